This is an optimization exercise on Yosys and OpenROAD, whose aim is small area, a short achievable clock period and few clock cycles, not a production implementation.
RTL that was checked went through simulation tests only; none was proved equivalent to the original.
Runs are listed by start time; runs that overlapped did not see each other's results, and the first one shown may already differ from the original design.
The series may have gaps, and a smaller design here may also do less where the tests do not look.
No functional check of the RTL was part of runs 1 and 2.
Power and IR drop assume default switching activity.

==> design/flow/design.v <==
module core #(                              
	parameter ADDR_W = 32,
	parameter INST_W = 32,
	parameter DATA_W = 32
)(
	input                   i_clk,
	input                   i_rst_n,
	output [ ADDR_W-1 : 0 ] o_i_addr,
	input  [ INST_W-1 : 0 ] i_i_inst,
	output                  o_d_wen,
	output [ ADDR_W-1 : 0 ] o_d_addr,
	output [ DATA_W-1 : 0 ] o_d_wdata,
	input  [ DATA_W-1 : 0 ] i_d_rdata,
	output [        1 : 0 ] o_status,
	output                  o_status_valid
);
reg     [31:0]  pc;          
reg             f_v;         
reg             boot;        
reg     [31:0]  sk;          
reg             sk_v;
reg     [31:0]  ir;
reg     [31:0]  r_sa, r_sb;    
reg             r_v;
reg     [31:0]  rpn;         
reg             halt;        
wire    [3:0]   r_op = ir[29:26];
wire    [4:0]   r_rs = ir[25:21];
wire    [4:0]   r_rt = ir[20:16];
wire    [4:0]   r_rd = ir[15:11];
wire    [15:0]  r_im = ir[15:0];
wire    r_lw    = (r_op == 4'd1);
wire    r_sw    = (r_op == 4'd2);
wire    r_sub   = (r_op == 4'd4);
wire    r_addi  = (r_op == 4'd5);
wire    r_or    = (r_op == 4'd6);
wire    r_xor   = (r_op == 4'd7);
wire    r_beq   = (r_op == 4'd8);
wire    r_bne   = (r_op == 4'd9);
wire    r_eof   = (r_op == 4'd10);
wire    r_br    = r_beq | r_bne;
wire    r_use_s = ~r_eof;
wire    r_use_t = ~(r_lw | r_addi | r_eof);
wire    r_wr    = r_lw | (r_op == 4'd3) | r_sub | r_addi | r_or | r_xor;
wire    r_use_im= r_lw | r_sw | r_addi;
wire    r_itype = r_lw | r_sw | r_addi | r_br;
wire    [4:0]   r_dst = (r_lw | r_addi) ? r_rt : r_rd;
reg             e_v, e_wr, e_lw, e_sw, e_sub, e_or, e_xor, e_use_im, e_itype, e_eof, e_arith;
reg     [4:0]   e_dst;
reg     [31:0]  e_a, e_b;
reg     [15:0]  e_im;
reg             e_fa, e_fb;
reg             e_beq, e_bne;
reg     [31:0]  e_tgt;
reg     [31:0]  m_res;
reg     [31:0]  m_wdata;
reg             m_wen;
reg             m_v;
reg     [1:0]   m_status;
reg             m_wr, m_lw;
reg     [4:0]   m_dst;
reg     [31:0]  w_res;
reg             w_wr, w_lw;
reg     [4:0]   w_dst;
wire    [31:0]  rf_a, rf_b;
wire    [31:0]  w_val = w_lw ? i_d_rdata : w_res;
Register u_register (
    .i_clk  (i_clk),
    .i_rst_n(i_rst_n),
    .i_sa   (r_sa),
    .i_sb   (r_sb),
    .i_we   (w_wr),
    .i_wa   (w_dst),
    .i_wd   (w_val),
    .o_rda  (rf_a),
    .o_rdb  (rf_b)
);
wire    hit_ea = e_v & e_wr & (e_dst == r_rs);
wire    hit_eb = e_v & e_wr & (e_dst == r_rt);
wire    hit_ma = m_v & m_wr & (m_dst == r_rs);
wire    hit_mb = m_v & m_wr & (m_dst == r_rt);
wire    hit_wa = w_wr & (w_dst == r_rs);
wire    hit_wb = w_wr & (w_dst == r_rt);
wire    stall_a = r_use_s & (hit_ea ? e_lw : (hit_ma & m_lw));
wire    stall_b = r_use_t & (hit_eb ? e_lw : (hit_mb & m_lw));
wire    stall   = r_v & (stall_a | stall_b);
wire    [31:0]  r_a = hit_ma ? m_res : hit_wa ? w_val : rf_a;
wire    [31:0]  r_b = hit_mb ? m_res : hit_wb ? w_val : rf_b;
wire    [31:0]  r_tgt = rpn + {16'd0, r_im};
wire            redirect;                    
wire    issue   = ~(stall & (sk_v | f_v));
wire    r_go    = r_v & ~stall & ~halt & ~redirect;      
always @(posedge i_clk or negedge i_rst_n) begin
    if (~i_rst_n) begin
        pc   <= 32'd0;
        f_v  <= 1'b1;
        boot <= 1'b1;
        sk_v <= 1'b0;
        r_v  <= 1'b0;
        rpn  <= 32'd0;
        halt <= 1'b0;
    end
    else begin
        boot <= 1'b0;
        if (redirect) begin
            pc   <= e_tgt;
            rpn  <= e_tgt;
            f_v  <= 1'b0;
            sk_v <= 1'b0;
            r_v  <= 1'b0;
        end
        else begin
            if (issue) pc <= pc + 32'd4;
            f_v <= issue & ~boot;
            if (stall) begin
                if (~sk_v & f_v) sk_v <= 1'b1;
            end
            else begin
                sk_v <= 1'b0;
                r_v  <= sk_v | f_v;
            end
            if (~stall & (sk_v | f_v))
                rpn <= rpn + 32'd4;
        end
        if (r_go & r_eof) halt <= 1'b1;
    end
end
wire    [31:0]  nxt_inst = sk_v ? sk : i_i_inst;
always @(posedge i_clk) begin
    if (stall) begin
        if (~sk_v) sk <= i_i_inst;
    end
    else begin
        ir   <= nxt_inst;
        r_sa <= 32'd1 << nxt_inst[25:21];
        r_sb <= 32'd1 << nxt_inst[20:16];
    end
end
always @(posedge i_clk or negedge i_rst_n) begin
    if (~i_rst_n) begin
        e_v   <= 1'b0;
        e_wr  <= 1'b0;
        e_sw  <= 1'b0;
        e_beq <= 1'b0;
        e_bne <= 1'b0;
    end
    else begin
        e_v   <= r_go;
        e_wr  <= r_go & r_wr;
        e_sw  <= r_go & r_sw;
        e_beq <= r_go & r_beq;
        e_bne <= r_go & r_bne;
    end
end
always @(posedge i_clk) begin
    e_lw     <= r_lw;
    e_sub    <= r_sub;
    e_or     <= r_or;
    e_xor    <= r_xor;
    e_use_im <= r_use_im;
    e_itype  <= r_itype;
    e_eof    <= r_eof;
    e_arith  <= ~(r_or | r_xor | r_br | r_eof);
    e_dst    <= r_dst;
    e_a      <= r_a;
    e_b      <= r_b;
    e_im     <= r_im;
    e_tgt    <= r_tgt;
    e_fa     <= hit_ea;
    e_fb     <= hit_eb;
end
wire    [31:0]  x_a = e_fa ? m_res : e_a;
wire    [31:0]  x_b = e_fb ? m_res : e_b;
wire    [31:0]  x_res;
wire            x_ovf;
Alu u_alu (
    .i_a        (x_a),
    .i_b        (x_b),
    .i_im       (e_im),
    .i_use_im   (e_use_im),
    .i_sub      (e_sub),
    .i_or       (e_or),
    .i_xor      (e_xor),
    .o_result   (x_res),
    .o_overflow (x_ovf)
);
wire            x_eq = (x_a == x_b);
assign  redirect = (e_beq & x_eq) | (e_bne & ~x_eq);
wire    [1:0]   x_status = e_eof ? 2'd3 : (e_arith & x_ovf) ? 2'd2 : {1'b0, e_itype};
always @(posedge i_clk or negedge i_rst_n) begin
    if (~i_rst_n) begin
        m_v   <= 1'b0;
        m_wen <= 1'b0;
        m_wr  <= 1'b0;
        w_wr  <= 1'b0;
    end
    else begin
        m_v   <= e_v;
        m_wen <= e_sw;
        m_wr  <= e_wr;
        w_wr  <= m_wr;
    end
end
always @(posedge i_clk) begin
    m_res    <= x_res;
    m_wdata  <= x_b;
    m_status <= x_status;
    m_lw     <= e_lw;
    m_dst    <= e_dst;
    w_res    <= m_res;
    w_lw     <= m_lw;
    w_dst    <= m_dst;
end
assign  o_i_addr       = pc;
assign  o_d_wen        = m_wen;
assign  o_d_addr       = m_res;
assign  o_d_wdata      = m_wdata;
assign  o_status       = m_status;
assign  o_status_valid = m_v;
endmodule
module Register (
    input               i_clk,
    input               i_rst_n,
    input       [31:0]  i_sa,        
    input       [31:0]  i_sb,        
    input               i_we,
    input       [4:0]   i_wa,
    input       [31:0]  i_wd,
    output reg  [31:0]  o_rda,
    output reg  [31:0]  o_rdb
);
reg     [1023:0]    rf;
reg     [31:0]      vld;
wire    [31:0]      wsel = i_we ? (32'd1 << i_wa) : 32'd0;
always @(posedge i_clk or negedge i_rst_n) begin
    if (~i_rst_n) vld <= 32'd0;
    else          vld <= vld | wsel;
end
genvar k;
generate
    for (k = 0; k < 32; k = k + 1) begin : g_reg
        always @(posedge i_clk) begin
            if (wsel[k]) rf[32*k +: 32] <= i_wd;
        end
    end
endgenerate
integer j;
always @(*) begin
    o_rda = 32'd0;
    o_rdb = 32'd0;
    for (j = 0; j < 32; j = j + 1) begin
        o_rda = o_rda | ({32{i_sa[j]}} & rf[32*j +: 32]);
        o_rdb = o_rdb | ({32{i_sb[j]}} & rf[32*j +: 32]);
    end
    o_rda = o_rda & {32{|(i_sa & vld)}};
    o_rdb = o_rdb & {32{|(i_sb & vld)}};
end
endmodule
module Alu (
    input       [31:0]  i_a,
    input       [31:0]  i_b,
    input       [15:0]  i_im,
    input               i_use_im,    
    input               i_sub,       
    input               i_or,
    input               i_xor,
    output      [31:0]  o_result,
    output              o_overflow
);
wire    [31:0]  y   = (i_use_im ? {{16{i_im[15]}}, i_im} : i_b) ^ {32{i_sub}};
wire    [31:0]  sum = i_a + y + {31'd0, i_sub};
assign o_overflow = (i_a[31] == y[31]) & (sum[31] != i_a[31]);
assign o_result   = i_or  ? (i_a | i_b) :
                    i_xor ? (i_a ^ i_b) : sum;
endmodule
==> design/flow/flow/run.sh <==
#!/bin/bash
# Standard ORFS flow; timing repair aims for extra setup slack so that the
# achieved period (clock period less slack) is as short as possible.
bash standard.sh SETUP_SLACK_MARGIN=8 finish > standard.log 2>&1
==> design/flow/standard.sh <==
#!/bin/bash
# synth_recipe.tcl (not shown) runs the flow's synth.tcl, then flattens the netlist and writes it again
# the make line also repeats each setting of config.mk as NAME=value (left out here)
make -C /OpenROAD-flow-scripts/flow DESIGN_CONFIG=/design/flow/config.mk WORK_HOME=/design/flow/orfs CLKGATE_MAP_FILE= SYNTH_SCRIPT=/design/flow/synth_recipe.tcl "${@:-finish}"
==> design/flow/config.mk <==
export PLATFORM = sky130hd
export DESIGN_NAME = core
export DESIGN_NICKNAME = core
export VERILOG_FILES = /design/flow/design.v
export SDC_FILE = /design/flow/constraint.sdc
export NUM_CORES = 4
export LEC_CHECK = 0
export CAP_MARGIN = 20
export CORE_MARGIN = 2
export CORE_UTILIZATION = 40
export PLACE_DENSITY = 0.55
export SETUP_SLACK_MARGIN = 5
export SLEW_MARGIN = 20
==> design/flow/constraint.sdc <==
create_clock -name core_clock -period 12.0 [get_ports {i_clk}]
set_input_delay 2.4000 -clock core_clock [delete_from_list [all_inputs] [get_ports {i_clk}]]
set_output_delay 2.4000 -clock core_clock [all_outputs]
set_load 0.01 [all_outputs]
==> summary.txt, run 1 <==
Outcome
  • Status: timing/DRC/antenna clean

Placed design
  • Placed Cells incl. Taps: just under 7,000
  • IO buf count: about 160
  • Routability cong.: just over 0.9
  • Hpwl dp: roughly 150,000 um
  • Area after DPL: 67,600 sq um

Worst setup path
  • CP max FO: 6
  • Worst Path Arrival: 1.55 ns
  • Worst R2R Path Depth: 15
  • CP endpoint kind: primary output
  • CP cell instances: clkdlybuf4s15_2
  • End of the worst register-to-register path: m_res[18]$_DFF_P_
  • Crit path max-delay family: flip-flops
  • Setup CP Type: reg2out
  • WP buf/inv: 1
  • Worst reg2reg setup slack: 8.08 ns
  • Max incr delay on CP: 0.45 ns
  • Slowest CP cell: dfxtp_1
  • CP startpoint kind: register
  • RR Startpoint: e_fb$_DFF_P_
  • Req. time, crit path: ~9.6 ns

Logic synthesis
  • Cell area after synthesis: 63,400 sq um
  • Avg Synthesized Cell Area: 13.4 sq um
  • Syn_nets: around 4,900
  • Cell variety after synth: between 80 and 90
  • Dominant synthesized flop cell: edfxtp_1
  • Number of synthesized flops with an enable pin: 1,148
  • Post-synthesis async set-or-reset flop share: 7.23%
  • Register area share after synthesis: 66.1%
  • YS warnings: 2
  • Gate Count Post-Synth: around 4,700
  • Synthesized flop and latch total: between 1,000 and 1,500

Timing
  • Final Max Slew Viols: 0
  • Tightest Pin Transition: 1.35 ns
  • Final setup viols: 0
  • Fmax: ~250 MHz
  • Final hold vios: 0
  • Skew final: 0.0409 ns
  • Rel. slew slack: between 10% and 20%
  • Sum Neg Setup Slack: 0 ns
  • RSZ-0062 raised after global routing: true
  • Tcrit/Tclk final: 32.9%
  • Tmin final: 3.95 ns

Global route
  • Largest net degree at the start of global routing: 89
  • First-pass GRT wire length: between 300,000 and 400,000 um
  • Total grt overflow: 0
  • Antenna violations before repair: 8
  • Vias in the first global route: a little under 50,000
  • Global Route Usage Sum: roughly 34%

CTS
  • CTS tree: done
  • Clock buffer depth: 3
  • Num CTS Buffers: around 160
  • Root buf cell: clkbuf_16
  • CTS Sinks: 1,493
  • Worst-Skew Late Latency: 0.83 ns
  • Clock slew seen by the registers of the worst setup and hold paths: 0.06 ns
  • H-tree levels: 4

Route
  • Initial DRC count: 10,200
  • DR DRC count: 0
  • First-pass DRT Iterations: 10
  • Routed len/inst: slightly above 40 um
  • Routed vias/inst: between 7 and 8
  • Total wire length: between 200,000 and 300,000 um
  • Vias post-DR: between 50,000 and 60,000
  • Antenna Violating Nets Remaining: 0

Floorplanning
  • Die area: 162,000 sq um
  • DIE HEIGHT: around 400 um
  • Die width: 402 um
  • Placeable Area: 158,000 sq um
  • Starting Density: 40.2%
  • Row count: roughly 150
  • Top-Level Pins: 166

Cells and area
  • Layout net count: between 5,000 and 6,000
  • Fraction of layout cells with a size suffix above 1: 12.9%
  • Fin util: between 40% and 50%
  • Synthesis-to-finish area growth: 15.7%
  • Fin area: 73,300 sq um
  • Fillers: 14,200
  • Multi-input logic area: a little over 20,000 sq um
  • Reg area: about 42,000 sq um
  • Finished Layout Cells: ~7,100

Min path
  • Worst min path class: reg2reg
  • WHS Endpoint: w_lw$_DFF_P_
  • Hold Path Stages: 0
  • Hold Path Origin: m_lw$_DFF_P_

Pwr
  • Overall power consumption: 0.0133 W
  • Peak supply drop: between 150 and 200 uV
  • PwrDens: roughly 180 nW/um^2
  • Leakage: ~25 nW

Flow run
  • Max cap viols: 0
logic make-up (layout without fill, tap and decap cells):
| group | count (synthesis) | after routing | share of synthesized area, % |
|---|---|---|---|
| AO/OA/AOI/OAI | 1461 | 1461 | 17.2 |
| XOR/XNOR | 161 | 161 | 2.22 |
| adder cells (fa/ha/maj) | 82 | 82 | 1.64 |
| buffers and inverters | 433 | 719 | 2.60 |
| flip-flops | 1493 | 1493 | 66.1 |
| multiplexers | 149 | 149 | 2.53 |
| other | 1 | 5 | 0.00592 |
| AND/OR/NAND/NOR | 940 | 941 | 7.69 |
synthesized netlist by cell type (4+ instances only):
master,instances,area [sq um]
edfxtp_1,1148,34500
a22oi_1,849,6370
clkbuf_1,300,1130
dfxtp_1,237,4740
nor2_1,221,830
nand3_1,174,871
nand4_1,160,1000
a221oi_1,137,1200
a22o_1,137,1200
nand2_1,137,514
a21oi_1,134,671
dfrtp_1,106,2650
xnor2_1,99,867
inv_1,96,360
mux2_2,87,980
o21ai_0,87,435
ha_1,80,1000
or4_1,65,488
xor2_1,62,543
mux2i_1,60,601
or2_2,38,238
nor3_1,34,170
buf_1,30,113
nor4_1,24,150
and3_1,21,131
nand2b_1,19,119
a21o_1,15,113
or3_1,14,87.6
o21a_1,13,97.6
a31oi_1,12,75.1
a211oi_1,11,82.6
a21boi_0,8,60.1
a221o_1,7,70.1
nor2b_1,6,37.5
and4_1,5,43.8
o211a_1,5,50.1
o211ai_1,5,37.5
and2_1,4,25.0
o311a_1,4,40.0
o31ai_1,4,30.0
per-layer routing:
layer  vias up  track usage [%]  share of wire (%)  routed length, um
met5         -            0.327              0.040                113
met4         8             21.4                7.6              21700
met3      1210             12.5                 15              43100
met2      4761             48.5                 41             118000
met1     24900             44.2                 36             102000
li1      19300                -                  -                  -
layout by cell type (no fill, tap or decap), types with 13 or more instances in the layout:
cell / count
a22o_1: 136
or4_1: 65
mux2_2: 86
nor3_1: 26
clkbuf_16: 169
ha_1: 79
nand4_1: 160
buf_4: 149
o21a_1: 13
or3_1: 14
clkinv_1: 26
or2_2: 38
nand3_1: 174
nor2_4: 28
xnor2_1: 99
a22oi_1: 849
nor4_1: 22
a21oi_1: 132
clkdlybuf4s50_1: 62
o21ai_0: 84
xor2_1: 62
dfxtp_1: 200
mux2i_1: 56
edfxtp_1: 1148
nor2_1: 192
and3_1: 19
clkinv_2: 32
clkbuf_1: 38
dfxtp_2: 30
dlygate4sd2_1: 90
inv_1: 95
a21o_1: 15
nand2_1: 137
a221oi_1: 136
dfrtp_1: 102
nand2b_1: 18
sequential cells by signal (all words and copies together), names as in the netlist, 2 cells and up:
signal,count
sk,30
e_dst,5
e_a,32
pc,31
rpn,31
w_res,32
e_im,16
u_register.vld,32
m_dst,5
e_tgt,32
e_b,32
m_status,2
m_res,32
u_register.rf,1024
m_wdata,32
ir,30
w_dst,5
r_sb,32
r_sa,32
worst max path at each step:
stage,startpoint,to,cells after the start
floorplan,ir[20]$_DFFE_PN_,rpn[18]$_DFFE_PN0P_,10
global placement,e_use_im$_DFF_P_,m_status[0]$_SDFF_PP1_,14
detailed placement,e_use_im$_DFF_P_,m_status[1]$_SDFF_PP1_,14
CTS,e_fb$_DFF_P_,m_res[28]$_DFF_P_,14
global route,e_fb$_DFF_P_,m_res[12]$_DFF_P_,14
finish,m_res[7]$_DFF_P_,o_d_addr[7],1
cell type report:
class / instances / share of cell area (%)
flip-flops and latches: 1493 / 57.3
multi-input cells: 2795 / 27.7
clock buffers: 214 / 6.08
repair buffers: 322 / 3.90
well taps: 2072 / 3.54
clock inverters: 85 / 1.04
inverters: 98 / 0.524
diodes: 4 / 0.0136
what timing repair did:
item                       4_1_cts  5_1_grt
gates cloned                     2        1
setup endpoints to repair      278       96
buffers inserted                 9       13
hold buffers                     0        0
pin swaps                        0       17
resized for setup              183       31
report_power, final:
group	switching, W	internal, W	leakage (nW)	total, W
clock network	0.00217	0.00284	2.55	0.00501
logic	0.00119	0.000646	8.77	0.00184
registers	0.000285	0.00617	14.0	0.00645
total	0.00365	0.00965	25.3	0.0133
through the flow:
step	hold WS [ns]	setup WS (ns)
final	0.348	8.05
after CTS	0.368	7.98
after global placement	0.336	7.24
after detailed placement	0.357	7.20
after global routing	0.378	7.91
after floorplan	0.331	8.12
==> inputs of run 2 (changes only) <==
==> design/flow/flow/run.sh (replaced) <==
#!/bin/bash
# Standard ORFS flow; timing repair aims for extra setup slack so that the
# achieved period (clock period less slack) is as short as possible.
bash standard.sh SETUP_SLACK_MARGIN=7 finish > standard.log 2>&1
==> run 2 against run 1 <==
Net effect:
- still clean on timing, DRC and antenna
- cell count down 0.52%
- first-iteration DRC count up 6.0%
- critical path depth increased by 11
- clock-buffer cell count shrank 8
- sequential share of layout area increased by 0.33 points
- clock power about the same
- combinational power hardly changed
- largest cell class unchanged
- largest power group unchanged
- highest routed layer unchanged
==> summary.txt, run 2 <==
Route
  • Routed len/inst: ~40 um
  • Antenna Violating Nets Remaining: 0
  • Total wire length: between 200,000 and 300,000 um
  • Routed vias/inst: 7.08
  • First-pass DRT Iterations: 11
  • DR DRC count: 0
  • Initial DRC count: roughly 11,000
  • Vias post-DR: roughly 50,000

Pwr
  • PwrDens: ~180 nW/um^2
  • Peak supply drop: ~170 uV
  • Overall power consumption: ~0.013 W
  • Leakage: around 25 nW

Timing
  • Fmax: 206 MHz
  • Sum Neg Setup Slack: 0 ns
  • Tcrit/Tclk final: roughly 40%
  • Tmin final: between 4 and 5 ns
  • Final setup viols: 0
  • Final Max Slew Viols: 0
  • Rel. slew slack: around an eighth
  • Hold slack: between 0.3 and 0.4 ns
  • Final hold vios: 0
  • RSZ-0062 raised after global routing: false
  • Tightest Pin Transition: around 1.3 ns
  • Skew final: 0.0365 ns

Placed design
  • Hpwl dp: 146,000 um
  • Area after DPL: about 68,000 sq um
  • IO buf count: approximately 160
  • Routability cong.: approximately 0.93

Worst setup path
  • Worst Path Arrival: ~5.6 ns
  • CP max FO: 60
  • Setup CP Type: reg2reg
  • Req. time, crit path: around 13 ns
  • CP endpoint kind: register
  • Worst R2R Path Depth: 12
  • CP startpoint kind: register

CTS
  • Root buf cell: clkbuf_16
  • CTS Hold Bufs: 0
  • Clock slew seen by the registers of the worst setup and hold paths: ~0.060 ns
  • Worst-Skew Late Latency: slightly above 0.8 ns
  • H-tree levels: 4
  • Post-CTS setup repair buffer count: 0
  • Num CTS Buffers: approximately 160
  • Clock buffer depth: 3
  • CTS tree: done
  • CTS Sinks: around 1,500

Logic synthesis
  • Post-synthesis async set-or-reset flop share: between 7 and 8%
  • Dominant synthesized flop cell: edfxtp_1
  • Register area share after synthesis: around 66%
  • Gate Count Post-Synth: approximately 4,700
  • Avg Synthesized Cell Area: between 10 and 15 sq um
  • Cell variety after synth: between 80 and 90
  • Number of synthesized flops with an enable pin: approximately 1,100
  • Count leader, synth: edfxtp_1
  • Synth area leader: edfxtp_1
  • Synthesized flop and latch total: between 1,000 and 1,500
  • Synth top area share: between 50% and 60%
  • Ranking of synthesized cells by area: edfxtp_1 (54%), a22oi_1 (10%), dfxtp_1 (7.5%)
  • YS warnings: 2
  • Syn_nets: roughly 5,000
  • Synth cell count leaders: edfxtp_1 (1,148), a22oi_1 (849), clkbuf_1 (300)
  • Cell area after synthesis: ~63,000 sq um

Cells and area
  • Synthesis-to-finish area growth: 14.9%
  • Most frequent cells in the layout: edfxtp_1 (1,148), a22oi_1 (849), dfxtp_1 (231)
  • Commonest non-fill, non-tap cell in the layout: edfxtp_1
  • Fin area: between 70,000 and 80,000 sq um
  • Reg with most FFs: u_register.rf
  • Max FFs per register: 1,024
  • Layout net count: ~5,000
  • Fraction of layout cells with a size suffix above 1: 11.1%

Floorplanning
  • Top-Level Pins: 166
  • Die width: about 400 um
  • Row count: 146
  • Placeable Area: about 160,000 sq um
  • DIE HEIGHT: about 400 um
  • Starting Density: between 40% and 50%
  • Die area: 162,000 sq um

Global route
  • Global Route Usage Sum: roughly a third
  • GR Util met1: about 45%
  • Vias in the first global route: roughly 48,000
  • Antenna violations before repair: 11
  • Most Crowded Layer GR: met2
  • GR Util met2: 47.4%
  • Largest net degree at the start of global routing: 77
  • Total grt overflow: 0
  • Grt met3 use: 12.0%
  • First-pass GRT wire length: approximately 380,000 um

Outcome
  • Status: timing/DRC/antenna clean

Flow run
  • Max cap viols: 0

Min path
  • Worst min path class: reg2reg
  • Hold Path Stages: 0
run 2: logic make-up after synthesis:
kind of cell | synth area share (%)
and+or+nand+nor | 7.69
AOI/OAI and AO/OA | 17.2
other | 0.00592
buffers and inverters | 2.60
DFF | 66.1
muxes | 2.53
adders and majority gates | 1.64
xor gates and xnor gates | 2.22
run 2: worst paths after layout:
path                                start                            to  slack, ns
setup / recovery             e_fb$_DFF_P_            rpn[9]$_DFFE_PN0P_       7.15
max in group asynchronous         i_rst_n  u_register.vld[16]$_DFF_PN0_       9.00
hold / removal             e_sw$_DFF_PN0_               m_wen$_DFF_PN0_       0.35
min in group asynchronous         i_rst_n            pc[23]$_DFFE_PN0P_       1.65
hold reg to reg            e_sw$_DFF_PN0_               m_wen$_DFF_PN0_       0.35
setup reg to reg             e_fb$_DFF_P_            rpn[9]$_DFFE_PN0P_       7.15
run 2: timing repair:
item | in CTS | in global routing
endpoints found under the hold margin | 0 | 0
gates resized for setup | 0 | 1
setup endpoints to repair | 0 | 2
run 2: worst max-delay path, cell delays in order, from the launching register on:
cell and delay [ns]:
dfxtp_2 0.32, buf_4 0.44, mux2_2 0.43, inv_1 0.06, ha_1 0.24, nor4_1 0.55
nand4_1 0.39, nor2_1 0.54, mux2i_4 0.33, buf_4 0.35, buf_4 0.57, nor2_1 0.24
a21oi_1 0.17
run 2: report_power, final:
part / internal, W / switching [W] / leakage, nW
sequential: 0.00615 / 0.000303 / 14.0
clock: 0.00291 / 0.00211 / 2.55
combinational: 0.000679 / 0.00116 / 8.30
run 2: layer usage:
metal,vias to the layer above,part of all wire (%)
met5,-,0.023
met4,10,8.0
met3,1174,16
met2,4942,40
met1,24500,36
li1,19200,-
run 2: metrics by stage:
| step | utilization, % | setup slack, ns | instances |
|---|---|---|---|
| finish | 46.1 | 7.15 | 7046 |
| global route | 46.1 | 7.01 | 7040 |
| CTS | 46.1 | 7.21 | 7040 |
| detailed placement | 42.8 | 7.24 | 6752 |
| global placement | 42.8 | 7.23 | 6752 |
| floorplan | - | 7.24 | 4720 |
run 2: layout make-up:
type | instances | area (sq um)
Antenna cell | 6 | 15.0
Fill cell | 14100 | 85000
Timing Repair Buffer | 295 | 2620
Clock inverter | 82 | 863
Multi-Input combinational cell | 2794 | 20100
Clock buffer | 206 | 4340
Tap cell | 2072 | 2590
Sequential cell | 1493 | 41900
Inverter | 98 | 368
==> inputs of run 3 (changes only) <==
--- a/design/flow/design.v
+++ b/design/flow/design.v
@@ -230,17 +230,13 @@
     output reg  [31:0]  o_rdb
 );
 reg     [1023:0]    rf;
-reg     [31:0]      vld;
-wire    [31:0]      wsel = i_we ? (32'd1 << i_wa) : 32'd0;
-always @(posedge i_clk or negedge i_rst_n) begin
-    if (~i_rst_n) vld <= 32'd0;
-    else          vld <= vld | wsel;
-end
+wire    [31:0]      wsel = (i_we ? (32'd1 << i_wa) : 32'd0) | {32{~i_rst_n}};
+wire    [31:0]      wd   = i_wd & {32{i_rst_n}};
 genvar k;
 generate
     for (k = 0; k < 32; k = k + 1) begin : g_reg
         always @(posedge i_clk) begin
-            if (wsel[k]) rf[32*k +: 32] <= i_wd;
+            if (wsel[k]) rf[32*k +: 32] <= wd;
         end
     end
 endgenerate
@@ -252,8 +248,6 @@
         o_rda = o_rda | ({32{i_sa[j]}} & rf[32*j +: 32]);
         o_rdb = o_rdb | ({32{i_sb[j]}} & rf[32*j +: 32]);
     end
-    o_rda = o_rda & {32{|(i_sa & vld)}};
-    o_rdb = o_rdb & {32{|(i_sb & vld)}};
 end
 endmodule
 module Alu (
==> design/flow/flow/run.sh (replaced) <==
#!/bin/bash
# Standard ORFS flow; timing repair aims for extra setup slack so that the
# achieved period (clock period less slack) is as short as possible.
bash standard.sh SETUP_SLACK_MARGIN=8 finish > standard.log 2>&1
==> run 3 against run 2 <==
Net effect:
- critical path type is now in2reg
- die area fell by 1.8%
- via count fell by 2.6%
- worst setup slack improved by 0.82 ns
- synthesized cell count fell by 3.7%
- sequential power rose by 16%
- still clean on timing, DRC and antenna
- clock skew rose by 0.0090 ns
- cell area barely moved
- total power rose by 14%
- largest cell class unchanged
==> summary.txt, run 3 <==
Logic synthesis
  • Ranking of synthesized cells by area: edfxtp_1 (55%), dfxtp_1 (7.6%), a221oi_1 (4.6%)
  • Post-synthesis async set-or-reset flop share: 5.20%
  • Syn_nets: approximately 4,700
  • Cell variety after synth: 76
  • Synthesized flop and latch total: between 1,000 and 1,500
  • Synth top area share: between 50% and 60%
  • YS warnings: 2
  • Number of synthesized flops with an enable pin: between 1,000 and 1,500
  • Dominant synthesized flop cell: edfxtp_1
  • Gate Count Post-Synth: about 4,500
  • Avg Synthesized Cell Area: ~14 sq um
  • Count leader, synth: edfxtp_1
  • Register area share after synthesis: 66.1%
  • Synth area leader: edfxtp_1
  • Cell area after synthesis: just over 60,000 sq um
  • Synth cell count leaders: edfxtp_1 (1,148), a22oi_1 (374), a221oi_1 (326), a22o_1 (326), clkbuf_1 (258)

Route
  • DR DRC count: 0
  • Routed len/inst: approximately 40 um
  • Routed vias/inst: 6.99
  • Antenna Violating Nets Remaining: 0
  • First-pass DRT Iterations: 9
  • Total wire length: between 200,000 and 300,000 um
  • Initial DRC count: slightly below 10,000
  • Vias post-DR: about 50,000

Worst setup path
  • Worst path most repeated cell: buf_12
  • Worst reg2reg setup slack: roughly 8 ns
  • Worst R2R Path Depth: 13
  • End of the worst register-to-register path: e_beq$_DFF_PN0_
  • Worst Path Arrival: ~4.4 ns
  • Req. time, crit path: about 12 ns
  • Setup CP Type: in2reg
  • Max incr delay on CP: 0.77 ns
  • CP max FO: between 60 and 70
  • Slowest CP cell: buf_4
  • RR Startpoint: e_fb$_DFF_P_
  • CP cell instances: clkbuf_16, buf_12, buf_12, o21ai_4, buf_4
  • CP startpoint kind: primary input
  • CP endpoint kind: register

Timing
  • Skew final: 0.0455 ns
  • Hold slack: 0.346 ns
  • Tmin final: about 4 ns
  • Final Max Slew Viols: 0
  • Fmax: between 200 and 250 MHz
  • Tightest Pin Transition: ~1.2 ns
  • Sum Neg Setup Slack: 0 ns
  • RSZ-0062 raised after global routing: true
  • Final hold vios: 0
  • Tcrit/Tclk final: approximately 34%
  • Final setup viols: 0
  • Rel. slew slack: between 10% and 20%

Global route
  • Vias in the first global route: 46,200
  • First-pass GRT wire length: roughly 370,000 um
  • Antenna violations before repair: 8
  • Global Route Usage Sum: 33.6%
  • Total grt overflow: 0
  • Largest net degree at the start of global routing: 76

Cells and area
  • Max FFs per register: roughly 1,000
  • Fillers: 13,700
  • Most frequent cells in the layout: edfxtp_1 (1,148), a22oi_1 (374), a22o_1 (326), a221oi_1 (326), dfxtp_1 (202)
  • Commonest non-fill, non-tap cell in the layout: edfxtp_1
  • Layout net count: 4,920
  • Reg with most FFs: u_register.rf
  • Synthesis-to-finish area growth: 17.0%
  • Fraction of layout cells with a size suffix above 1: roughly 14%
  • Fin area: 72,800 sq um

Placed design
  • IO buf count: approximately 160
  • Area after DPL: 67,000 sq um
  • Routability cong.: between 0.9 and 1
  • Hpwl dp: ~150,000 um

Pwr
  • Leakage: 25.9 nW
  • Peak supply drop: between 150 and 200 uV
  • PwrDens: ~210 nW/um^2

CTS
  • CTS tree: done
  • Clock slew seen by the registers of the worst setup and hold paths: roughly 0.060 ns
  • Root buf cell: clkbuf_16
  • CTS Sinks: 1,461
  • Worst-Skew Late Latency: between 0.8 and 0.9 ns
  • H-tree levels: 4
  • Num CTS Buffers: approximately 150
  • CTS Hold Bufs: 0
  • Clock buffer depth: 3

Min path
  • Worst min path class: reg2reg
  • WHS Endpoint: m_wen$_DFF_PN0_
  • Hold Path Stages: 0
  • Hold Path Origin: e_sw$_DFF_PN0_

Floorplanning
  • Row count: between 100 and 150
  • Starting Density: around 40%
  • Top-Level Pins: 166
  • Die area: 159,000 sq um
  • Die width: 398 um
  • Placeable Area: approximately 150,000 sq um
  • DIE HEIGHT: 398 um

Outcome
  • Status: timing/DRC/antenna clean

Flow run
  • Max cap viols: 0
## run 3: report_power, final
group | switching [W] | internal [W]
combinational | 0.00184 | 0.00104
clock | 0.00211 | 0.00265
sequential | 0.000696 | 0.00678
## run 3: how the worst max path moves through the flow
stage,cells after the start,to,slack [ns],start
2_1_floorplan,3,u_register.rf[100]$_DFFE_PP_,7.80,i_rst_n
3_3_place_gp,4,u_register.rf[163]$_DFFE_PP_,6.06,i_rst_n
3_5_place_dp,4,u_register.rf[937]$_DFFE_PP_,6.00,i_rst_n
4_1_cts,11,e_beq$_DFF_PN0_,7.90,e_fa$_DFF_P_
5_1_grt,13,e_beq$_DFF_PN0_,7.94,e_fb$_DFF_P_
6_report,5,u_register.rf[515]$_DFFE_PP_,7.97,i_rst_n
## run 3: critical path, delay by kind of cell
kind                   cells  cell delay (ns)
AO/OA/AOI/OAI              1             0.31
buffers and inverters      4             1.60
## run 3: repair_timing
action	CTS	global route
setup buffers	24	5
gates resized for setup	188	36
pin swaps	12	12
setup endpoints to repair	1368	224
gates cloned	6	1
## run 3: layout make-up
type                       instances  area [sq um]  area share, %
tap                             2044          2560           3.51
multi-input combinational       2694         20500           28.2
inverter                         100           375          0.516
antenna                            5          12.5         0.0172
clock buffer                     201          4090           5.62
clock inverter                    80           862           1.18
sequential                      1461         41200           56.6
timing repair buffer             361          3200           4.40
## run 3: per-layer routing
layer	GRT usage, %	wire [um]
met5	0	49
met4	18.7	19000
met3	12.6	43400
met2	46.5	110000
met1	45.1	100000
## run 3: logic make-up (layout without fill, tap and decap cells)
family | Yosys count | in the layout | synth area share (%)
compound gates | 1434 | 1434 | 17.6
xor+xnor | 164 | 164 | 2.31
simple gates | 830 | 833 | 6.81
other cells | 1 | 6 | 0.00603
mux | 180 | 180 | 3.07
fa+ha+maj | 82 | 82 | 1.67
flops | 1461 | 1461 | 66.1
buf+inv | 395 | 742 | 2.40
## run 3: through the flow
stage               setup slack [ns]  utilization (%)  cells  power (W)
CTS                             7.90             47.0   6930     0.0150
floorplan                       7.80                -   4547    0.00886
global placement                6.06             43.4   6619     0.0102
detailed placement              6.00             43.4   6619     0.0103
global route                    7.94             47.2   6941     0.0156
finish                          7.97             47.2   6946     0.0151
Testbench counts for the RTL of run 3, summed over its fixed seeds: cycles 30,198.
==> inputs of run 4 (changes only) <==
--- a/design/flow/design.v
+++ b/design/flow/design.v
@@ -45,13 +45,13 @@
 wire    r_use_im= r_lw | r_sw | r_addi;
 wire    r_itype = r_lw | r_sw | r_addi | r_br;
 wire    [4:0]   r_dst = (r_lw | r_addi) ? r_rt : r_rd;
-reg             e_v, e_wr, e_lw, e_sw, e_sub, e_or, e_xor, e_use_im, e_itype, e_eof, e_arith;
+reg             e_v, e_wr, e_lw, e_sw, e_sub, e_or, e_xor, e_itype, e_eof, e_arith;
 reg     [4:0]   e_dst;
-reg     [31:0]  e_a, e_b;
-reg     [15:0]  e_im;
-reg             e_fa, e_fb;
+reg     [31:0]  e_a;
+reg     [31:0]  e_y;         
+reg             e_fa, e_fb, e_fy;
 reg             e_beq, e_bne;
-reg     [31:0]  e_tgt;
+reg     [31:0]  e_tgt;       
 reg     [31:0]  m_res;
 reg     [31:0]  m_wdata;
 reg             m_wen;
@@ -132,9 +132,9 @@
     end
     else begin
         ir   <= nxt_inst;
-        r_sa <= 32'd1 << nxt_inst[25:21];
-        r_sb <= 32'd1 << nxt_inst[20:16];
-    end
+    end
+    r_sa <= 32'd1 << (stall ? r_rs : nxt_inst[25:21]);
+    r_sb <= 32'd1 << (stall ? r_rt : nxt_inst[20:16]);
 end
 always @(posedge i_clk or negedge i_rst_n) begin
     if (~i_rst_n) begin
@@ -157,27 +157,27 @@
     e_sub    <= r_sub;
     e_or     <= r_or;
     e_xor    <= r_xor;
-    e_use_im <= r_use_im;
     e_itype  <= r_itype;
     e_eof    <= r_eof;
     e_arith  <= ~(r_or | r_xor | r_br | r_eof);
     e_dst    <= r_dst;
     e_a      <= r_a;
-    e_b      <= r_b;
-    e_im     <= r_im;
-    e_tgt    <= r_tgt;
+    e_y      <= (r_use_im ? {{16{r_im[15]}}, r_im} : r_b) ^ {32{r_sub}};
+    e_tgt    <= r_sw ? r_b : r_tgt;
     e_fa     <= hit_ea;
     e_fb     <= hit_eb;
+    e_fy     <= hit_eb & ~r_use_im;
 end
 wire    [31:0]  x_a = e_fa ? m_res : e_a;
-wire    [31:0]  x_b = e_fb ? m_res : e_b;
+wire    [31:0]  x_b = e_fb ? m_res : e_y;
+wire    [31:0]  x_sd = e_fb ? m_res : e_tgt;
+wire    [31:0]  x_y = e_fy ? (m_res ^ {32{e_sub}}) : e_y;
 wire    [31:0]  x_res;
 wire            x_ovf;
 Alu u_alu (
     .i_a        (x_a),
     .i_b        (x_b),
-    .i_im       (e_im),
-    .i_use_im   (e_use_im),
+    .i_y        (x_y),
     .i_sub      (e_sub),
     .i_or       (e_or),
     .i_xor      (e_xor),
@@ -203,7 +203,7 @@
 end
 always @(posedge i_clk) begin
     m_res    <= x_res;
-    m_wdata  <= x_b;
+    m_wdata  <= x_sd;
     m_status <= x_status;
     m_lw     <= e_lw;
     m_dst    <= e_dst;
@@ -230,8 +230,13 @@
     output reg  [31:0]  o_rdb
 );
 reg     [1023:0]    rf;
-wire    [31:0]      wsel = (i_we ? (32'd1 << i_wa) : 32'd0) | {32{~i_rst_n}};
-wire    [31:0]      wd   = i_wd & {32{i_rst_n}};
+reg                 run;         
+always @(posedge i_clk or negedge i_rst_n) begin
+    if (~i_rst_n) run <= 1'b0;
+    else          run <= 1'b1;
+end
+wire    [31:0]      wsel = (i_we ? (32'd1 << i_wa) : 32'd0) | {32{~run}};
+wire    [31:0]      wd   = i_wd & {32{run}};
 genvar k;
 generate
     for (k = 0; k < 32; k = k + 1) begin : g_reg
@@ -253,17 +258,15 @@
 module Alu (
     input       [31:0]  i_a,
     input       [31:0]  i_b,
-    input       [15:0]  i_im,
-    input               i_use_im,    
+    input       [31:0]  i_y,
     input               i_sub,       
     input               i_or,
     input               i_xor,
     output      [31:0]  o_result,
     output              o_overflow
 );
-wire    [31:0]  y   = (i_use_im ? {{16{i_im[15]}}, i_im} : i_b) ^ {32{i_sub}};
-wire    [31:0]  sum = i_a + y + {31'd0, i_sub};
-assign o_overflow = (i_a[31] == y[31]) & (sum[31] != i_a[31]);
+wire    [31:0]  sum = i_a + i_y + {31'd0, i_sub};
+assign o_overflow = (i_a[31] == i_y[31]) & (sum[31] != i_a[31]);
 assign o_result   = i_or  ? (i_a | i_b) :
                     i_xor ? (i_a ^ i_b) : sum;
 endmodule
==> design/flow/flow/run.sh (replaced) <==
#!/bin/bash
# Standard ORFS flow; timing repair aims for extra setup slack so that the
# achieved period (clock period less slack) is as short as possible.
bash standard.sh SETUP_SLACK_MARGIN=8.3 finish > standard.log 2>&1
--- a/design/flow/config.mk
+++ b/design/flow/config.mk
@@ -8,6 +8,8 @@
 export CAP_MARGIN = 20
 export CORE_MARGIN = 2
 export CORE_UTILIZATION = 40
+export CTS_CLUSTER_DIAMETER = 60
+export CTS_CLUSTER_SIZE = 20
 export PLACE_DENSITY = 0.55
 export SETUP_SLACK_MARGIN = 5
 export SLEW_MARGIN = 20
==> run 4 against run 3 <==
Net effect:
- clock skew fell by 0.00065 ns
- synthesized cell count rose by 1.2%
- total power rose by 1.4%
- wire length rose by 8.5%
- clock-buffer cell count fell by 70
- cell count rose by 0.60%
- clock power fell by 9.2%
- still clean
- register-to-register slack improved by 0.10 ns
- via count rose by 3.5%
==> summary.txt, run 4 <==
Worst setup path
  • Worst path most repeated cell: buf_6
  • CP max FO: 3
  • CP endpoint kind: primary output
  • Max incr delay on CP: approximately 0.32 ns
  • Setup CP Type: reg2out
  • Worst Path Arrival: approximately 1.5 ns
  • CP cell instances: buf_6, buf_4, buf_6
  • Worst R2R Path Depth: 9
  • CP startpoint kind: register
  • Slowest CP cell: dfxtp_2
  • Req. time, crit path: about 9.6 ns

Placed design
  • Hpwl dp: 158,000 um
  • Placed Cells incl. Taps: roughly 6,600
  • Routability cong.: approximately 0.9
  • IO buf count: approximately 160
  • Post-Place Setup Slack: around 6.4 ns

Outcome
  • Status: timing/DRC/antenna clean

Floorplanning
  • Starting Density: 40.2%
  • Die width: roughly 400 um
  • Placeable Area: 156,000 sq um
  • Row count: between 100 and 150
  • Top-Level Pins: roughly 170
  • Die area: between 150,000 and 200,000 sq um
  • DIE HEIGHT: between 300 and 400 um

Min path
  • Hold Path Stages: 0
  • Worst min path class: reg2reg

Logic synthesis
  • Syn_nets: between 4,000 and 5,000
  • Number of synthesized flops with an enable pin: ~1,100
  • Synth area leader: edfxtp_1
  • Dominant synthesized flop cell: edfxtp_1
  • Count leader, synth: edfxtp_1
  • Synth top area share: 51.9%
  • Register area share after synthesis: between 60% and 70%
  • Cell variety after synth: 76
  • Ranking of synthesized cells by area: edfxtp_1 (52%), dfxtp_1 (9.1%), a221oi_1 (7.2%)
  • Cell area after synthesis: between 60,000 and 70,000 sq um
  • Synth cell count leaders: edfxtp_1 (1,084), a221oi_1 (517), a22o_1 (512)
  • YS warnings: 2
  • Avg Synthesized Cell Area: around 14 sq um
  • Post-synthesis async set-or-reset flop share: between 5 and 6%
  • Gate Count Post-Synth: around 4,600
  • Synthesized flop and latch total: between 1,000 and 1,500

Timing
  • Fin worst setup slack: between 8 and 9 ns
  • Final Max Slew Viols: 0
  • Tcrit/Tclk final: about a third
  • Sum Neg Setup Slack: 0 ns
  • Skew final: about 0.045 ns
  • Rel. slew slack: between 10% and 20%
  • Final hold vios: 0
  • Fmax: ~260 MHz
  • Tightest Pin Transition: 1.29 ns
  • RSZ-0062 raised after global routing: true
  • Final setup viols: 0
  • Tmin final: between 3 and 4 ns
  • Hold slack: approximately 0.36 ns

Cells and area
  • Commonest non-fill, non-tap cell in the layout: edfxtp_1
  • Synthesis-to-finish area growth: 17.2%
  • Most frequent cells in the layout: edfxtp_1 (1,084), a221oi_1 (514), a22o_1 (512)
  • Layout net count: 4,966
  • Fraction of layout cells with a size suffix above 1: between 10% and 20%
  • Fin util: a little under half
  • Reg with most FFs: u_register.rf
  • Finished Layout Cells: ~7,000
  • Max FFs per register: around 1,000

Pwr
  • PwrDens: between 200 and 250 nW/um^2
  • Peak supply drop: 136 uV
  • Leakage: around 26 nW

Route
  • DR DRC count: 0
  • Routed vias/inst: between 7 and 8
  • Antenna Violating Nets Remaining: 0
  • Initial DRC count: between 9,000 and 10,000
  • First-pass DRT Iterations: 7
  • Vias post-DR: 50,300
  • Routed len/inst: around 42 um
  • Total wire length: 296,000 um

CTS
  • Num CTS Buffers: about 120
  • Root buf cell: clkbuf_16
  • Worst-Skew Late Latency: between 0.8 and 0.9 ns
  • Clock buffer depth: 3
  • Clock slew seen by the registers of the worst setup and hold paths: ~0.070 ns
  • CTS Sinks: 1,446
  • CTS Hold Bufs: 0
  • CTS tree: done
  • H-tree levels: 3

Global route
  • Total grt overflow: 0
  • Vias in the first global route: 47,300
  • Largest net degree at the start of global routing: ~80
  • Antenna violations before repair: 16
  • First-pass GRT wire length: roughly 390,000 um
  • Grt met3 use: between 10% and 20%
  • GR Util met2: around 54%
  • Most Crowded Layer GR: met2
  • GR Util met1: 42.9%
  • Global Route Usage Sum: about 36%

Flow run
  • Max cap viols: 0
## run 4: power breakdown
group | internal [W] | switching, W | total (W)
clock | 0.00219 | 0.00213 | 0.00432
sequential | 0.00674 | 0.000761 | 0.00750
combinational | 0.00134 | 0.00216 | 0.00350
total | 0.0103 | 0.00506 | 0.0153
## run 4: path summary, 6_finish.rpt
path | start | to | slack, ns
max | m_res[0]$_DFF_P_ | o_d_addr[0] | 8.10
min | e_lw$_DFF_P_ | m_lw$_DFF_P_ | 0.36
max reg2reg | r_sb[6]$_SDFF_PP0_ | e_y[12]$_DFF_P_ | 8.15
min reg2reg | e_lw$_DFF_P_ | m_lw$_DFF_P_ | 0.36
max in group asynchronous | i_rst_n | u_register.run$_DFF_PN0_ | 9.70
min in group asynchronous | i_rst_n | rpn[13]$_DFFE_PN0P_ | 1.65
## run 4: layer usage
layer / up-vias / wire [um]
met5: - / 368
met4: 26 / 24700
met3: 1520 / 43600
met2: 4884 / 128000
met1: 24600 / 99800
li1: 19200 / -
## run 4: layout make-up
cell class / instances / area [sq um]
fillers: 13700 / 82500
flip-flops and latches: 1446 / 40500
multi-input cells: 2763 / 22200
repair buffers: 412 / 3620
clock buffers: 131 / 3100
well taps: 2058 / 2570
clock inverters: 95 / 1190
inverters: 75 / 285
diodes: 8 / 20.0
## run 4: cell families after synthesis
logic type,after synthesis,synth area share (%)
other,2,0.0120
and+or+nand+nor,736,5.96
xor gates and xnor gates,204,2.85
adders and majority gates,83,1.69
muxes,250,4.18
DFF,1446,64.1
AOI/OAI and AO/OA,1487,18.8
buffers and inverters,393,2.42
## run 4: through the flow
stage / cell area, sq um / power [W]
finish: 73500 / 0.0153
global route: 73500 / 0.0158
CTS: 72700 / 0.0150
detailed placement: 67300 / 0.0106
global placement: 67300 / 0.0105
floorplan: 62800 / 0.00901
## run 4: repair_timing
item / CTS / global route
cloned: 4 / 3
gates resized for setup: 604 / 80
endpoints found under the setup margin: 531 / 219
pin swaps: 10 / 19
setup buffers: 88 / 26
## run 4: critical path, delay by kind of cell, from the launching register on
family,cells,cell delay [ns]
buffers and inverters,3,0.40
flip-flops,1,0.32
Testbench counts for the RTL of run 4, summed over its fixed seeds: cycles 30,198.
==> inputs of run 5 (changes only) <==
==> design/flow/flow/run.sh (replaced) <==
#!/bin/bash
# Standard ORFS flow with two changes to how the layout is made:
#  - ports are buffered with buf_4 instead of the delay cell buffer_ports
#    would otherwise pick;
#  - timing repair aims for extra setup slack, so that the achieved period
#    (clock period less slack) is as short as possible.
bash standard.sh "BUFFER_PORTS_ARGS=-buffer_cell sky130_fd_sc_hd__buf_4" SETUP_SLACK_MARGIN=8.3 finish > standard.log 2>&1
==> run 5 against run 4 <==
Net effect:
- critical endpoint is now e_y[12]$_DFF_P_
- sequential cell count unchanged
- global-route usage up 0.059 points
- worst hold slack better by 0.0019 ns
- largest cell class unchanged
==> summary.txt, run 5 <==
Logic synthesis
  • Avg Synthesized Cell Area: around 14 sq um
  • Synth top area share: 51.9%
  • Ranking of synthesized cells by area: edfxtp_1 (52%), dfxtp_1 (9.1%), a221oi_1 (7.2%)
  • Syn_nets: between 4,000 and 5,000
  • YS warnings: 2
  • Number of synthesized flops with an enable pin: about 1,100
  • Synth cell count leaders: edfxtp_1 (1,084), a221oi_1 (517), a22o_1 (512)
  • Synthesized flop and latch total: 1,446
  • Count leader, synth: edfxtp_1
  • Cell variety after synth: 76
  • Synth area leader: edfxtp_1
  • Register area share after synthesis: between 60 and 70%
  • Gate Count Post-Synth: 4,601
  • Post-synthesis async set-or-reset flop share: around 5.3%
  • Cell area after synthesis: between 60,000 and 70,000 sq um
  • Dominant synthesized flop cell: edfxtp_1

Route
  • First-pass DRT Iterations: 9
  • Vias post-DR: 50,400
  • Routed len/inst: 42.3 um
  • Antenna Violating Nets Remaining: 0
  • Total wire length: approximately 300,000 um
  • DR DRC count: 0
  • Initial DRC count: between 9,000 and 10,000
  • Routed vias/inst: 7.21

Cells and area
  • Multi-input logic area: ~22,000 sq um
  • Layout net count: roughly 5,000
  • Max FFs per register: roughly 1,000
  • Reg with most FFs: u_register.rf
  • Synthesis-to-finish area growth: 17.5%
  • Most frequent cells in the layout: edfxtp_1 (1,084), a221oi_1 (515), a22o_1 (512)
  • Fraction of layout cells with a size suffix above 1: around a fifth
  • Commonest non-fill, non-tap cell in the layout: edfxtp_1
  • Reg area: around 40,000 sq um
  • Fillers: between 10,000 and 15,000

Worst setup path
  • Req. time, crit path: 12.64 ns
  • Worst Path Arrival: between 4 and 5 ns
  • CP endpoint kind: register
  • CP startpoint kind: register
  • End of the worst register-to-register path: e_y[12]$_DFF_P_
  • RR Startpoint: r_sb[16]$_SDFF_PN0_
  • Setup CP Type: reg2reg
  • CP max FO: 21
  • Worst reg2reg setup slack: between 8 and 9 ns
  • Worst R2R Path Depth: 9

Floorplanning
  • Die area: between 150,000 and 200,000 sq um
  • Placeable Area: roughly 160,000 sq um
  • Die width: ~400 um
  • Row count: between 100 and 150
  • Top-Level Pins: 166
  • Starting Density: 40.2%
  • DIE HEIGHT: ~400 um

CTS
  • CTS tree: done
  • Num CTS Buffers: between 100 and 150
  • Clock slew seen by the registers of the worst setup and hold paths: roughly 0.09 ns
  • Root buf cell: clkbuf_16
  • Worst-Skew Late Latency: approximately 0.8 ns
  • H-tree levels: 3
  • CTS Sinks: approximately 1,400
  • Clock buffer depth: 3

Timing
  • Final setup viols: 0
  • Rel. slew slack: between 10% and 20%
  • Sum Neg Setup Slack: 0 ns
  • Skew final: around 0.055 ns
  • Fin worst setup slack: 8.21 ns
  • Tmin final: between 3 and 4 ns
  • Tightest Pin Transition: roughly 1.2 ns
  • Final hold vios: 0
  • Final Max Slew Viols: 0
  • Hold slack: approximately 0.36 ns
  • RSZ-0062 raised after global routing: true
  • Tcrit/Tclk final: between 30% and 40%
  • Fmax: roughly 260 MHz

Global route
  • Vias in the first global route: 47,300
  • Global Route Usage Sum: a little over a third
  • Most Crowded Layer GR: met2
  • Largest net degree at the start of global routing: 78
  • GR Util met2: 54.3%
  • Antenna violations before repair: 7
  • Total grt overflow: 0
  • GR Util met1: between 40 and 50%
  • First-pass GRT wire length: just under 400,000 um
  • Grt met3 use: a little over an eighth

Min path
  • Hold Path Origin: e_lw$_DFF_P_
  • Hold Path Stages: 0
  • WHS Endpoint: m_lw$_DFF_P_
  • Worst min path class: reg2reg

Flow run
  • Max cap viols: 0

Pwr
  • PwrDens: roughly 210 nW/um^2
  • Overall power consumption: roughly 0.015 W
  • Peak supply drop: between 100 and 150 uV
  • Leakage: around 26 nW

Placed design
  • Hpwl dp: 159,000 um
  • Post-Place Setup Slack: around 6.5 ns
  • IO buf count: approximately 160
  • Routability cong.: around 0.96

Outcome
  • Status: timing/DRC/antenna clean
run 5: cell counts after synthesis:
Identical to the previous run, type by type.
run 5: through the flow:
| stage | cell area, sq um | std cells | utilization (%) |
|---|---|---|---|
| final | 73700 | 6995 | 47.2 |
| after global routing | 73700 | 6987 | 47.2 |
| after CTS | 73000 | 6965 | 46.8 |
| after detailed placement | 66900 | 6637 | 42.9 |
| after global placement | 66900 | 6637 | 42.9 |
| after floorplan | 62800 | 4601 | - |
run 5: metal layers:
layer	routed length, um	vias to the layer above	share of wire (%)
met2	127000	4860	43
li1	-	19200	-
met3	43700	1440	15
met1	101000	24900	34
met5	14	-	0.0047
met4	23700	2	8.0
run 5: worst max-delay path by stage:
stage | from | endpoint | cells after the start
after global placement | e_fb$_DFF_P_ | e_beq$_DFF_PN0_ | 13
after global routing | pc[31]$_DFFE_PN0P_ | o_i_addr[31] | 1
final | r_sb[16]$_SDFF_PN0_ | e_y[12]$_DFF_P_ | 9
after CTS | pc[31]$_DFFE_PN0P_ | o_i_addr[31] | 1
after floorplan | i_d_rdata[8] | u_register.rf[1000]$_DFFE_PP_ | 2
after detailed placement | e_fb$_DFF_P_ | e_beq$_DFF_PN0_ | 13
run 5: logic make-up (layout without fill, tap and decap cells):
logic type / count (synthesis) / count (layout) / synth area share (%)
DFF: 1446 / 1446 / 64.1
AOI/OAI and AO/OA: 1487 / 1487 / 18.8
xor gates and xnor gates: 204 / 204 / 2.85
other: 2 / 12 / 0.0120
and+or+nand+nor: 736 / 737 / 5.96
muxes: 250 / 250 / 4.18
buffers and inverters: 393 / 718 / 2.42
adders and majority gates: 83 / 83 / 1.69
run 5: critical path, cell delays in order (launching register included):
cell	delay, ns
dfxtp_2	0.58
buf_4	0.49
a22o_1	0.30
a221oi_1	0.24
nand4_1	0.20
nor3_2	0.57
a21oi_1	0.17
mux2i_1	0.56
o21ai_0	0.33
xor2_1	0.20
run 5: area by class of cell:
class	instances	share of cell area, %
diodes	10	0.0340
clock buffers	139	4.33
clock inverters	86	1.50
inverters	75	0.382
multi-input cells	2763	30.2
flip-flops and latches	1446	54.9
well taps	2058	3.49
repair buffers	418	5.14
run 5: timing repair:
action | CTS | global route
cloned | 9 | 3
resized for setup | 211 | 58
buffers inserted | 94 | 17
pin swaps | 9 | 14
setup endpoints to repair | 274 | 205
hold buffers | 0 | 0
endpoints found under the hold margin | 0 | 0
run 5: report_power, final:
group | total [W] | switching [W] | internal, W | leakage (nW)
clock network | 0.00432 | 0.00209 | 0.00223 | 2.07
logic | 0.00355 | 0.00220 | 0.00136 | 10.0
registers | 0.00749 | 0.000756 | 0.00674 | 14.3
total | 0.0154 | 0.00504 | 0.0103 | 26.4
==> inputs of run 6 (changes only) <==
==> design/flow/flow/run.sh (replaced) <==
#!/bin/bash
# Standard ORFS flow; timing repair aims for extra setup slack so that the
# achieved period (clock period less slack) is as short as possible.
bash standard.sh SETUP_SLACK_MARGIN=8.3 finish > standard.log 2>&1
--- a/design/flow/config.mk
+++ b/design/flow/config.mk
@@ -7,9 +7,9 @@
 export LEC_CHECK = 0
 export CAP_MARGIN = 20
 export CORE_MARGIN = 2
-export CORE_UTILIZATION = 40
+export CORE_UTILIZATION = 50
 export CTS_CLUSTER_DIAMETER = 60
 export CTS_CLUSTER_SIZE = 20
-export PLACE_DENSITY = 0.55
+export PLACE_DENSITY = 0.65
 export SETUP_SLACK_MARGIN = 5
 export SLEW_MARGIN = 20
==> run 6 against run 5 <==
Net effect:
- still clean on timing, DRC and antenna
- cell area fell by 2.0%
- combinational power fell by 5.9%
- clock power fell by 5.6%
- synthesized cell count did not move
- highest routed layer unchanged
==> summary.txt, run 6 <==
CTS
  • H-tree levels: 3
  • CTS tree: done
  • CTS Hold Bufs: 0
  • Worst-Skew Late Latency: roughly 0.80 ns
  • CTS Sinks: 1,446
  • Clock slew seen by the registers of the worst setup and hold paths: 0.07 ns
  • Num CTS Buffers: about 110
  • Root buf cell: clkbuf_16
  • Clock buffer depth: 3

Worst setup path
  • Req. time, crit path: 12.64 ns
  • CP endpoint kind: register
  • Setup CP Type: reg2reg
  • Worst Path Arrival: around 4.4 ns
  • Slowest CP cell: nor3_1
  • CP max FO: 22
  • Crit path max-delay family: simple AND/OR/NAND/NOR gates
  • CP cell instances: buf_4, a22o_1, a221oi_1, nand4_1, nor3_1, a21oi_1, mux2i_1, o21ai_0, xor2_1
  • Max incr delay on CP: roughly 1.1 ns
  • CP startpoint kind: register
  • WP buf/inv: 1

Pwr
  • Clock power frac: a little over a quarter
  • Leakage: between 20 and 30 nW
  • Psw: ~0.0048 W
  • Switching Fraction: 32.3%
  • PwrDens: between 200 and 250 nW/um^2
  • Reg power frac: between 50% and 60%
  • Peak supply drop: about 160 uV
  • Logic pwr share: 22.4%
  • Pint: approximately 0.01 W

Floorplanning
  • Die area: roughly 130,000 sq um
  • Starting Density: between 50% and 60%
  • Row count: about 130
  • DIE HEIGHT: between 300 and 400 um
  • Top-Level Pins: ~170
  • Die width: 358 um
  • Placeable Area: ~120,000 sq um

Timing
  • Tightest Pin Transition: between 1 and 1.5 ns
  • Sum Neg Setup Slack: 0 ns
  • Hold slack: roughly 0.36 ns
  • Fmax: 266 MHz
  • RSZ-0062 raised after global routing: true
  • Rel. slew slack: approximately 8.4%
  • Tmin final: between 3 and 4 ns
  • Tcrit/Tclk final: a little under a third
  • Skew final: around 0.035 ns
  • Final setup viols: 0
  • Final Max Slew Viols: 0
  • Final hold vios: 0

Cells and area
  • Synthesis-to-finish area growth: 15.2%
  • Max FFs per register: slightly above 1,000
  • Fraction of layout cells with a size suffix above 1: between 15 and 20%
  • Reg with most FFs: u_register.rf
  • Commonest non-fill, non-tap cell in the layout: edfxtp_1
  • Fin area: slightly above 70,000 sq um
  • Layout net count: ~5,000
  • Most frequent cells in the layout: edfxtp_1 (1,084), a221oi_1 (516), a22o_1 (512)

Logic synthesis
  • Cell area after synthesis: about 63,000 sq um
  • Synthesized flop and latch total: approximately 1,400
  • YS warnings: 2
  • Number of synthesized flops with an enable pin: around 1,100
  • Syn_nets: roughly 4,800
  • Gate Count Post-Synth: ~4,600
  • Count leader, synth: edfxtp_1
  • Avg Synthesized Cell Area: around 14 sq um
  • Post-synthesis async set-or-reset flop share: under 10%
  • Dominant synthesized flop cell: edfxtp_1
  • Register area share after synthesis: 64.1%
  • Ranking of synthesized cells by area: edfxtp_1 (52%), dfxtp_1 (9.1%), a221oi_1 (7.2%)
  • Synth top area share: between 50% and 60%
  • Cell variety after synth: 76
  • Synth cell count leaders: edfxtp_1 (1,084), a221oi_1 (517), a22o_1 (512)
  • Synth area leader: edfxtp_1

Route
  • Antenna Violating Nets Remaining: 0
  • First-pass DRT Iterations: 10
  • Initial DRC count: 12,000
  • Total wire length: 273,000 um
  • Vias post-DR: 50,800
  • Routed vias/inst: approximately 7.8
  • DR DRC count: 0
  • Routed len/inst: 41.7 um

Flow run
  • Max cap viols: 0

Global route
  • Largest net degree at the start of global routing: 61
  • Antenna violations before repair: 9
  • First-pass GRT wire length: 370,000 um
  • Total grt overflow: 0
  • Global Route Usage Sum: a little over two fifths
  • Vias in the first global route: 47,700

Placed design
  • Hpwl dp: about 140,000 um
  • Routability cong.: ~0.96
  • IO buf count: approximately 160
  • Area after DPL: roughly 67,000 sq um

Min path
  • Worst min path class: reg2reg

Outcome
  • Status: timing/DRC/antenna clean
-- run 6: routing by layer --
layer / wire length [um] / track usage, %
met5: 393 / 1.26
met4: 22700 / 25.9
met3: 49800 / 18.8
met2: 107000 / 56.2
met1: 93000 / 54.5
-- run 6: repair_timing --
item                                    CTS  global route
cloned                                    6             0
endpoints found under the setup margin  623           343
pin swaps                                 7            11
buffers inserted                         80            20
gates resized for setup                 560            59
-- run 6: area by class of cell --
type / count / area [sq um]
Timing Repair Buffer: 396 / 3420
Clock inverter: 89 / 1010
Inverter: 75 / 282
Fill cell: 9769 / 51900
Multi-Input combinational cell: 2763 / 22000
Antenna cell: 13 / 32.5
Sequential cell: 1446 / 40400
Tap cell: 1637 / 2050
Clock buffer: 127 / 3000
-- run 6: cell families (layout without fill, tap and decap cells) --
logic type	after synthesis	after routing	synth area share [%]
AND/OR/NAND/NOR	736	737	5.96
flip-flops	1446	1446	64.1
other	2	15	0.0120
buffers and inverters	393	687	2.42
AO/OA/AOI/OAI	1487	1487	18.8
adder cells (fa/ha/maj)	83	83	1.69
XOR/XNOR	204	204	2.85
multiplexers	250	250	4.18
-- run 6: power by group through the flow --
stage	Sequential [W]	Clock [W]	Combinational (W)
after floorplan	0.00734	0	0.00167
after global placement	0.00756	0	0.00279
after detailed placement	0.00759	0	0.00282
after CTS	0.00741	0.00406	0.00309
after global routing	0.00753	0.00425	0.00352
final	0.00746	0.00408	0.00334
-- run 6: final timing paths --
path	startpoint	to	slack, ns	depth (start not counted)
setup / recovery	r_sb[6]$_SDFF_PP0_	e_y[13]$_DFF_P_	8.24	9
hold / removal	e_lw$_DFF_P_	m_lw$_DFF_P_	0.36	0
setup reg to reg	r_sb[6]$_SDFF_PP0_	e_y[13]$_DFF_P_	8.24	9
hold reg to reg	e_lw$_DFF_P_	m_lw$_DFF_P_	0.36	0
max in group asynchronous	i_rst_n	m_v$_DFF_PN0_	9.32	2
min in group asynchronous	i_rst_n	pc[28]$_DFFE_PN0P_	1.48	1
-- run 6: per-stage QoR --
stage	utilization [%]	power, W	std cells	setup slack (ns)
after global placement	53.7	0.0104	6206	7.20
after floorplan	-	0.00901	4601	8.31
final	58.2	0.0149	6546	8.24
after global routing	58.2	0.0153	6537	8.21
after detailed placement	53.7	0.0104	6206	7.16
after CTS	57.7	0.0146	6508	8.15
-- run 6: worst register-to-register path, stage by stage (launching register included) --
cell      delay (ns)
dfxtp_2         0.52
buf_4           0.47
a22o_1          0.34
a221oi_1        0.26
nand4_1         0.17
nor3_1          1.05
a21oi_1         0.16
mux2i_1         0.31
o21ai_0         0.16
xor2_1          0.17
==> inputs of run 7 (changes only) <==
--- a/design/flow/config.mk
+++ b/design/flow/config.mk
@@ -7,9 +7,9 @@
 export LEC_CHECK = 0
 export CAP_MARGIN = 20
 export CORE_MARGIN = 2
-export CORE_UTILIZATION = 50
+export CORE_UTILIZATION = 60
 export CTS_CLUSTER_DIAMETER = 60
 export CTS_CLUSTER_SIZE = 20
-export PLACE_DENSITY = 0.65
+export PLACE_DENSITY = 0.75
 export SETUP_SLACK_MARGIN = 5
 export SLEW_MARGIN = 20
==> run 7 against run 6 <==
Net effect:
- sequential cell count did not move
- cell area fell by 0.94%
- sequential power barely moved
- first-iteration DRC count rose by 5.2%
- cell count fell by 4.0%
- worst setup slack got worse by 0.0025 ns
- register-to-register slack improved by 0.06 ns
- combinational power barely moved
- core utilization rose by 11 points
- critical endpoint is now e_y[24]$_DFF_P_
- non-clock buffer count rose by 14
- clock-buffer cell count fell by 8
==> summary.txt, run 7 <==
Global route
  • Vias in the first global route: between 40,000 and 50,000
  • Total grt overflow: 0
  • Antenna violations before repair: 8
  • Largest net degree at the start of global routing: 83
  • Global Route Usage Sum: between 40 and 50%
  • First-pass GRT wire length: around 350,000 um

Logic synthesis
  • Syn_nets: ~4,800
  • YS warnings: 2
  • Synth cell count leaders: edfxtp_1 (1,084), a221oi_1 (517), a22o_1 (512)
  • Ranking of synthesized cells by area: edfxtp_1 (52%), dfxtp_1 (9.1%), a221oi_1 (7.2%)
  • Post-synthesis async set-or-reset flop share: 5.33%
  • Synth Area in Adders: 1.69%
  • Number of synthesized flops with an enable pin: around 1,100
  • Largest family of logic cells by synthesized area: compound AO/OA/AOI/OAI gates
  • Synth area leader: edfxtp_1
  • Dominant synthesized flop cell: edfxtp_1
  • Cell area after synthesis: 62,700 sq um
  • Synth Area in Compound Gates: a little under a fifth
  • Avg Synthesized Cell Area: around 14 sq um
  • Post-synthesis mux area share: under 10%
  • Synth Area in XOR/XNOR: between 2 and 3%
  • Post-Synth Simple-Gate Area: 5.96%
  • Synth top area share: 51.9%
  • Gate Count Post-Synth: ~4,600
  • Register area share after synthesis: 64.1%
  • Synthesized flop and latch total: approximately 1,400
  • Count leader, synth: edfxtp_1
  • Cell variety after synth: between 70 and 80

Route
  • Total wire length: ~260,000 um
  • First-pass DRT Iterations: 14
  • Antenna Violating Nets Remaining: 0
  • Initial DRC count: between 10,000 and 15,000
  • Vias post-DR: between 50,000 and 60,000
  • DR DRC count: 0
  • Routed len/inst: 41.8 um
  • Routed vias/inst: about 8.3

Floorplanning
  • Die width: 327 um
  • Die area: between 100,000 and 150,000 sq um
  • Top-Level Pins: roughly 170
  • Row count: roughly 120
  • DIE HEIGHT: 327 um
  • Starting Density: 60.5%
  • Placeable Area: 104,000 sq um

Worst setup path
  • Worst reg2reg setup slack: around 8.3 ns
  • CP endpoint kind: register
  • RR Startpoint: r_sb[16]$_SDFF_PN0_
  • CP max FO: 3
  • End of the worst register-to-register path: e_y[12]$_DFF_P_
  • CP cell instances: clkdlybuf4s50_1, mux2i_1, a21oi_1, mux2i_1, a21oi_1, xor2_1
  • Setup CP Type: in2reg
  • Req. time, crit path: between 10 and 15 ns
  • Worst Path Arrival: 4.37 ns
  • Critical path launch point: i_d_rdata[24]
  • CP startpoint kind: primary input
  • Max incr delay on CP: 0.73 ns
  • Worst R2R Path Depth: 9
  • Slowest CP cell: mux2i_1
  • Critical Path Sink: e_y[24]$_DFF_P_

Pwr
  • Peak supply drop: around 170 uV
  • Pint: 0.00986 W
  • Clock power frac: approximately a quarter
  • Psw: between 0.004 and 0.005 W
  • Switching Fraction: between 30% and 40%
  • Logic pwr share: between 20% and 30%
  • Overall power consumption: approximately 0.015 W
  • Leakage: 25.8 nW
  • Reg power frac: between 50% and 60%
  • PwrDens: roughly 200 nW/um^2

CTS
  • CTS Hold Bufs: 0
  • Root buf cell: clkbuf_16
  • Worst-Skew Late Latency: approximately 0.76 ns
  • CTS tree: done
  • Num CTS Buffers: between 100 and 150
  • Clock slew seen by the registers of the worst setup and hold paths: about 0.08 ns
  • CTS Sinks: between 1,000 and 1,500
  • H-tree levels: 3
  • Clock buffer depth: 3

Placed design
  • Area after DPL: around 66,000 sq um
  • Hpwl dp: 135,000 um
  • Routability cong.: about 0.97
  • IO buf count: ~160

Cells and area
  • Max FFs per register: slightly above 1,000
  • Most frequent cells in the layout: edfxtp_1 (1,084), a221oi_1 (514), a22o_1 (512)
  • Reg with most FFs: u_register.rf
  • Synthesis-to-finish area growth: 14.1%
  • Fin util: between 60% and 70%
  • Fin area: 71,600 sq um
  • Layout net count: ~5,000
  • Commonest non-fill, non-tap cell in the layout: edfxtp_1
  • Fraction of layout cells with a size suffix above 1: 18.7%

Outcome
  • Status: timing/DRC/antenna clean

Timing
  • Tmin final: between 3 and 4 ns
  • Skew final: roughly 0.035 ns
  • Fmax: 266 MHz
  • Sum Neg Setup Slack: 0 ns
  • RSZ-0062 raised after global routing: true
  • Final setup viols: 0
  • Tcrit/Tclk final: around a third
  • Rel. slew slack: between 10% and 20%
  • Final hold vios: 0
  • Final Max Slew Viols: 0
  • Tightest Pin Transition: ~1.3 ns

Min path
  • Hold Path Stages: 0
  • Worst min path class: reg2reg
  • Hold Path Origin: e_sw$_DFF_PN0_

Flow run
  • Max cap viols: 0
==> run 7: cell type report <==
class	count	area, sq um
timing repair buffer	410	3400
timing repair inverter	1	7.51
fill	7081	32100
clock buffer	119	2800
sequential	1446	40400
clock inverter	83	925
inverter	75	285
multi-input combinational	2763	22000
tap	1380	1730
antenna	10	25.0
==> run 7: how the worst min path moves through the flow <==
stage | end | slack (ns)
after floorplan | m_lw$_DFF_P_ | 0.32
after global placement | m_wen$_DFF_PN0_ | 0.34
after detailed placement | m_wen$_DFF_PN0_ | 0.34
after CTS | m_wen$_DFF_PN0_ | 0.35
after global routing | m_lw$_DFF_P_ | 0.36
final | m_wen$_DFF_PN0_ | 0.35
==> run 7: repair_timing <==
action | in CTS | in global routing
gates resized for setup | 477 | 82
setup endpoints to repair | 532 | 380
cloned | 6 | 2
pin swaps | 10 | 17
buffers inserted | 87 | 26
hold endpoints to repair | 0 | 0
==> run 7: stage by stage <==
stage | setup slack (ns) | std cells | hold slack (ns)
after floorplan | 8.31 | 4601 | 0.325
after global placement | 7.02 | 5946 | 0.337
after detailed placement | 6.99 | 5946 | 0.336
after CTS | 8.22 | 6241 | 0.353
after global routing | 8.22 | 6278 | 0.364
final | 8.24 | 6287 | 0.352
==> run 7: per-layer routing <==
metal	up-vias	track usage [%]	part of all wire, %
li1	19200	-	-
met1	24600	59.2	32
met2	6158	63.9	39
met3	1945	24.8	20
met4	9	32.5	9.8
met5	-	0.799	0.041
==> run 7: kinds of logic after synthesis <==
kind of cell	after synthesis
flip-flops	1446
buffers and inverters	393
other	2
XOR/XNOR	204
adder cells (fa/ha/maj)	83
multiplexers	250
AND/OR/NAND/NOR	736
AO/OA/AOI/OAI	1487
==> run 7: power by group through the flow <==
stage / Sequential, W / Combinational, W / Clock, W
3_3_place_gp: 0.00752 / 0.00274 / 0
2_1_floorplan: 0.00734 / 0.00167 / 0
6_report: 0.00744 / 0.00331 / 0.00387
4_1_cts: 0.00738 / 0.00304 / 0.00383
3_5_place_dp: 0.00756 / 0.00281 / 0
5_1_grt: 0.00749 / 0.00346 / 0.00400
==> run 7: worst max-delay path, delay by kind of cell <==
kind,cells,cell delay (ns)
AO/OA/AOI/OAI,2,0.28
XOR/XNOR,1,0.19
buffers and inverters,1,0.44
multiplexers,2,1.06
==> inputs of run 8 (changes only) <==
==> design/flow/flow/run.sh (replaced) <==
#!/bin/bash
# Standard ORFS flow with two changes to how the layout is made:
#  - ports are buffered with buf_4 instead of the delay cell buffer_ports
#    would otherwise pick;
#  - timing repair aims for extra setup slack, so that the achieved period
#    (clock period less slack) is as short as possible.
bash standard.sh "BUFFER_PORTS_ARGS=-buffer_cell sky130_fd_sc_hd__buf_4" SETUP_SLACK_MARGIN=8.4 finish > standard.log 2>&1
--- a/design/flow/config.mk
+++ b/design/flow/config.mk
@@ -7,9 +7,9 @@
 export LEC_CHECK = 0
 export CAP_MARGIN = 20
 export CORE_MARGIN = 2
-export CORE_UTILIZATION = 60
+export CORE_UTILIZATION = 50
 export CTS_CLUSTER_DIAMETER = 60
 export CTS_CLUSTER_SIZE = 20
-export PLACE_DENSITY = 0.75
+export PLACE_DENSITY = 0.65
 export SETUP_SLACK_MARGIN = 5
 export SLEW_MARGIN = 20
==> run 8 against run 7 <==
Net effect:
- highest routed layer unchanged
- clock skew grew 0.0042 ns
- still clean
- combinational power grew 6%
- worst setup slack gained 0.022 ns
- critical endpoint is now o_i_addr[9]
==> summary.txt, run 8 <==
Floorplanning
  • Starting Density: around half
  • Die width: 358 um
  • Top-Level Pins: 166
  • Placeable Area: roughly 120,000 sq um
  • DIE HEIGHT: 358 um
  • Row count: between 100 and 150
  • Die area: roughly 130,000 sq um

Placed design
  • Hpwl dp: between 100,000 and 150,000 um
  • Placed Cells incl. Taps: a little over 6,000
  • IO buf count: approximately 160
  • Post-Place Setup Slack: slightly above 7 ns
  • Area after DPL: about 66,000 sq um
  • Routability cong.: between 0.9 and 1

Timing
  • Rel. slew slack: a little under an eighth
  • Sum Neg Setup Slack: 0 ns
  • RSZ-0062 raised after global routing: true
  • Tcrit/Tclk final: between 30% and 40%
  • Final Max Slew Viols: 0
  • Final hold vios: 0
  • Fin worst setup slack: slightly above 8 ns
  • Tmin final: between 3 and 4 ns
  • Final setup viols: 0
  • Fmax: 267 MHz
  • Skew final: ~0.039 ns
  • Tightest Pin Transition: ~1.3 ns

Worst setup path
  • Slowest CP cell: dfrtp_2
  • CP max FO: 5
  • CP endpoint kind: primary output
  • Crit path max-delay family: flip-flops
  • Worst Path Arrival: between 1 and 1.5 ns
  • Setup CP Type: reg2out
  • Max incr delay on CP: 0.44 ns
  • Req. time, crit path: approximately 9.6 ns
  • WP buf/inv: 1
  • Worst reg2reg setup slack: 8.34 ns
  • CP cell instances: buf_6
  • CP startpoint kind: register

Logic synthesis
  • Syn_nets: around 4,800
  • Cell area after synthesis: about 63,000 sq um
  • YS warnings: 2
  • Gate Count Post-Synth: between 4,000 and 5,000
  • Synth cell count leaders: edfxtp_1 (1,084), a221oi_1 (517), a22o_1 (512)
  • Synth top area share: approximately half
  • Register area share after synthesis: between 60 and 70%
  • Cell variety after synth: between 70 and 80
  • Synthesized flop and latch total: around 1,400
  • Count leader, synth: edfxtp_1
  • Synth area leader: edfxtp_1
  • Dominant synthesized flop cell: edfxtp_1
  • Number of synthesized flops with an enable pin: between 1,000 and 1,500
  • Post-synthesis async set-or-reset flop share: 5.33%
  • Avg Synthesized Cell Area: 13.6 sq um
  • Ranking of synthesized cells by area: edfxtp_1 (52%), dfxtp_1 (9.1%), a221oi_1 (7.2%)

Pwr
  • Clock power frac: a little over a quarter
  • Peak supply drop: 145 uV
  • PwrDens: between 200 and 250 nW/um^2
  • Psw: 0.00488 W
  • Reg power frac: 49.9%
  • Pint: 0.0101 W
  • Logic pwr share: a little under a quarter
  • Leakage: ~26 nW
  • Switching Fraction: between 30% and 40%

Cells and area
  • Reg with most FFs: u_register.rf
  • Most frequent cells in the layout: edfxtp_1 (1,084), a221oi_1 (515), a22o_1 (512)
  • Fin util: between 50% and 60%
  • Fin area: 72,800 sq um
  • Commonest non-fill, non-tap cell in the layout: edfxtp_1
  • Fillers: a little under 10,000
  • Layout net count: just under 5,000
  • Max FFs per register: 1,024
  • Finished Layout Cells: roughly 6,600
  • Synthesis-to-finish area growth: 16.2%
  • Fraction of layout cells with a size suffix above 1: around 22%

Route
  • Total wire length: ~270,000 um
  • Routed len/inst: between 40 and 50 um
  • Initial DRC count: about 12,000
  • DR DRC count: 0
  • Antenna Violating Nets Remaining: 0
  • First-pass DRT Iterations: 11
  • Vias post-DR: ~51,000
  • DR WL met2: 108,000 um
  • Top routing layer in use: met5
  • WL met1: a little over 90,000 um
  • WL met3: between 40,000 and 50,000 um
  • Routed vias/inst: 7.76

Outcome
  • Status: timing/DRC/antenna clean

CTS
  • Num CTS Buffers: about 110
  • CTS tree: done
  • H-tree levels: 3
  • Clock buffer depth: 3
  • Clock slew seen by the registers of the worst setup and hold paths: 0.08 ns
  • Worst-Skew Late Latency: just under 0.8 ns
  • CTS Sinks: approximately 1,400
  • Root buf cell: clkbuf_16

Global route
  • First-pass GRT wire length: about 370,000 um
  • Total grt overflow: 0
  • Global Route Usage Sum: between 40% and 50%
  • Largest net degree at the start of global routing: 64
  • Vias in the first global route: 47,800
  • Antenna violations before repair: 16

Min path
  • Worst min path class: reg2reg

Flow run
  • Max cap viols: 0
-- run 8: cell counts after synthesis --
No cell type changed its count.
-- run 8: cell type report --
type | instances | area, sq um | share of cell area, %
clock inverters | 89 | 988 | 1.36
multi-input cells | 2764 | 22200 | 30.5
repair buffers | 421 | 3900 | 5.35
diodes | 17 | 42.5 | 0.0584
clock buffers | 120 | 2900 | 3.98
repair inverters | 1 | 7.51 | 0.0103
flip-flops and latches | 1446 | 40500 | 55.6
well taps | 1637 | 2050 | 2.81
inverters | 75 | 285 | 0.392
-- run 8: power by group through the flow --
stage / Clock [W] / Sequential [W] / Combinational, W
6_report: 0.00403 / 0.00749 / 0.00350
5_1_grt: 0.00419 / 0.00755 / 0.00370
4_1_cts: 0.00402 / 0.00743 / 0.00322
3_5_place_dp: 0 / 0.00758 / 0.00275
3_3_place_gp: 0 / 0.00756 / 0.00271
2_1_floorplan: 0 / 0.00734 / 0.00167
-- run 8: through the flow --
| stage | hold slack, ns | total power [W] |
|---|---|---|
| after floorplan | 0.325 | 0.00901 |
| after global placement | 0.336 | 0.0103 |
| after detailed placement | 0.332 | 0.0103 |
| after CTS | 0.353 | 0.0147 |
| after global routing | 0.371 | 0.0154 |
| final | 0.354 | 0.0150 |
-- run 8: path summary, 6_finish.rpt --
check / start / to / cells after the start
setup / recovery: pc[9]$_DFFE_PN0P_ / o_i_addr[9] / 1
hold / removal: e_sw$_DFF_PN0_ / m_wen$_DFF_PN0_ / 0
setup reg to reg: e_fa$_DFF_P_ / m_res[30]$_DFF_P_ / 15
hold reg to reg: e_sw$_DFF_PN0_ / m_wen$_DFF_PN0_ / 0
max in group asynchronous: i_rst_n / m_v$_DFF_PN0_ / 2
min in group asynchronous: i_rst_n / u_register.run$_DFF_PN0_ / 1
-- run 8: logic make-up (layout without fill, tap and decap cells) --
| group | Yosys count | in the layout | share of synthesized area, % |
|---|---|---|---|
| buf+inv | 393 | 706 | 2.42 |
| simple gates | 736 | 738 | 5.96 |
| xor+xnor | 204 | 204 | 2.85 |
| compound gates | 1487 | 1487 | 18.8 |
| mux | 250 | 250 | 4.18 |
| flops | 1446 | 1446 | 64.1 |
| other cells | 2 | 19 | 0.0120 |
| fa+ha+maj | 83 | 83 | 1.69 |
-- run 8: what timing repair did --
| action | 4_1_cts | 5_1_grt |
|---|---|---|
| setup buffers | 94 | 32 |
| cloned | 8 | 2 |
| resized for setup | 255 | 90 |
| endpoints found under the setup margin | 327 | 228 |
| hold buffers | 0 | 0 |
| pin swaps | 13 | 33 |
-- run 8: per-layer routing --
metal / vias up / global-route usage, %
met3: 1430 / 19.2
met4: 8 / 25.7
met5: - / 0.444
met1: 24600 / 53.7
li1: 19200 / -
met2: 5680 / 55.8

==> static timing again, ports no longer ideal <==
No port has a modelled driver above. Below, the same layouts with a new extraction and two added sets of constraints. Step 1, drivers: a clkbuf_16 drives i_clk and a buf_2 each remaining input, both assumed. Step 2 adds t to the input delays and takes it off the output delays; t is the mean of the earliest and latest rising clock arrival at the registers after step 1. Input paths then give back, and output paths get back, about the clock's delay inside the block. Three values: ideal ports, drivers, drivers and shift; two values: the first two.
run	shift t [ns]	slack for setup (ns)	worst setup path at the end
run 1	0.894	8.047 / 7.969 / 7.700	input to register
run 2	0.870	7.153 / 7.153 / 7.153	register to register
run 3	0.863	7.971 / 7.964 / 7.145	input to register
run 4	0.891	8.096 / 8.011 / 7.401	input to register
run 5	0.849	8.209 / 8.142 / 7.454	input to register
run 6	0.859	8.240 / 8.169 / 7.487	input to register
run 7	0.822	8.238 / 8.213 / 7.464	input to register
run 8	0.842	8.260 / 8.188 / 7.638	input to register
After both steps every run listed still meets setup and hold. The setup slack of run 3, which loses most, moves by -0.007 ns with the drivers and by -0.826 ns with both steps.
